This is an optimization exercise on Yosys and OpenROAD, whose aim is a short achievable clock period and few clock cycles, not a production implementation. The RTL was checked by simulation tests, not by an equivalence proof against the original design. Order is by start time. A run may have started before the one above it ended, and the first run may already hold edits. Some runs may be left out. An edit can pass the tests and still lose a function that they never use.

$ cat run.sh
#!/bin/bash
# synth_recipe.tcl (not shown) runs the flow's synth.tcl, then flattens the netlist and writes it again
# the make line also repeats each setting of config.mk as NAME=value (left out here)
make -C /OpenROAD-flow-scripts/flow DESIGN_CONFIG=/design/flow/config.mk WORK_HOME=/design/flow/orfs CLKGATE_MAP_FILE= SYNTH_SCRIPT=/design/flow/synth_recipe.tcl finish
$ cat config.mk
export PLATFORM = sky130hd
export DESIGN_NAME = processor_verilog
export DESIGN_NICKNAME = processor_verilog
export VERILOG_FILES = /design/flow/design.v
export SDC_FILE = /design/flow/constraint.sdc
export NUM_CORES = 4
export LEC_CHECK = 0
export CAP_MARGIN = 20
export CORE_MARGIN = 2
export CORE_UTILIZATION = 35
export PLACE_DENSITY = 0.55
export SLEW_MARGIN = 20
$ cat constraint.sdc
create_clock -name core_clock -period 12.0 [get_ports {clk}]
set_input_delay 2.4000 -clock core_clock [delete_from_list [all_inputs] [get_ports {clk}]]
set_output_delay 2.4000 -clock core_clock [all_outputs]
set_load 0.01 [all_outputs]
$ cat design.v
module  alu_verilog (
    input wire [(16 - 1):0] opcode,    
    input wire [(16 - 1):0] a,  
    input wire [(16 - 1):0] b,  
    output wire [(16 - 1):0] c,  
    output wire [3:0] flags  
);
    reg [16:0] operation_result;  
    wire [3:0] alu_op_operation;
    assign alu_op_operation = opcode[11:8];
    always @(*) begin
        case(alu_op_operation)
            4'b0000: operation_result = a + b;   
            4'b0001: operation_result = a - b;   
            4'b0010: operation_result = a & b;   
            4'b0011: operation_result = a | b;   
            4'b0100: operation_result = a ^ b;   
            4'b0101: operation_result = ~a;      
            4'b0110: operation_result = a << 1;  
            4'b0111: operation_result = a >> 1;  
            4'b1000: operation_result = a * b;   
            default: operation_result = {(16+1){1'b0}};
        endcase
    end
    assign c = operation_result[(16 - 1):0];
    assign flags[0] = (operation_result[(16 - 1):0] == {16{1'b0}});  
    assign flags[1] = operation_result[16];  
    assign flags[2] = operation_result[(16 - 1)];  
    assign flags[3] = (a[(16 - 1)] == b[(16 - 1)]) && (operation_result[(16 - 1)] != a[(16 - 1)]);  
endmodule
module dual_read_register_verilog (
    input wire clk,
    input wire reset,
    input wire [3:0] addr_1, addr_2, addr_3,
    input wire [(16 - 1):0] write_data,
    input wire write_enable,
    output wire [(16 - 1):0] read_data_1, read_data_2, read_data_reg
);
    reg [(16 - 1):0] registers[0:(16 - 1)] ;  
    integer i;  
    always @(posedge clk) begin
        if (reset) begin
            for (i = 0; i < 16; i = i + 1) registers[i] <= {16{1'b0}};
        end else if (write_enable) begin
            registers[addr_3] <= write_data;
        end
    end
    assign read_data_1 = registers[addr_1];
    assign read_data_2 = registers[addr_2];
    assign read_data_reg = registers[addr_3];
endmodule
module  ram_verilog (
    input wire clk,
    input wire [7:0] write_addr,
    input wire [(16 - 1):0] write_data,
    input wire write_enable,
    input wire [7:0] read_addr,
    output wire [(16 - 1):0] read_data
);
    reg [(16 - 1):0] ram_array [0:255];
    always @(posedge clk) begin
        if (write_enable) begin
            ram_array[write_addr] <= write_data;
        end
    end
    assign read_data = ram_array[read_addr];
endmodule
module  pc_verilog (
    input wire clk,
    input wire reset,
    input wire pc_enable,
    input wire [(16 - 1):0] opcode,
    input wire [(16 - 1):0] operand,
    input wire [(16 - 1):0] data,   
    input wire [3:0] flags,  
    output wire [(16 - 1):0] pc  
);
    localparam PC_JMP = 4'h0;
    localparam PC_JMPZ = 4'h1;
    localparam PC_JMPC = 4'h2;
    localparam PC_JMPN = 4'h3;
    localparam PC_JMPO = 4'h4;
    localparam PC_JMP_REL = 4'h5;
    localparam PC_JMPZ_REL = 4'h6;
    localparam PC_JMPC_REL = 4'h7;
    localparam PC_JMPN_REL = 4'h8;
    localparam PC_JMPO_REL = 4'h9;
    wire [3:0] pc_op_select;
    wire [3:0] pc_op_operation;
    assign pc_op_select = opcode[15:12];
    assign pc_op_operation = opcode[11:8];
    reg [(16 - 1):0] pc_register;
    assign pc = pc_register;
    reg [(16 - 1):0] jump_val;
    always @(*) begin
        if (pc_op_select == 4'b0111) begin
            jump_val = data;
        end else begin
            jump_val = operand;
        end
    end
    always @(posedge clk) begin
        if (reset) begin
            pc_register <= {16{1'b0}};
        end else if (pc_enable) begin
            if ((pc_op_select == 4'b0111) || (pc_op_select == 4'b1111)) begin
                case(pc_op_operation)
                    PC_JMP: pc_register <= jump_val;
                    PC_JMPZ: pc_register <= (flags[0] == 1'b1) ? jump_val : pc_register + 1'b1;
                    PC_JMPC: pc_register <= (flags[1] == 1'b1) ? jump_val : pc_register + 1'b1;
                    PC_JMPN: pc_register <= (flags[2] == 1'b1) ? jump_val : pc_register + 1'b1;
                    PC_JMPO: pc_register <= (flags[3] == 1'b1) ? jump_val : pc_register + 1'b1;
                    PC_JMP_REL: pc_register <= pc_register + jump_val;
                    PC_JMPZ_REL: pc_register <= (flags[0] == 1'b1) ? pc_register + jump_val : pc_register + 1'b1;
                    PC_JMPC_REL: pc_register <= (flags[1] == 1'b1) ? pc_register + jump_val : pc_register + 1'b1;
                    PC_JMPN_REL: pc_register <= (flags[2] == 1'b1) ? pc_register + jump_val : pc_register + 1'b1;
                    PC_JMPO_REL: pc_register <= (flags[3] == 1'b1) ? pc_register + jump_val : pc_register + 1'b1;
                    default: pc_register <= pc_register + 1'b1;
                endcase
            end else begin
                pc_register <= pc_register + 1'b1;
            end
        end
    end
endmodule
module alu_register_verilog (
    input wire clk,
    input wire reset,
    input wire [(16 - 1):0] opcode,
    input wire [(16 - 1):0] operand,
    input wire [(16 - 1):0] reg_write_data,  
    output wire [(16 - 1):0] reg_read_data,  
    input wire write_enable,
    output reg [3:0] alu_flags
);
    wire [(16 - 1):0] reg_a_data;
    wire [(16 - 1):0] reg_b_data;
    wire [(16 - 1):0] alu_result;
    wire [3:0] alu_flags_next;
    wire [3:0] alu_addr_1, alu_addr_2, alu_addr_3;  
    assign alu_addr_1 = operand[3:0];
    assign alu_addr_2 = operand[11:8];
    assign alu_addr_3 = opcode[3:0];
    wire is_alu_op;
    assign is_alu_op = (opcode[15:12] == 4'b0001);
    wire [(16 - 1):0] final_write_data;
    assign final_write_data = is_alu_op ? alu_result : reg_write_data;
    dual_read_register_verilog register(
        .clk(clk),
        .reset(reset),
        .addr_1(alu_addr_1),
        .addr_2(alu_addr_2),
        .addr_3(alu_addr_3),
        .write_data(final_write_data),
        .write_enable(write_enable),
        .read_data_1(reg_a_data),
        .read_data_2(reg_b_data),
        .read_data_reg(reg_read_data)
    );
    alu_verilog alu(
        .opcode(opcode),
        .a(reg_a_data),
        .b(reg_b_data),
        .c(alu_result),
        .flags(alu_flags_next)
    );
    always @(posedge clk) begin
        if (reset) begin
            alu_flags <= 4'b0001;  
        end else if (write_enable && is_alu_op) begin
            alu_flags <= alu_flags_next;
        end
    end
endmodule
module processor_verilog (
    input wire clk,
    input wire reset,
    output wire [(16 - 1):0] rom_addr,
    input wire [31:0] rom_data,
    output wire out_valid,
    output wire [(16 - 1):0] out_data,
    output wire halted
);
    localparam FETCH  = 3'd0;
    localparam DECODE = 3'd1;
    localparam EXEC   = 3'd2;
    localparam WB     = 3'd3;
    localparam HALT   = 3'd4;
    reg [2:0] current_state;
    reg [31:0] ir;  
    wire [(16 - 1):0] opcode_bus;
    wire [(16 - 1):0] operand_bus;
    assign opcode_bus = ir[31:16];
    assign operand_bus = ir[15:0];
    wire [7:0] op_hi;
    assign op_hi = opcode_bus[15:8];
    wire in_exec, in_wb;
    assign in_exec = (current_state == EXEC);
    assign in_wb = (current_state == WB);
    wire [(16 - 1):0] pc;
    wire [(16 - 1):0] reg_read_data;
    wire [(16 - 1):0] ram_read_data;
    wire [3:0] flags_bus;
    reg [7:0] ram_write_addr;
    reg [(16 - 1):0] ram_write_data;
    reg ram_write_enable;
    wire [7:0] ram_read_addr;
    assign ram_read_addr = (op_hi == 8'h32) ? opcode_bus[7:0] : operand_bus[7:0];
    always @* begin
        ram_write_enable = 1'b0;
        ram_write_addr = operand_bus[7:0];
        ram_write_data = operand_bus;
        if (in_exec) begin
            if (op_hi == 8'h41) begin  
                ram_write_enable = 1'b1;
                ram_write_data = operand_bus;
            end else if (op_hi == 8'h91) begin  
                ram_write_enable = 1'b1;
                ram_write_data = reg_read_data;
            end
        end else if (in_wb) begin
            if (op_hi == 8'h31) begin  
                ram_write_enable = 1'b1;
                ram_write_addr = opcode_bus[7:0];
                ram_write_data = rom_data[15:0];
            end else if (op_hi == 8'h32) begin  
                ram_write_enable = 1'b1;
                ram_write_data = rom_data[15:0];
            end
        end
    end
    wire reg_write_enable;
    assign reg_write_enable = in_exec && ((opcode_bus[15:12] == 4'h1) || (op_hi == 8'h92));
    alu_register_verilog alu(
        .clk(clk),
        .reset(reset),
        .opcode(opcode_bus),
        .operand(operand_bus),
        .reg_write_data(ram_read_data),
        .reg_read_data(reg_read_data),
        .write_enable(reg_write_enable),
        .alu_flags(flags_bus)
    );
    pc_verilog pc_unit(
        .clk(clk),
        .reset(reset),
        .pc_enable(in_wb),
        .opcode(opcode_bus),
        .operand(operand_bus),
        .data(ram_read_data),
        .flags(flags_bus),
        .pc(pc)
    );
    ram_verilog ram(
        .clk(clk),
        .write_addr(ram_write_addr),
        .write_data(ram_write_data),
        .write_enable(ram_write_enable),
        .read_addr(ram_read_addr),
        .read_data(ram_read_data)
    );
    assign rom_addr = (in_exec && (op_hi == 8'h31)) ? operand_bus :
                      (in_exec && (op_hi == 8'h32)) ? ram_read_data : pc;
    assign out_valid = in_exec && ((op_hi == 8'h22) || (op_hi == 8'h42));
    assign out_data = (op_hi == 8'h22) ? reg_read_data : ram_read_data;
    assign halted = (current_state == HALT);
    always @(posedge clk) begin
        if (current_state == DECODE) begin
            ir <= rom_data;
        end
    end
    always @(posedge clk) begin
        if (reset) begin
            current_state <= FETCH;
        end else begin
            case (current_state)
                FETCH:  current_state <= DECODE;
                DECODE: current_state <= EXEC;
                EXEC:   current_state <= (opcode_bus == 16'b0) ? HALT : WB;
                WB:     current_state <= FETCH;
                HALT:   current_state <= HALT;
                default: current_state <= FETCH;
            endcase
        end
    end
endmodule
==> flow_summary.json, run 1 <==
{
  "status": "timing/DRC/antenna clean",
  "grt_pass1_vias": 109635,
  "largest_register_ffs": 4096,
  "dieArea_um2": 543000,
  "yosysSeqAreaShare": 0.703,
  "yosysMostFrequentCell": "edfxtp_1",
  "setup_tns_ns": 0,
  "end_kind": "output pin",
  "drt_wl_total_um": 652000,
  "gp_congestion": 0.945,
  "tightest_slew_ns": 1.35,
  "num_vias": 116303,
  "rsz0062_at_grt": "false",
  "arrival_ns": 9.38,
  "start_util": 0.351,
  "drt-initial-drc-count": 17724,
  "dieHeight_um": 737,
  "htree_levels": 5,
  "post_drt_wl_per_cell_um": 33.3,
  "grt_overflow": 0,
  "syn_area_um2": 188000,
  "postSynthAreaPerCell_um2": 16.2,
  "finalCritPeriodShare": 0.981,
  "clockBufferDepth": 4,
  "die_x_um": 737,
  "nets": 12204,
  "finClkSkew_ns": 0.0977,
  "top_register": "ram.ram_array",
  "yosys-top-cells-count": "edfxtp_1 (4384), nand2_1 (1564), mux4_2 (838)",
  "io_buffers": 67,
  "viasPerCell": 5.94,
  "drive_above_1_share": 0.195,
  "syn_nets": 11883,
  "clkSlewWorstSetupHoldPaths_ns": 0.07,
  "fmax_mhz": 84.9,
  "synthArstFlopShare": 0,
  "final_max_slew_viol_count": 0,
  "period_needed_ns": 11.78,
  "cap_viol_max_count": 0,
  "rows": 269,
  "grt_start_max_net_pins": 197,
  "n_fill_cell": 48560,
  "hold_viol": 0,
  "start_kind": "flop",
  "synthDistinctLibCells": 95,
  "drc_errors": 0,
  "synthTopCellsByArea": "edfxtp_1 (70%), mux4_2 (10%), nand2_1 (3.1%)",
  "dpl.hpwl_um": 394000,
  "path_max_fanout": 64,
  "required_ns": 9.60,
  "cts_made_buffers": 458,
  "cts_hold_buf": 0,
  "ys_warn_count": 6,
  "finalSetupViolCount": 0,
  "cts_tree": "done",
  "area_growth_pct": 14.5,
  "ys_ff_latch": 4419,
  "antenna_found_initial": 45,
  "yosys.area.top_type": "edfxtp_1",
  "yosys.area.top_type_share": 0.700,
  "ant_nets": 0,
  "synthCells": 11638,
  "root_buffer": "clkbuf_16",
  "grt_usage": 0.233,
  "synth_ff_type": "edfxtp_1",
  "path_class": "flop to output pin",
  "cts_num_sinks": 4419,
  "clock_latency_ns": 1.06,
  "core-area_um2": 536000,
  "hold_path.class": "flop to flop",
  "synth_edf_count": 4384,
  "slew_headroom": 0.0999,
  "grt_pass1_wl_um": 897000,
  "top_regs": "ram.ram_array (4096), alu.register.registers (256), ir (32)",
  "drt_pass1_iterations": 25,
  "num_io_pins": 68
}
[worst max-delay path, stage by stage, from the launching register on]
cell,delay (ns)
edfxtp_1,0.55
and4bb_2,0.71
a21oi_2,0.12
buf_4,0.26
nor2_4,0.73
buf_4,0.56
buf_4,0.60
buf_12,0.48
mux4_2,0.32
nand2_1,0.05
and3_1,0.21
a31oi_1,0.55
a221oi_1,0.25
o22ai_1,0.89
a221o_1,0.94
nand2_1,0.10
a21oi_1,0.23
clkdlybuf4s50_1,0.58
[what timing repair did]
item | 4_1_cts | 5_1_grt
resized for setup | 0 | 1
buffers inserted | 0 | 4
endpoints found under the setup margin | 0 | 4
[placed cells by master, fill, tap and decap left out, types with 36 or more instances in the layout]
cell type	count
inv_1	185
clkdlybuf4s50_1	67
a211oi_1	205
a31oi_1	173
clkbuf_16	467
nand4_1	55
bufinv_16	43
o21ai_0	199
nor2_4	39
a22oi_1	39
nand2_1	1533
buf_12	43
buf_4	530
nand3_1	493
nor2b_1	165
xnor2_1	60
nor3_1	56
edfxtp_1	4384
a21oi_1	149
nor2_1	512
mux4_2	838
and3_1	191
o211ai_1	47
clkbuf_1	97
o22ai_1	36
mux2_2	60
mux2i_1	339
clkinv_1	115
ha_1	115
nand2b_1	36
diode_2	37
nor2_2	117
a32oi_1	139
a311oi_1	47
clkinv_2	97
fa_1	96
[metrics by stage]
stage	area, um2	std cells	util	hold slack [ns]	setup slack, ns
floorplan	188000	11638	-	0.447	4.09
global placement	200000	18669	0.373	0.491	1.06
detailed placement	200000	18675	0.374	0.504	1.34
CTS	215000	19531	0.401	0.521	0.276
global route	215000	19543	0.402	0.551	0.453
finish	215000	19573	0.402	0.534	0.223
[routing by layer]
metal | global-route usage | wire (um) | vias to the layer above
met3 | 0.0598 | 75400 | 1345
met4 | 0.0884 | 28200 | 22
met1 | 0.327 | 261000 | 61166
met5 | 0 | 166 | -
li1 | - | - | 46497
met2 | 0.350 | 288000 | 7273
[worst paths after layout]
path,startpoint,endpoint,slack [ns],cells past startpoint
max reg2reg,ir[30],pc_unit.pc_register[15],1.34,27
min,current_state[2],current_state[0],0.53,1
max,ir[30],rom_addr[4],0.22,17
min reg2reg,current_state[2],current_state[0],0.53,1
[layout make-up]
cell class | instances | area, um2 | area share
well taps | 7181 | 8980 | 0.0417
diodes | 37 | 92.6 | 0.000430
multi-input cells | 6246 | 52900 | 0.245
inverters | 188 | 706 | 0.00328
flip-flops and latches | 4419 | 132000 | 0.614
clock buffers | 564 | 12100 | 0.0559
repair buffers | 646 | 5600 | 0.0260
clock inverters | 292 | 2750 | 0.0128
[kinds of logic after synthesis]
family                     after synthesis  synth area share
DFF                                   4419             0.703
and+or+nand+nor                       3351            0.0787
AOI/OAI and AO/OA                     1348            0.0507
muxes                                 1249             0.123
buffers and inverters                  973            0.0225
adders and majority gates              211            0.0179
xor gates and xnor gates                87           0.00420
Testbench counts, summed over its fixed seeds: cycles 408,760.
Power of run 1 is not shown: the default activity estimate is doubtful for this run.
==> run 2: changes to the inputs <==
==> design.v (replaced) <==
module processor_verilog (
    input  wire        clk,
    input  wire        reset,
    output wire [15:0] rom_addr,
    input  wire [31:0] rom_data,
    output wire        out_valid,
    output wire [15:0] out_data,
    output wire        halted
);
    reg [15:0] regs [0:15];
    reg [15:0] ram  [0:255];
    reg  [3:0] flags;             
    reg        halted_r;
    reg        out_valid_r;
    reg [15:0] out_data_r;
    reg [15:0] fa;                
    reg        rflag;             
    reg [15:0] res;
    reg        arr_i;             
    reg [15:0] arr_pc;
    reg [15:0] arr_pn;            
    reg [15:0] arr_po;            
    reg        arr_pt;            
    reg        arr_d;             
    reg  [1:0] qc;
    reg [31:0] q0_ir, q1_ir;
    reg [15:0] q0_pc, q1_pc, q0_pn, q1_pn, q0_po, q1_po;
    reg        q0_pt, q1_pt;
    reg        ev;
    reg [31:0] ir;
    reg [15:0] pce, pne, poe;
    reg        pte;
    reg        pend;
    reg        wpend;
    reg  [7:0] rdst;
    reg [15:0] rdr;
    reg  [1:0] mst;
    reg [15:0] ma, mb;
    reg [16:0] ms, mc;
    reg        vst;
    reg [15:0] vreg;
    localparam NB = 4;
    reg [15:0] bt_tag [0:NB-1];
    reg [15:0] bt_tgt [0:NB-1];
    reg [15:0] bt_off [0:NB-1];
    reg        bt_v   [0:NB-1];
    reg  [1:0] bt_ptr;
    wire [7:0]  h     = ir[31:24];
    wire [3:0]  k     = ir[27:24];
    wire [3:0]  rd    = ir[19:16];
    wire [15:0] opnd  = ir[15:0];
    wire [7:0]  ra    = ir[7:0];
    wire is_halt = (ir[31:16] == 16'h0000);
    wire is_alu  = (h[7:4] == 4'h1);
    wire is_mul  = is_alu && (k == 4'h8);
    wire is_out_r  = (h == 8'h22);
    wire is_out_m  = (h == 8'h42);
    wire is_st_imm = (h == 8'h41);
    wire is_ld_rom = (h == 8'h31);
    wire is_ld_ind = (h == 8'h32);
    wire is_ld_reg = (h == 8'h92);
    wire is_st_reg = (h == 8'h91);
    wire is_jf   = (h[7:4] == 4'hF);
    wire is_j7   = (h[7:4] == 4'h7);
    wire is_jmp  = is_jf || is_j7;
    wire is_rom  = is_ld_rom || is_ld_ind;
    wire uses_ra = is_out_m || is_st_imm || is_st_reg || is_ld_reg || is_j7;
    wire [15:0] a  = regs[ir[3:0]];
    wire [15:0] b  = regs[ir[11:8]];
    wire [15:0] dv = regs[rd];
    wire [15:0] ram_a = ram[ra];
    wire [15:0] ram_b = ram[ir[23:16]];
    reg cond;
    always @* begin
        case (k)
            4'd0, 4'd5: cond = 1'b1;
            4'd1, 4'd6: cond = flags[0];
            4'd2, 4'd7: cond = flags[1];
            4'd3, 4'd8: cond = flags[2];
            4'd4, 4'd9: cond = flags[3];
            default:    cond = 1'b0;
        endcase
    end
    wire taken = is_jmp && cond;
    wire rel   = (k >= 4'd5);
    wire [15:0] jv = is_j7 ? vreg : opnd;
    wire [15:0] pc1 = pce + 16'd1;
    wire [15:0] tgt_rel = pce + jv;
    wire [15:0] target = taken ? (rel ? tgt_rel : jv) : pc1;
    wire pred_ok = taken ? (pte ? (rel ? (poe == jv) : (pne == jv))
                                : (rel ? (jv == 16'd1) : (jv == pc1)))
                         : !pte;
    wire haz     = pend && (is_rom || (uses_ra && (ra == rdst)));
    wire mulwait = is_mul && (mst != 2'd2);
    wire v7wait  = is_j7 && cond && !vst;
    wire stall   = haz || mulwait || v7wait;
    wire fire    = ev && !stall && !halted_r;
    wire redirect = fire && !pred_ok;
    wire halting  = fire && is_halt;
    wire dreq     = fire && is_rom;
    wire [16:0] mres = ms + mc;
    reg  [16:0] r;
    always @* begin
        case (k)
            4'd0: r = {1'b0, a} + {1'b0, b};
            4'd1: r = {1'b0, a} - {1'b0, b};
            4'd2: r = {1'b0, a & b};
            4'd3: r = {1'b0, a | b};
            4'd4: r = {1'b0, a ^ b};
            4'd5: r = {1'b1, ~a};
            4'd6: r = {a, 1'b0};
            4'd7: r = {2'b00, a[15:1]};
            4'd8: r = mres;
            default: r = 17'd0;
        endcase
    end
    wire [3:0] alu_flags;
    assign alu_flags[0] = (r[15:0] == 16'd0);
    assign alu_flags[1] = r[16];
    assign alu_flags[2] = r[15];
    assign alu_flags[3] = (a[15] == b[15]) && (r[15] != a[15]);
    function [33:0] csa;   
        input [16:0] x, y, z;
        csa = {((x & y) | (x & z) | (y & z)) << 1, x ^ y ^ z};
    endfunction
    reg [16:0] l0 [0:15];
    reg [16:0] l1 [0:10];
    reg [16:0] l2 [0:7];
    reg [16:0] l3 [0:5];
    reg [16:0] l4 [0:3];
    reg [16:0] l5 [0:2];
    reg [16:0] l6 [0:1];
    integer j;
    always @* begin
        for (j = 0; j < 16; j = j + 1) l0[j] = mb[j] ? ({1'b0, ma} << j) : 17'd0;
        for (j = 0; j < 5; j = j + 1) {l1[2*j+1], l1[2*j]} = csa(l0[3*j], l0[3*j+1], l0[3*j+2]);
        l1[10] = l0[15];
        for (j = 0; j < 3; j = j + 1) {l2[2*j+1], l2[2*j]} = csa(l1[3*j], l1[3*j+1], l1[3*j+2]);
        l2[6] = l1[9];
        l2[7] = l1[10];
        for (j = 0; j < 2; j = j + 1) {l3[2*j+1], l3[2*j]} = csa(l2[3*j], l2[3*j+1], l2[3*j+2]);
        l3[4] = l2[6];
        l3[5] = l2[7];
        for (j = 0; j < 2; j = j + 1) {l4[2*j+1], l4[2*j]} = csa(l3[3*j], l3[3*j+1], l3[3*j+2]);
        {l5[1], l5[0]} = csa(l4[0], l4[1], l4[2]);
        l5[2] = l4[3];
        {l6[1], l6[0]} = csa(l5[0], l5[1], l5[2]);
    end
    reg        bhit;
    reg [15:0] btgt, boff;
    integer bi;
    always @* begin
        bhit = 1'b0;
        btgt = 16'd0;
        boff = 16'd0;
        for (bi = 0; bi < NB; bi = bi + 1) begin
            if (bt_v[bi] && bt_tag[bi] == fa) begin
                bhit = 1'b1;
                btgt = bt_tgt[bi];
                boff = bt_off[bi];
            end
        end
    end
    wire [15:0] pred = bhit ? btgt : fa + 16'd1;
    wire can_issue = !rflag && !halted_r && !halting && !redirect &&
                     (qc == 2'd0 || (qc == 2'd1 && !arr_i));
    always @(posedge clk) begin
        if (reset) begin
            fa     <= {15'd0, fa == 16'd0};
            arr_i  <= (fa == 16'd0);
            arr_pc <= 16'd0;
            arr_pn <= 16'd1;
            arr_po <= 16'd1;
            arr_pt <= 1'b0;
            arr_d  <= 1'b0;
            rflag  <= 1'b0;
        end else begin
            arr_i  <= can_issue;
            arr_pc <= fa;
            arr_pn <= pred;
            arr_po <= boff;
            arr_pt <= bhit;
            arr_d  <= rflag;
            if (halting || halted_r) begin
                fa    <= 16'd0;
                rflag <= 1'b0;
            end else if (redirect) begin
                fa    <= target;
                rflag <= 1'b0;
            end else if (dreq) begin
                fa    <= is_ld_rom ? opnd : ram_b;
                res   <= can_issue ? pred : fa;
                rflag <= 1'b1;
            end else if (rflag) begin
                fa    <= res;
                rflag <= 1'b0;
            end else if (can_issue) begin
                fa    <= pred;
            end
        end
    end
    reg        bmatch;
    reg  [1:0] bmi;
    always @* begin
        bmatch = 1'b0;
        bmi = bt_ptr;
        for (bi = 0; bi < NB; bi = bi + 1) begin
            if (bt_v[bi] && bt_tag[bi] == pce) begin
                bmatch = 1'b1;
                bmi = bi[1:0];
            end
        end
    end
    always @(posedge clk) begin
        if (reset) begin
            for (bi = 0; bi < NB; bi = bi + 1) bt_v[bi] <= 1'b0;
            bt_ptr <= 2'd0;
        end else if (redirect) begin
            if (taken) begin
                bt_v[bmi]   <= 1'b1;
                bt_tag[bmi] <= pce;
                bt_tgt[bmi] <= target;
                bt_off[bmi] <= target - pce;
                if (!bmatch) bt_ptr <= bt_ptr + 2'd1;
            end else if (bmatch) begin
                bt_v[bmi] <= 1'b0;
            end
        end
    end
    wire take = !ev || fire;
    always @(posedge clk) begin
        if (reset || redirect || halting || halted_r) begin
            ev <= 1'b0;
            qc <= 2'd0;
        end else if (take) begin
            if (qc == 2'd0) begin
                ev  <= arr_i;
                ir  <= rom_data;
                pce <= arr_pc; pne <= arr_pn; poe <= arr_po; pte <= arr_pt;
            end else begin
                ev  <= 1'b1;
                ir  <= q0_ir;
                pce <= q0_pc; pne <= q0_pn; poe <= q0_po; pte <= q0_pt;
                if (qc == 2'd1) begin
                    q0_ir <= rom_data;
                    q0_pc <= arr_pc; q0_pn <= arr_pn; q0_po <= arr_po; q0_pt <= arr_pt;
                    qc <= arr_i ? 2'd1 : 2'd0;
                end else begin
                    q0_ir <= q1_ir;
                    q0_pc <= q1_pc; q0_pn <= q1_pn; q0_po <= q1_po; q0_pt <= q1_pt;
                    q1_ir <= rom_data;
                    q1_pc <= arr_pc; q1_pn <= arr_pn; q1_po <= arr_po; q1_pt <= arr_pt;
                    qc <= arr_i ? 2'd2 : 2'd1;
                end
            end
        end else if (arr_i) begin
            if (qc == 2'd0) begin
                q0_ir <= rom_data;
                q0_pc <= arr_pc; q0_pn <= arr_pn; q0_po <= arr_po; q0_pt <= arr_pt;
            end else begin
                q1_ir <= rom_data;
                q1_pc <= arr_pc; q1_pn <= arr_pn; q1_po <= arr_po; q1_pt <= arr_pt;
            end
            qc <= qc + 2'd1;
        end
    end
    wire reg_we = fire && (is_alu || is_ld_reg);
    wire [15:0] reg_wd = is_alu ? r[15:0] : ram_a;
    integer ri;
    always @(posedge clk) begin
        if (reset) begin
            for (ri = 0; ri < 16; ri = ri + 1) regs[ri] <= 16'd0;
            flags <= 4'b0001;
        end else begin
            if (reg_we) regs[rd] <= reg_wd;
            if (fire && is_alu) flags <= alu_flags;
        end
    end
    wire        ram_we = fire && (is_st_imm || is_st_reg);
    wire [15:0] ram_wd = is_st_imm ? opnd : dv;
    integer wi;
    always @(posedge clk) begin
        for (wi = 0; wi < 256; wi = wi + 1) begin
            if (ram_we && ra == wi[7:0]) ram[wi] <= ram_wd;
            else if (wpend && rdst == wi[7:0]) ram[wi] <= rdr;
        end
    end
    always @(posedge clk) begin
        if (reset) begin
            pend  <= 1'b0;
            wpend <= 1'b0;
        end else begin
            if (dreq) begin
                pend <= 1'b1;
                rdst <= is_ld_rom ? ir[23:16] : ra;
            end
            if (arr_d) begin
                rdr   <= rom_data[15:0];
                wpend <= 1'b1;
            end
            if (wpend) begin
                wpend <= 1'b0;
                pend  <= 1'b0;
            end
        end
    end
    always @(posedge clk) begin
        if (reset) begin
            mst <= 2'd0;
            vst <= 1'b0;
        end else begin
            if (ev && is_mul && !halted_r) begin
                case (mst)
                    2'd0: begin ma <= a; mb <= b; mst <= 2'd1; end
                    2'd1: begin ms <= l6[0]; mc <= l6[1]; mst <= 2'd2; end
                    default: mst <= 2'd0;
                endcase
            end
            if (ev && v7wait && !haz && !halted_r) begin
                vreg <= ram_a;
                vst  <= 1'b1;
            end else if (fire) begin
                vst <= 1'b0;
            end
        end
    end
    always @(posedge clk) begin
        if (reset) begin
            out_valid_r <= 1'b0;
            halted_r    <= 1'b0;
        end else begin
            out_valid_r <= fire && (is_out_r || is_out_m);
            if (fire) out_data_r <= is_out_r ? dv : ram_a;
            if (halting) halted_r <= 1'b1;
        end
    end
    assign rom_addr  = fa;
    assign out_valid = out_valid_r;
    assign out_data  = out_data_r;
    assign halted    = halted_r;
endmodule
--- a/config.mk
+++ b/config.mk
@@ -5,8 +5,9 @@
 export SDC_FILE = /design/flow/constraint.sdc
 export NUM_CORES = 4
 export LEC_CHECK = 0
+export ABC_CLOCK_PERIOD_IN_PS = 3000
 export CAP_MARGIN = 20
 export CORE_MARGIN = 2
-export CORE_UTILIZATION = 35
-export PLACE_DENSITY = 0.55
+export CORE_UTILIZATION = 40
+export PLACE_DENSITY = 0.6
 export SLEW_MARGIN = 20
==> flow_summary.json, run 2 <==
{
  "postSynthAreaPerCell_um2": 10.1,
  "synthArstFlopShare": 0,
  "stop_error": "[ERROR GRT-0116] Global routing finished with congestion. Check the congestion regions in the DRC Viewer.",
  "synth-simple-area-share": 0.126,
  "start_util": 0.401,
  "yosys.area_share.xor_xnor": 0.00831,
  "ys_warn_count": 9,
  "grt_usage": 1.23,
  "cts_made_buffers": 577,
  "synthDistinctLibCells": 108,
  "synth_top_family_by_area": "compound AO/OA/AOI/OAI gates",
  "grt_pass1_vias": 358534,
  "cts_num_sinks": 5018,
  "io_buffers": 67,
  "synth_mux_area_frac": 0.0387,
  "yosysMostFrequentCell": "edfxtp_1",
  "synth_edf_count": 4922,
  "yosys.area.top_type": "edfxtp_1",
  "synth_ff_type": "edfxtp_1",
  "synth_compound_area_frac": 0.226,
  "root_buffer": "clkbuf_16",
  "die_x_um": 835,
  "grt_start_max_net_pins": 105,
  "post_cts_buffers": 0,
  "synthCells": 27292,
  "grt_pass1_wl_um": 5390000,
  "yosys.area.top_type_share": 0.535,
  "grt_overflow": 142977,
  "yosys-top-cells-count": "edfxtp_1 (4922), nand2_1 (4450), o21ai_0 (3865)",
  "synthTopCellsByArea": "edfxtp_1 (54%), a22oi_1 (7.2%), o21ai_0 (7.0%)",
  "synth_fa_ha_area_frac": 0.0131,
  "cts_hold_buf": 0,
  "status": "did not finish",
  "ys_ff_latch": 5018,
  "gp_congestion": 2.24,
  "syn_nets": 27555,
  "yosysSeqAreaShare": 0.542,
  "rows": 305,
  "htree_levels": 6,
  "pre_cts_ws_ns": 3.89,
  "clockBufferDepth": 4,
  "dpl.hpwl_um": 3130000,
  "flow.stopped_at": "global routing (5_1_grt)",
  "num_io_pins": 68,
  "syn_area_um2": 276000,
  "post_cts_resized": 0,
  "dieHeight_um": 835
}
## run 2: cell count changes after synthesis, sizes merged, moves of 361 or more
cell / before / now
a22oi: 41 / 2643
clkbuf: 409 / 2139
nor2: 668 / 1909
a22o: 9 / 370
a21oi: 155 / 1238
o21ai: 218 / 3876
buf: 376 / 859
nand2: 1566 / 4451
edfxtp: 4384 / 4922
mux4: 838 / 237
## run 2: worst max-delay path by stage
stage | to | slack (ns) | cells past startpoint
floorplan | q1_ir[0] | 2.29 | 6
global placement | regs[0][9] | 0.18 | 15
detailed placement | regs[8][9] | 3.89 | 14
CTS | regs[2][2] | 3.89 | 16
## run 2: through the flow
step,cells,utilization,area [um2]
floorplan,27292,-,276000
global placement,35976,0.438,302000
detailed placement,36150,0.442,305000
CTS,37189,0.469,323000
## run 2: cell families after synthesis
logic type / count (synthesis)
DFF: 5018
AOI/OAI and AO/OA: 9799
and+or+nand+nor: 8066
buffers and inverters: 3184
adders and majority gates: 229
xor gates and xnor gates: 262
muxes: 734
## run 2: routing by layer
layer,GRT overflow,global-route usage
met1,33345,1.16
met2,78436,1.52
met5,1792,0.947
met3,16831,1.06
met4,12573,1.10
Testbench counts for the RTL of run 2, summed over its fixed seeds: cycles 123,096.
==> run 3: changes to the inputs <==
--- a/design.v
+++ b/design.v
@@ -26,17 +26,18 @@
     reg [31:0] q0_ir, q1_ir;
     reg [15:0] q0_pc, q1_pc, q0_pn, q1_pn, q0_po, q1_po;
     reg        q0_pt, q1_pt;
+    reg        q0_bi, q1_bi;
     reg        ev;
     reg [31:0] ir;
+    reg  [7:0] raddr;             
     reg [15:0] pce, pne, poe;
     reg        pte;
-    reg        pend;
-    reg        wpend;
-    reg  [7:0] rdst;
-    reg [15:0] rdr;
-    reg  [1:0] mst;
-    reg [15:0] ma, mb;
-    reg [16:0] ms, mc;
+    reg        bie;               
+    reg  [7:0] rq_dst, ar_dst;
+    reg        mwb;               
+    reg [16:0] m8 [0:7];          
+    reg  [3:0] md;                
+    reg        ma15, mb15;
     reg        vst;
     reg [15:0] vreg;
     localparam NB = 4;
@@ -68,8 +69,7 @@
     wire [15:0] a  = regs[ir[3:0]];
     wire [15:0] b  = regs[ir[11:8]];
     wire [15:0] dv = regs[rd];
-    wire [15:0] ram_a = ram[ra];
-    wire [15:0] ram_b = ram[ir[23:16]];
+    wire [15:0] ram_a = ram[raddr];    
     reg cond;
     always @* begin
         case (k)
@@ -87,18 +87,21 @@
     wire [15:0] pc1 = pce + 16'd1;
     wire [15:0] tgt_rel = pce + jv;
     wire [15:0] target = taken ? (rel ? tgt_rel : jv) : pc1;
-    wire pred_ok = taken ? (pte ? (rel ? (poe == jv) : (pne == jv))
+    wire pred_ok = bie ? 1'b1 : taken ? (pte ? (rel ? (poe == jv) : (pne == jv))
                                 : (rel ? (jv == 16'd1) : (jv == pc1)))
                          : !pte;
-    wire haz     = pend && (is_rom || (uses_ra && (ra == rdst)));
-    wire mulwait = is_mul && (mst != 2'd2);
+    wire haz     = (rflag && ((uses_ra && ra == rq_dst) || (is_ld_ind && raddr == rq_dst))) ||
+                   (arr_d && ((uses_ra && ra == ar_dst) || (is_ld_ind && raddr == ar_dst)));
+    wire needs_flags = is_jmp && (k != 4'd0) && (k != 4'd5) && (k <= 4'd9);
+    wire mulwait = mwb && ((is_alu && (ir[3:0] == md || ir[11:8] == md)) ||
+                           ((is_out_r || is_st_reg) && rd == md) || needs_flags);
     wire v7wait  = is_j7 && cond && !vst;
     wire stall   = haz || mulwait || v7wait;
     wire fire    = ev && !stall && !halted_r;
     wire redirect = fire && !pred_ok;
     wire halting  = fire && is_halt;
     wire dreq     = fire && is_rom;
-    wire [16:0] mres = ms + mc;
+    wire [16:0] mres = l6[0] + l6[1];
     reg  [16:0] r;
     always @* begin
         case (k)
@@ -110,10 +113,14 @@
             4'd5: r = {1'b1, ~a};
             4'd6: r = {a, 1'b0};
             4'd7: r = {2'b00, a[15:1]};
-            4'd8: r = mres;
             default: r = 17'd0;
         endcase
     end
+    wire [3:0] mflags;
+    assign mflags[0] = (mres[15:0] == 16'd0);
+    assign mflags[1] = mres[16];
+    assign mflags[2] = mres[15];
+    assign mflags[3] = (ma15 == mb15) && (mres[15] != ma15);
     wire [3:0] alu_flags;
     assign alu_flags[0] = (r[15:0] == 16'd0);
     assign alu_flags[1] = r[16];
@@ -126,26 +133,55 @@
     reg [16:0] l0 [0:15];
     reg [16:0] l1 [0:10];
     reg [16:0] l2 [0:7];
+    reg [16:0] l2r [0:7];
     reg [16:0] l3 [0:5];
     reg [16:0] l4 [0:3];
     reg [16:0] l5 [0:2];
     reg [16:0] l6 [0:1];
     integer j;
     always @* begin
-        for (j = 0; j < 16; j = j + 1) l0[j] = mb[j] ? ({1'b0, ma} << j) : 17'd0;
+        for (j = 0; j < 16; j = j + 1) l0[j] = b[j] ? ({1'b0, a} << j) : 17'd0;
         for (j = 0; j < 5; j = j + 1) {l1[2*j+1], l1[2*j]} = csa(l0[3*j], l0[3*j+1], l0[3*j+2]);
         l1[10] = l0[15];
         for (j = 0; j < 3; j = j + 1) {l2[2*j+1], l2[2*j]} = csa(l1[3*j], l1[3*j+1], l1[3*j+2]);
         l2[6] = l1[9];
         l2[7] = l1[10];
-        for (j = 0; j < 2; j = j + 1) {l3[2*j+1], l3[2*j]} = csa(l2[3*j], l2[3*j+1], l2[3*j+2]);
-        l3[4] = l2[6];
-        l3[5] = l2[7];
+    end
+    always @* begin
+        for (j = 0; j < 8; j = j + 1) l2r[j] = m8[j];
+        for (j = 0; j < 2; j = j + 1) {l3[2*j+1], l3[2*j]} = csa(l2r[3*j], l2r[3*j+1], l2r[3*j+2]);
+        l3[4] = l2r[6];
+        l3[5] = l2r[7];
         for (j = 0; j < 2; j = j + 1) {l4[2*j+1], l4[2*j]} = csa(l3[3*j], l3[3*j+1], l3[3*j+2]);
         {l5[1], l5[0]} = csa(l4[0], l4[1], l4[2]);
         l5[2] = l4[3];
         {l6[1], l6[0]} = csa(l5[0], l5[1], l5[2]);
     end
+    wire [31:0] w     = rom_data;
+    wire [3:0]  wk    = w[27:24];
+    wire        w_jf  = (w[31:28] == 4'hF) && (wk <= 4'd9);
+    reg         wcond;
+    always @* begin
+        case (wk)
+            4'd0, 4'd5: wcond = 1'b1;
+            4'd1, 4'd6: wcond = flags[0];
+            4'd2, 4'd7: wcond = flags[1];
+            4'd3, 4'd8: wcond = flags[2];
+            4'd4, 4'd9: wcond = flags[3];
+            default:    wcond = 1'b0;
+        endcase
+    end
+    wire        wrel   = (wk >= 4'd5);
+    wire [15:0] wpc1   = arr_pc + 16'd1;
+    wire [15:0] wnext  = wcond ? (wrel ? arr_pc + w[15:0] : w[15:0]) : wpc1;
+    wire        wself  = wrel ? (w[15:0] == 16'd1) : (w[15:0] == wpc1);
+    wire        flags_final = (qc == 2'd0) && (!ev || !is_alu) && !mwb;
+    wire        early  = arr_i && w_jf && (flags_final || wk == 4'd0 || wk == 4'd5) &&
+                         (arr_pt ? !wcond : (wcond && !wself));
+    wire [15:0] in_pn  = arr_pn;
+    wire [15:0] in_po  = arr_po;
+    wire        in_pt  = arr_pt;
+    wire        in_bi  = early;    
     reg        bhit;
     reg [15:0] btgt, boff;
     integer bi;
@@ -162,7 +198,7 @@
         end
     end
     wire [15:0] pred = bhit ? btgt : fa + 16'd1;
-    wire can_issue = !rflag && !halted_r && !halting && !redirect &&
+    wire can_issue = !rflag && !halted_r && !halting && !redirect && !early &&
                      (qc == 2'd0 || (qc == 2'd1 && !arr_i));
     always @(posedge clk) begin
         if (reset) begin
@@ -188,9 +224,12 @@
                 fa    <= target;
                 rflag <= 1'b0;
             end else if (dreq) begin
-                fa    <= is_ld_rom ? opnd : ram_b;
-                res   <= can_issue ? pred : fa;
+                fa    <= is_ld_rom ? opnd : ram_a;
+                res   <= early ? wnext : rflag ? res : can_issue ? pred : fa;
                 rflag <= 1'b1;
+            end else if (early) begin
+                fa    <= wnext;
+                rflag <= 1'b0;
             end else if (rflag) begin
                 fa    <= res;
                 rflag <= 1'b0;
@@ -215,7 +254,7 @@
         if (reset) begin
             for (bi = 0; bi < NB; bi = bi + 1) bt_v[bi] <= 1'b0;
             bt_ptr <= 2'd0;
-        end else if (redirect) begin
+        end else if (redirect || (fire && bie)) begin
             if (taken) begin
                 bt_v[bmi]   <= 1'b1;
                 bt_tag[bmi] <= pce;
@@ -228,6 +267,10 @@
         end
     end
     wire take = !ev || fire;
+    wire [31:0] ir_in = (qc == 2'd0) ? rom_data : q0_ir;
+    always @(posedge clk) begin
+        if (take) raddr <= (ir_in[31:24] == 8'h32) ? ir_in[23:16] : ir_in[7:0];
+    end
     always @(posedge clk) begin
         if (reset || redirect || halting || halted_r) begin
             ev <= 1'b0;
@@ -236,35 +279,35 @@
             if (qc == 2'd0) begin
                 ev  <= arr_i;
                 ir  <= rom_data;
-                pce <= arr_pc; pne <= arr_pn; poe <= arr_po; pte <= arr_pt;
+                pce <= arr_pc; pne <= in_pn; poe <= in_po; pte <= in_pt; bie <= in_bi;
             end else begin
                 ev  <= 1'b1;
                 ir  <= q0_ir;
-                pce <= q0_pc; pne <= q0_pn; poe <= q0_po; pte <= q0_pt;
+                pce <= q0_pc; pne <= q0_pn; poe <= q0_po; pte <= q0_pt; bie <= q0_bi;
                 if (qc == 2'd1) begin
                     q0_ir <= rom_data;
-                    q0_pc <= arr_pc; q0_pn <= arr_pn; q0_po <= arr_po; q0_pt <= arr_pt;
+                    q0_pc <= arr_pc; q0_pn <= in_pn; q0_po <= in_po; q0_pt <= in_pt; q0_bi <= in_bi;
                     qc <= arr_i ? 2'd1 : 2'd0;
                 end else begin
                     q0_ir <= q1_ir;
-                    q0_pc <= q1_pc; q0_pn <= q1_pn; q0_po <= q1_po; q0_pt <= q1_pt;
+                    q0_pc <= q1_pc; q0_pn <= q1_pn; q0_po <= q1_po; q0_pt <= q1_pt; q0_bi <= q1_bi;
                     q1_ir <= rom_data;
-                    q1_pc <= arr_pc; q1_pn <= arr_pn; q1_po <= arr_po; q1_pt <= arr_pt;
+                    q1_pc <= arr_pc; q1_pn <= in_pn; q1_po <= in_po; q1_pt <= in_pt; q1_bi <= in_bi;
                     qc <= arr_i ? 2'd2 : 2'd1;
                 end
             end
         end else if (arr_i) begin
             if (qc == 2'd0) begin
                 q0_ir <= rom_data;
-                q0_pc <= arr_pc; q0_pn <= arr_pn; q0_po <= arr_po; q0_pt <= arr_pt;
+                q0_pc <= arr_pc; q0_pn <= in_pn; q0_po <= in_po; q0_pt <= in_pt; q0_bi <= in_bi;
             end else begin
                 q1_ir <= rom_data;
-                q1_pc <= arr_pc; q1_pn <= arr_pn; q1_po <= arr_po; q1_pt <= arr_pt;
+                q1_pc <= arr_pc; q1_pn <= in_pn; q1_po <= in_po; q1_pt <= in_pt; q1_bi <= in_bi;
             end
             qc <= qc + 2'd1;
         end
     end
-    wire reg_we = fire && (is_alu || is_ld_reg);
+    wire reg_we = fire && ((is_alu && !is_mul) || is_ld_reg);
     wire [15:0] reg_wd = is_alu ? r[15:0] : ram_a;
     integer ri;
     always @(posedge clk) begin
@@ -272,8 +315,12 @@
             for (ri = 0; ri < 16; ri = ri + 1) regs[ri] <= 16'd0;
             flags <= 4'b0001;
         end else begin
-            if (reg_we) regs[rd] <= reg_wd;
-            if (fire && is_alu) flags <= alu_flags;
+            for (ri = 0; ri < 16; ri = ri + 1) begin
+                if (reg_we && rd == ri[3:0]) regs[ri] <= reg_wd;
+                else if (mwb && md == ri[3:0]) regs[ri] <= mres[15:0];
+            end
+            if (fire && is_alu && !is_mul) flags <= alu_flags;
+            else if (mwb) flags <= mflags;
         end
     end
     wire        ram_we = fire && (is_st_imm || is_st_reg);
@@ -282,39 +329,24 @@
     always @(posedge clk) begin
         for (wi = 0; wi < 256; wi = wi + 1) begin
             if (ram_we && ra == wi[7:0]) ram[wi] <= ram_wd;
-            else if (wpend && rdst == wi[7:0]) ram[wi] <= rdr;
+            else if (arr_d && ar_dst == wi[7:0]) ram[wi] <= rom_data[15:0];
         end
     end
     always @(posedge clk) begin
-        if (reset) begin
-            pend  <= 1'b0;
-            wpend <= 1'b0;
-        end else begin
-            if (dreq) begin
-                pend <= 1'b1;
-                rdst <= is_ld_rom ? ir[23:16] : ra;
-            end
-            if (arr_d) begin
-                rdr   <= rom_data[15:0];
-                wpend <= 1'b1;
-            end
-            if (wpend) begin
-                wpend <= 1'b0;
-                pend  <= 1'b0;
-            end
-        end
+        if (dreq) rq_dst <= is_ld_rom ? ir[23:16] : ra;
+        ar_dst <= rq_dst;
     end
     always @(posedge clk) begin
         if (reset) begin
-            mst <= 2'd0;
+            mwb <= 1'b0;
             vst <= 1'b0;
         end else begin
-            if (ev && is_mul && !halted_r) begin
-                case (mst)
-                    2'd0: begin ma <= a; mb <= b; mst <= 2'd1; end
-                    2'd1: begin ms <= l6[0]; mc <= l6[1]; mst <= 2'd2; end
-                    default: mst <= 2'd0;
-                endcase
+            mwb <= fire && is_mul;
+            if (fire && is_mul) begin
+                for (j = 0; j < 8; j = j + 1) m8[j] <= l2[j];
+                md   <= rd;
+                ma15 <= a[15];
+                mb15 <= b[15];
             end
             if (ev && v7wait && !haz && !halted_r) begin
                 vreg <= ram_a;
==> flow/run.sh (new file) <==
#!/bin/bash
# Standard ORFS layout (standard.sh, standard synthesis), with the setup repair
# steps aiming for a larger slack than the 12 ns clock needs, so that the layout is
# optimised for a short period. The SDC is the standard flow's, unchanged.
set -eo pipefail
export SETUP_SLACK_MARGIN=7.5
export SKIP_LAST_GASP=1
bash standard.sh > make_standard.log 2>&1
==> standard.sh (new file) <==
#!/bin/bash
# synth_recipe.tcl (not shown) runs the flow's synth.tcl, then flattens the netlist and writes it again
# the make line also repeats each setting of config.mk as NAME=value (left out here)
make -C /OpenROAD-flow-scripts/flow DESIGN_CONFIG=/design/flow/config.mk WORK_HOME=/design/flow/orfs CLKGATE_MAP_FILE= SYNTH_SCRIPT=/design/flow/synth_recipe.tcl "${@:-finish}"
--- a/config.mk
+++ b/config.mk
@@ -5,9 +5,9 @@
 export SDC_FILE = /design/flow/constraint.sdc
 export NUM_CORES = 4
 export LEC_CHECK = 0
-export ABC_CLOCK_PERIOD_IN_PS = 3000
 export CAP_MARGIN = 20
 export CORE_MARGIN = 2
-export CORE_UTILIZATION = 40
-export PLACE_DENSITY = 0.6
+export CORE_UTILIZATION = 35
+export PLACE_DENSITY = 0.55
 export SLEW_MARGIN = 20
+export TNS_END_PERCENT = 5
removed: run.sh
==> flow_summary.json, run 3 <==
{
  "stop_error": "[ERROR GRT-0116] Global routing finished with congestion. Check the congestion regions in the DRC Viewer.",
  "grt_pass1_vias": 355280,
  "synth_ff_type": "edfxtp_1",
  "grt_start_max_net_pins": 103,
  "htree_levels": 6,
  "cts_hold_buf": 0,
  "ys_ff_latch": 5024,
  "syn_nets": 25251,
  "yosys.area.top_type": "edfxtp_1",
  "cts_made_buffers": 600,
  "flow.stopped_at": "global routing (5_1_grt)",
  "dieHeight_um": 859,
  "grt_overflow": 28462,
  "yosysMostFrequentCell": "nand2_1",
  "io_buffers": 67,
  "synthArstFlopShare": 0,
  "yosys.area.top_type_share": 0.549,
  "status": "did not finish",
  "grt_pass1_wl_um": 4530000,
  "synth_edf_count": 4679,
  "dpl.hpwl_um": 1750000,
  "synthTopCellsByArea": "edfxtp_1 (55%), o21ai_0 (8.6%), nand2_1 (6.9%)",
  "ys_warn_count": 12,
  "start_util": 0.352,
  "cts_num_sinks": 5024,
  "die_x_um": 859,
  "yosys-top-cells-count": "nand2_1 (4732), edfxtp_1 (4679), o21ai_0 (4411)",
  "num_io_pins": 68,
  "root_buffer": "clkbuf_16",
  "clockBufferDepth": 4,
  "synthDistinctLibCells": 119,
  "postSynthAreaPerCell_um2": 10.2,
  "syn_area_um2": 256000,
  "gp_congestion": 1.70,
  "yosysSeqAreaShare": 0.576,
  "synthCells": 24974,
  "rows": 313,
  "grt_usage": 0.918
}
[run 3: cell count changes after synthesis, sizes merged, moves of 155 or more]
cell / delta
a22oi: -1488
nor2: -792
a21oi: -631
o21ai: +554
a211oi: +375
nand2: +282
dfxtp: +249
edfxtp: -243
mux4: -224
o22ai: -200
nand3: +157
a221oi: -155
[run 3: worst min path at each step]
stage,depth (start not counted),from,endpoint,slack [ns]
after global placement,0,arr_po[6],q1_po[6],0.44
after detailed placement,0,arr_po[6],q1_po[6],0.44
after CTS,0,arr_po[6],q1_po[6],0.45
after floorplan,0,arr_pc[15],q1_pc[15],0.41
[run 3: per-stage QoR]
| stage | std cells | hold WS [ns] | cell area, um2 | utilization | setup WS [ns] |
|---|---|---|---|---|---|
| after CTS | 35799 | 0.453 | 320000 | 0.439 | 5.83 |
| after detailed placement | 33749 | 0.438 | 280000 | 0.385 | 2.35 |
| after global placement | 33532 | 0.442 | 276000 | 0.379 | 1.61 |
| after floorplan | 24974 | 0.406 | 256000 | - | 6.29 |
[run 3: per-layer routing]
layer,GRT usage,overflow
met1,0.919,6155
met2,0.988,12027
met3,0.872,4636
met5,0.783,575
met4,0.869,5069
[run 3: timing repair]
action                                  4_1_cts
cloned                                       96
endpoints found under the setup margin     9364
gates resized for setup                    1913
pin swaps                                   295
setup buffers                               865
[run 3: cell families after synthesis]
logic type	Yosys count	share of synthesized area
AOI/OAI and AO/OA	8228	0.199
xor gates and xnor gates	322	0.0112
adders and majority gates	243	0.0149
buffers and inverters	3051	0.0472
DFF	5024	0.576
muxes	539	0.0230
and+or+nand+nor	7567	0.128
Testbench counts for the RTL of run 3, summed over its fixed seeds: cycles 115,775.
==> run 4: changes to the inputs <==
==> design.v (replaced) <==
module processor_verilog (
    input  wire        clk,
    input  wire        reset,
    output wire [15:0] rom_addr,
    input  wire [31:0] rom_data,
    output wire        out_valid,
    output wire [15:0] out_data,
    output wire        halted
);
    reg [15:0] regs [0:15];
    reg [15:0] ram  [0:255];
    reg        fo, fn, fc;        
    reg [15:0] zr;                
    wire       fz = (zr == 16'd0);
    reg        halted_r;
    reg        out_valid_r;
    reg [15:0] out_data_r;
    reg [15:0] fa;                
    reg        rflag;             
    reg [15:0] res;
    reg        arr_i;             
    reg [15:0] arr_pc;
    reg [15:0] arr_pc1;           
    reg [15:0] arr_pn;            
    reg [15:0] arr_po;            
    reg        arr_pt;            
    reg        arr_d;             
    reg  [1:0] qc;
    reg [31:0] q0_ir, q1_ir;
    reg [15:0] q0_pc, q1_pc, q0_pn, q1_pn, q0_po, q1_po;
    reg        q0_pt, q1_pt, q0_bi, q1_bi;
    reg        ev;
    reg [31:0] ir;
    reg [15:0] pce, pc1e, pne, poe;
    reg        pte;
    reg        bie;               
    reg  [7:0] rq_dst, ar_dst;
    reg        mwb;               
    reg [16:0] m8 [0:7];          
    reg [15:0] md_oh;             
    reg        ma15, mb15;
    reg        w_v;
    reg [15:0] w_data;
    reg [15:0] w_lo, w_hi;        
    reg        fwd;               
    localparam NB = 4;
    reg [15:0] bt_tag [0:NB-1];
    reg [15:0] bt_tgt [0:NB-1];
    reg [15:0] bt_off [0:NB-1];
    reg        bt_v   [0:NB-1];
    reg  [1:0] bt_ptr;
    reg        bu_v, bu_taken;
    reg [15:0] bu_pc, bu_tgt, bu_off;
    reg  [7:0] raddr;             
    reg        d_alu, d_mul, d_regwe, d_out_r, d_out_m, d_st_imm, d_store, d_ld_reg;
    reg        d_ld_rom, d_rom, d_jmp, d_j7, d_rel, d_halt, d_self;
    reg  [8:0] d_op;              
    reg  [4:0] d_cs;              
    reg [15:0] d_rd_oh;           
    reg [15:0] d_rlo, d_rhi;      
    reg        hz_rq, hz_ar;      
    reg        mdep;              
    wire [3:0]  rd    = ir[19:16];
    wire [15:0] opnd  = ir[15:0];
    wire [15:0] a  = regs[ir[3:0]];
    wire [15:0] b  = regs[ir[11:8]];
    wire [15:0] dv = regs[rd];
    wire [15:0] ram_a = fwd ? w_data : ram[raddr];    
    wire cond  = (d_cs[0]) | (d_cs[1] & fz) | (d_cs[2] & fc) | (d_cs[3] & fn) | (d_cs[4] & fo);
    wire taken = d_jmp && cond;
    wire [15:0] jv = d_j7 ? ram_a : opnd;
    wire [15:0] target = taken ? (d_rel ? pce + jv : jv) : pc1e;
    wire pred_ok = bie | (d_j7 ? (!taken && !pte) :
                          taken ? (pte ? (d_rel ? (poe == opnd) : (pne == opnd)) : d_self) : !pte);
    wire haz      = hz_rq || hz_ar;
    wire stall    = haz || mdep || (d_store && rflag);
    wire fire     = ev && !stall && !halted_r;
    wire redirect = fire && !pred_ok;
    wire halting  = fire && d_halt;
    wire dreq     = fire && d_rom;
    wire [16:0] sum  = {1'b0, a} + {1'b0, b};
    wire [16:0] diff = {1'b0, a} - {1'b0, b};
    wire [16:0] r = ({17{d_op[0]}} & sum) |
                    ({17{d_op[1]}} & diff) |
                    ({17{d_op[2]}} & {1'b0, a & b}) |
                    ({17{d_op[3]}} & {1'b0, a | b}) |
                    ({17{d_op[4]}} & {1'b0, a ^ b}) |
                    ({17{d_op[5]}} & {1'b1, ~a}) |
                    ({17{d_op[6]}} & {a, 1'b0}) |
                    ({17{d_op[7]}} & {2'b00, a[15:1]});
    wire alu_o = (a[15] == b[15]) && (r[15] != a[15]);
    function [33:0] csa;   
        input [16:0] x, y, z;
        csa = {((x & y) | (x & z) | (y & z)) << 1, x ^ y ^ z};
    endfunction
    reg [16:0] l0 [0:15];
    reg [16:0] l1 [0:10];
    reg [16:0] l2 [0:7];
    reg [16:0] l3 [0:5];
    reg [16:0] l4 [0:3];
    reg [16:0] l5 [0:2];
    reg [16:0] l6 [0:1];
    integer j;
    always @* begin
        for (j = 0; j < 16; j = j + 1) l0[j] = b[j] ? ({1'b0, a} << j) : 17'd0;
        for (j = 0; j < 5; j = j + 1) {l1[2*j+1], l1[2*j]} = csa(l0[3*j], l0[3*j+1], l0[3*j+2]);
        l1[10] = l0[15];
        for (j = 0; j < 3; j = j + 1) {l2[2*j+1], l2[2*j]} = csa(l1[3*j], l1[3*j+1], l1[3*j+2]);
        l2[6] = l1[9];
        l2[7] = l1[10];
    end
    always @* begin
        for (j = 0; j < 2; j = j + 1) {l3[2*j+1], l3[2*j]} = csa(m8[3*j], m8[3*j+1], m8[3*j+2]);
        l3[4] = m8[6];
        l3[5] = m8[7];
        for (j = 0; j < 2; j = j + 1) {l4[2*j+1], l4[2*j]} = csa(l3[3*j], l3[3*j+1], l3[3*j+2]);
        {l5[1], l5[0]} = csa(l4[0], l4[1], l4[2]);
        l5[2] = l4[3];
        {l6[1], l6[0]} = csa(l5[0], l5[1], l5[2]);
    end
    wire [16:0] mres = l6[0] + l6[1];
    wire mul_o = (ma15 == mb15) && (mres[15] != ma15);
    wire [31:0] w     = rom_data;
    wire [3:0]  wk    = w[27:24];
    wire        w_jf  = (w[31:28] == 4'hF) && (wk <= 4'd9);
    reg         wcond;
    always @* begin
        case (wk)
            4'd0, 4'd5: wcond = 1'b1;
            4'd1, 4'd6: wcond = fz;
            4'd2, 4'd7: wcond = fc;
            4'd3, 4'd8: wcond = fn;
            4'd4, 4'd9: wcond = fo;
            default:    wcond = 1'b0;
        endcase
    end
    wire        wrel   = (wk >= 4'd5);
    wire [15:0] wnext  = wcond ? (wrel ? arr_pc + w[15:0] : w[15:0]) : arr_pc1;
    wire        wself  = wrel ? (w[15:0] == 16'd1) : (w[15:0] == arr_pc1);
    wire        flags_final = (qc == 2'd0) && (!ev || !d_alu) && !mwb;
    wire        early  = arr_i && w_jf && (flags_final || wk == 4'd0 || wk == 4'd5) &&
                         (arr_pt ? !wcond : (wcond && !wself));
    reg        bhit;
    reg [15:0] btgt, boff;
    integer bi;
    always @* begin
        bhit = 1'b0;
        btgt = 16'd0;
        boff = 16'd0;
        for (bi = 0; bi < NB; bi = bi + 1) begin
            if (bt_v[bi] && bt_tag[bi] == fa) begin
                bhit = 1'b1;
                btgt = bt_tgt[bi];
                boff = bt_off[bi];
            end
        end
    end
    wire [15:0] fa1  = fa + 16'd1;
    wire [15:0] pred = bhit ? btgt : fa1;
    wire can_issue = !rflag && !halted_r && !halting && !redirect && !early &&
                     (qc == 2'd0 || (qc == 2'd1 && !arr_i));
    always @(posedge clk) begin
        if (reset) begin
            fa      <= {15'd0, fa == 16'd0};
            arr_i   <= (fa == 16'd0);
            arr_pc  <= 16'd0;
            arr_pc1 <= 16'd1;
            arr_pn  <= 16'd1;
            arr_po  <= 16'd1;
            arr_pt  <= 1'b0;
            arr_d   <= 1'b0;
            rflag   <= 1'b0;
        end else begin
            arr_i   <= can_issue;
            arr_pc  <= fa;
            arr_pc1 <= fa1;
            arr_pn  <= pred;
            arr_po  <= boff;
            arr_pt  <= bhit;
            arr_d   <= rflag;
            if (halting || halted_r) begin
                fa    <= 16'd0;
                rflag <= 1'b0;
            end else if (redirect) begin
                fa    <= target;
                rflag <= 1'b0;
            end else if (dreq) begin
                fa    <= d_ld_rom ? opnd : ram_a;
                res   <= early ? wnext : rflag ? res : can_issue ? pred : fa;
                rflag <= 1'b1;
            end else if (early) begin
                fa    <= wnext;
                rflag <= 1'b0;
            end else if (rflag) begin
                fa    <= res;
                rflag <= 1'b0;
            end else if (can_issue) begin
                fa    <= pred;
            end
        end
    end
    always @(posedge clk) begin
        if (reset) begin
            bu_v <= 1'b0;
        end else begin
            bu_v     <= (redirect || (fire && bie)) && d_jmp && !d_j7;
            bu_taken <= taken;
            bu_pc    <= pce;
            bu_tgt   <= target;
            bu_off   <= d_rel ? jv : jv - pce;
        end
    end
    reg        bmatch;
    reg  [1:0] bmi;
    always @* begin
        bmatch = 1'b0;
        bmi = bt_ptr;
        for (bi = 0; bi < NB; bi = bi + 1) begin
            if (bt_v[bi] && bt_tag[bi] == bu_pc) begin
                bmatch = 1'b1;
                bmi = bi[1:0];
            end
        end
    end
    always @(posedge clk) begin
        if (reset) begin
            for (bi = 0; bi < NB; bi = bi + 1) bt_v[bi] <= 1'b0;
            bt_ptr <= 2'd0;
        end else if (bu_v) begin
            if (bu_taken) begin
                bt_v[bmi]   <= 1'b1;
                bt_tag[bmi] <= bu_pc;
                bt_tgt[bmi] <= bu_tgt;
                bt_off[bmi] <= bu_off;
                if (!bmatch) bt_ptr <= bt_ptr + 2'd1;
            end else if (bmatch) begin
                bt_v[bmi] <= 1'b0;
            end
        end
    end
    wire take = !ev || fire;
    always @(posedge clk) begin
        if (reset || redirect || halting || halted_r) begin
            ev <= 1'b0;
            qc <= 2'd0;
        end else if (take) begin
            if (qc == 2'd0) begin
                ev  <= arr_i;
                ir  <= rom_data;
                pce <= arr_pc; pc1e <= arr_pc1; pne <= arr_pn; poe <= arr_po; pte <= arr_pt; bie <= early;
            end else begin
                ev  <= 1'b1;
                ir  <= q0_ir;
                pce <= q0_pc; pc1e <= q0_pc + 16'd1; pne <= q0_pn; poe <= q0_po; pte <= q0_pt; bie <= q0_bi;
                if (qc == 2'd1) begin
                    q0_ir <= rom_data;
                    q0_pc <= arr_pc; q0_pn <= arr_pn; q0_po <= arr_po; q0_pt <= arr_pt; q0_bi <= early;
                    qc <= arr_i ? 2'd1 : 2'd0;
                end else begin
                    q0_ir <= q1_ir;
                    q0_pc <= q1_pc; q0_pn <= q1_pn; q0_po <= q1_po; q0_pt <= q1_pt; q0_bi <= q1_bi;
                    q1_ir <= rom_data;
                    q1_pc <= arr_pc; q1_pn <= arr_pn; q1_po <= arr_po; q1_pt <= arr_pt; q1_bi <= early;
                    qc <= arr_i ? 2'd2 : 2'd1;
                end
            end
        end else if (arr_i) begin
            if (qc == 2'd0) begin
                q0_ir <= rom_data;
                q0_pc <= arr_pc; q0_pn <= arr_pn; q0_po <= arr_po; q0_pt <= arr_pt; q0_bi <= early;
            end else begin
                q1_ir <= rom_data;
                q1_pc <= arr_pc; q1_pn <= arr_pn; q1_po <= arr_po; q1_pt <= arr_pt; q1_bi <= early;
            end
            qc <= qc + 2'd1;
        end
    end
    wire [31:0] x    = (qc == 2'd0) ? rom_data : q0_ir;
    wire [15:0] xpc1 = (qc == 2'd0) ? arr_pc1 : q0_pc + 16'd1;
    wire [7:0]  xh   = x[31:24];
    wire [3:0]  xk   = x[27:24];
    wire x_alu    = (xh[7:4] == 4'h1);
    wire x_mul    = x_alu && (xk == 4'h8);
    wire x_out_r  = (xh == 8'h22);
    wire x_out_m  = (xh == 8'h42);
    wire x_st_imm = (xh == 8'h41);
    wire x_st_reg = (xh == 8'h91);
    wire x_ld_reg = (xh == 8'h92);
    wire x_ld_rom = (xh == 8'h31);
    wire x_ld_ind = (xh == 8'h32);
    wire x_jmp    = (xh[7:4] == 4'hF) || (xh[7:4] == 4'h7);
    wire x_rel    = (xk >= 4'd5);
    wire x_uses_ra = x_out_m || x_st_imm || x_st_reg || x_ld_reg || (xh[7:4] == 4'h7);
    wire x_flags  = x_jmp && (xk != 4'd0) && (xk != 4'd5) && (xk <= 4'd9);
    wire [7:0] x_raddr = x_ld_ind ? x[23:16] : x[7:0];
    wire [7:0] e_dst = d_ld_rom ? ir[23:16] : ir[7:0];
    wire x_hz_rq = dreq && ((x_uses_ra && x[7:0] == e_dst) || (x_ld_ind && x[23:16] == e_dst));
    wire x_hz_ar = rflag && ((x_uses_ra && x[7:0] == rq_dst) || (x_ld_ind && x[23:16] == rq_dst));
    wire x_mdep  = fire && d_mul && ((x_alu && (x[3:0] == rd || x[11:8] == rd)) ||
                                     ((x_out_r || x_st_reg) && x[19:16] == rd) || x_flags);
    wire x_fwd   = fire && d_store && (x_raddr == ir[7:0]);
    integer di;
    always @(posedge clk) begin
        if (reset) begin
            hz_rq <= 1'b0;
            hz_ar <= 1'b0;
            mdep  <= 1'b0;
            fwd   <= 1'b0;
        end else if (take) begin
            hz_rq <= x_hz_rq;
            hz_ar <= x_hz_ar;
            mdep  <= x_mdep;
            fwd   <= x_fwd;
        end else begin
            hz_rq <= 1'b0;
            hz_ar <= hz_rq;
            mdep  <= 1'b0;
            fwd   <= 1'b0;
        end
        if (take) begin
            raddr    <= x_raddr;
            d_alu    <= x_alu;
            d_mul    <= x_mul;
            d_regwe  <= (x_alu && !x_mul) || x_ld_reg;
            d_out_r  <= x_out_r;
            d_out_m  <= x_out_m;
            d_st_imm <= x_st_imm;
            d_store  <= x_st_imm || x_st_reg;
            d_ld_reg <= x_ld_reg;
            d_ld_rom <= x_ld_rom;
            d_rom    <= x_ld_rom || x_ld_ind;
            d_jmp    <= x_jmp;
            d_j7     <= (xh[7:4] == 4'h7);
            d_rel    <= x_rel;
            d_halt   <= (x[31:16] == 16'h0000);
            d_self   <= x_rel ? (x[15:0] == 16'd1) : (x[15:0] == xpc1);
            for (di = 0; di < 9; di = di + 1) d_op[di] <= x_alu && (xk == di[3:0]);
            d_cs[0]  <= x_jmp && (xk == 4'd0 || xk == 4'd5);
            d_cs[1]  <= x_jmp && (xk == 4'd1 || xk == 4'd6);
            d_cs[2]  <= x_jmp && (xk == 4'd2 || xk == 4'd7);
            d_cs[3]  <= x_jmp && (xk == 4'd3 || xk == 4'd8);
            d_cs[4]  <= x_jmp && (xk == 4'd4 || xk == 4'd9);
            for (di = 0; di < 16; di = di + 1) begin
                d_rd_oh[di] <= (x[19:16] == di[3:0]);
                d_rlo[di]   <= (x[3:0] == di[3:0]);
                d_rhi[di]   <= (x[7:4] == di[3:0]);
            end
        end
    end
    wire reg_we = ev && d_regwe && !mdep;
    wire [15:0] reg_wd = d_ld_reg ? ram_a : r[15:0];
    integer ri;
    always @(posedge clk) begin
        if (reset) begin
            for (ri = 0; ri < 16; ri = ri + 1) regs[ri] <= 16'd0;
            fo <= 1'b0;
            fn <= 1'b0;
            fc <= 1'b0;
            zr <= 16'd0;
        end else begin
            for (ri = 0; ri < 16; ri = ri + 1) begin
                if (reg_we && d_rd_oh[ri]) regs[ri] <= reg_wd;
                else if (mwb && md_oh[ri]) regs[ri] <= mres[15:0];
            end
            if (ev && d_alu && !d_mul) begin
                fo <= alu_o;
                fn <= r[15];
                fc <= r[16];
                zr <= r[15:0];
            end else if (mwb) begin
                fo <= mul_o;
                fn <= mres[15];
                fc <= mres[16];
                zr <= mres[15:0];
            end
        end
    end
    wire [15:0] ram_wd = d_st_imm ? opnd : dv;
    always @(posedge clk) begin
        if (reset) begin
            w_v <= 1'b0;
        end else begin
            w_v <= fire && d_store;
        end
        if (fire && d_store) begin
            w_data <= ram_wd;
            w_lo   <= d_rlo;
            w_hi   <= d_rhi;
        end
    end
    wire [15:0] ram_wbus = arr_d ? rom_data[15:0] : w_data;
    wire [15:0] ar_lo, ar_hi;
    genvar gi;
    generate
        for (gi = 0; gi < 16; gi = gi + 1) begin : g_dec
            assign ar_lo[gi] = (ar_dst[3:0] == gi);
            assign ar_hi[gi] = (ar_dst[7:4] == gi);
        end
    endgenerate
    wire [15:0] wen_lo = arr_d ? ar_lo : (w_v ? w_lo : 16'd0);
    wire [15:0] wen_hi = arr_d ? ar_hi : w_hi;
    integer wi;
    always @(posedge clk) begin
        for (wi = 0; wi < 256; wi = wi + 1) begin
            if (wen_hi[wi / 16] && wen_lo[wi % 16]) ram[wi] <= ram_wbus;
        end
    end
    always @(posedge clk) begin
        if (dreq) rq_dst <= e_dst;
        ar_dst <= rq_dst;
    end
    always @(posedge clk) begin
        if (reset) begin
            mwb <= 1'b0;
        end else begin
            mwb <= fire && d_mul;
            if (ev && d_mul) begin
                for (j = 0; j < 8; j = j + 1) m8[j] <= l2[j];
                md_oh <= d_rd_oh;
                ma15  <= a[15];
                mb15  <= b[15];
            end
        end
    end
    always @(posedge clk) begin
        if (reset) begin
            out_valid_r <= 1'b0;
            halted_r    <= 1'b0;
        end else begin
            out_valid_r <= fire && (d_out_r || d_out_m);
            out_data_r  <= d_out_r ? dv : ram_a;
            if (halting) halted_r <= 1'b1;
        end
    end
    assign rom_addr  = fa;
    assign out_valid = out_valid_r;
    assign out_data  = out_data_r;
    assign halted    = halted_r;
endmodule
--- a/config.mk
+++ b/config.mk
@@ -5,9 +5,10 @@
 export SDC_FILE = /design/flow/constraint.sdc
 export NUM_CORES = 4
 export LEC_CHECK = 0
+export ABC_CLOCK_PERIOD_IN_PS = 4000
 export CAP_MARGIN = 20
 export CORE_MARGIN = 2
-export CORE_UTILIZATION = 35
-export PLACE_DENSITY = 0.55
+export CORE_UTILIZATION = 38
+export PLACE_DENSITY = 0.6
 export SLEW_MARGIN = 20
 export TNS_END_PERCENT = 5
==> flow_summary.json, run 4 <==
{
  "root_buffer": "clkbuf_16",
  "cts_num_sinks": 5236,
  "rows": 279,
  "synth_compound_area_frac": 0.134,
  "grt_overflow": 2,
  "dieHeight_um": 766,
  "gp_congestion": 1.24,
  "yosysSeqAreaShare": 0.695,
  "yosys.area.top_type_share": 0.661,
  "synth_edf_count": 4856,
  "grt_usage": 0.688,
  "num_io_pins": 68,
  "synth_mux_area_frac": 0.0275,
  "synth_fa_ha_area_frac": 0.0176,
  "stop_error": "[ERROR GRT-0232] Routing congestion too high. Check the congestion heatmap in the GUI.",
  "synth_ff_type": "edfxtp_1",
  "synthTopCellsByArea": "edfxtp_1 (66%), a22oi_1 (4.2%), dfxtp_1 (3.4%)",
  "yosys-top-cells-count": "edfxtp_1 (4856), nor2_1 (1245), a22oi_1 (1244)",
  "synth_top_family_by_area": "compound AO/OA/AOI/OAI gates",
  "yosys.area_share.xor_xnor": 0.0132,
  "ys_ff_latch": 5236,
  "syn_nets": 15956,
  "htree_levels": 6,
  "status": "did not finish",
  "syn_area_um2": 221000,
  "dpl.hpwl_um": 1360000,
  "start_util": 0.382,
  "flow.stopped_at": "global routing (5_1_grt)",
  "synthArstFlopShare": 0,
  "yosysMostFrequentCell": "edfxtp_1",
  "yosys.area.top_type": "edfxtp_1",
  "synthDistinctLibCells": 114,
  "synthCells": 15673,
  "grt_start_max_net_pins": 210,
  "postSynthAreaPerCell_um2": 14.1,
  "ys_warn_count": 11,
  "cts_made_buffers": 595,
  "io_buffers": 67,
  "synth-simple-area-share": 0.0846,
  "cts_hold_buf": 0,
  "die_x_um": 766,
  "clockBufferDepth": 4
}
-- run 4: cell count changes after synthesis, moves of 62 or more --
cell	change
nand3_1	+75
and3_1	-83
o22ai_1	+71
buf_2	-62
a22oi_1	+89
o21ai_0	-4007
a211oi_1	-248
clkbuf_1	-1370
buf_1	-290
a311oi_1	+92
nand2_1	-3887
edfxtp_1	+177
a21oi_1	-109
nor2_1	+133
-- run 4: worst min-delay path by stage --
stage	startpoint	end	cells after the start
4_1_cts	d_rhi[11]	w_hi[11]	0
2_1_floorplan	d_rhi[0]	w_hi[0]	0
3_3_place_gp	d_rlo[4]	w_lo[4]	0
3_5_place_dp	d_rhi[2]	w_hi[2]	0
-- run 4: routing by layer --
| layer | GRT usage | GRT overflow |
|---|---|---|
| met4 | 0.590 | 2 |
| met2 | 0.773 | 0 |
| met5 | 0.445 | 0 |
| met1 | 0.727 | 0 |
| met3 | 0.610 | 0 |
-- run 4: cell families after synthesis --
| logic type | after synthesis |
|---|---|
| flops | 5236 |
| compound gates | 4046 |
| simple gates | 3856 |
| buf+inv | 1389 |
| mux | 564 |
| xor+xnor | 333 |
| fa+ha+maj | 249 |
-- run 4: repair_timing --
action,CTS
endpoints found under the hold margin,0
setup buffers,349
endpoints found under the setup margin,1781
gates cloned,54
pin swaps,189
resized for setup,880
-- run 4: per-stage QoR --
stage           util  worst slack, ns  instances  instance area (um2)  hold WS [ns]
3_3_place_gp   0.418             1.42      23741               242000         0.402
4_1_cts        0.468             4.61      25262               271000         0.417
2_1_floorplan      -             5.82      15673               221000         0.400
3_5_place_dp   0.420             1.86      23784               243000         0.405
Testbench counts for the RTL of run 4, summed over its fixed seeds: cycles 116,226.
==> run 5: changes to the inputs <==
--- a/design.v
+++ b/design.v
@@ -51,7 +51,8 @@
     reg  [1:0] bt_ptr;
     reg        bu_v, bu_taken;
     reg [15:0] bu_pc, bu_tgt, bu_off;
-    reg  [7:0] raddr;             
+    reg [15:0] ra_lo, ra_hi;      
+    reg [15:0] d_a_oh, d_b_oh;    
     reg        d_alu, d_mul, d_regwe, d_out_r, d_out_m, d_st_imm, d_store, d_ld_reg;
     reg        d_ld_rom, d_rom, d_jmp, d_j7, d_rel, d_halt, d_self;
     reg  [8:0] d_op;              
@@ -62,14 +63,55 @@
     reg        mdep;              
     wire [3:0]  rd    = ir[19:16];
     wire [15:0] opnd  = ir[15:0];
-    wire [15:0] a  = regs[ir[3:0]];
-    wire [15:0] b  = regs[ir[11:8]];
-    wire [15:0] dv = regs[rd];
-    wire [15:0] ram_a = fwd ? w_data : ram[raddr];    
+    reg  [15:0] a, b, dv, ram_rd;
+    reg  [15:0] ram_grp [0:15];
+    integer si, sj;
+    always @* begin
+        a  = 16'd0;
+        b  = 16'd0;
+        dv = 16'd0;
+        for (si = 0; si < 16; si = si + 1) begin
+            a  = a  | ({16{d_a_oh[si]}}  & regs[si]);
+            b  = b  | ({16{d_b_oh[si]}}  & regs[si]);
+            dv = dv | ({16{d_rd_oh[si]}} & regs[si]);
+        end
+        ram_rd = 16'd0;
+        for (si = 0; si < 16; si = si + 1) begin
+            ram_grp[si] = 16'd0;
+            for (sj = 0; sj < 16; sj = sj + 1)
+                ram_grp[si] = ram_grp[si] | ({16{ra_lo[sj]}} & ram[16 * si + sj]);
+            ram_rd = ram_rd | ({16{ra_hi[si]}} & ram_grp[si]);
+        end
+    end
+    wire [15:0] ram_a = fwd ? w_data : ram_rd;    
+    function [16:0] ks17;
+        input [16:0] x, y;
+        input        cin;
+        reg   [16:0] g, p, gg, pp;
+        integer i;
+        begin
+            g = x & y;
+            p = x ^ y;
+            gg = g;
+            pp = p;
+            gg[0] = g[0] | (p[0] & cin);
+            for (i = 16; i >= 1; i = i - 1) begin gg[i] = gg[i] | (pp[i] & gg[i-1]); pp[i] = pp[i] & pp[i-1]; end
+            for (i = 16; i >= 2; i = i - 1) begin gg[i] = gg[i] | (pp[i] & gg[i-2]); pp[i] = pp[i] & pp[i-2]; end
+            for (i = 16; i >= 4; i = i - 1) begin gg[i] = gg[i] | (pp[i] & gg[i-4]); pp[i] = pp[i] & pp[i-4]; end
+            for (i = 16; i >= 8; i = i - 1) begin gg[i] = gg[i] | (pp[i] & gg[i-8]); pp[i] = pp[i] & pp[i-8]; end
+            for (i = 16; i >= 16; i = i - 1) begin gg[i] = gg[i] | (pp[i] & gg[i-16]); pp[i] = pp[i] & pp[i-16]; end
+            ks17 = p ^ {gg[15:0], cin};
+        end
+    endfunction
     wire cond  = (d_cs[0]) | (d_cs[1] & fz) | (d_cs[2] & fc) | (d_cs[3] & fn) | (d_cs[4] & fo);
     wire taken = d_jmp && cond;
-    wire [15:0] jv = d_j7 ? ram_a : opnd;
-    wire [15:0] target = taken ? (d_rel ? pce + jv : jv) : pc1e;
+    wire [15:0] jv = opnd;
+    wire [16:0] pce_jv = ks17({1'b0, pce}, {1'b0, jv}, 1'b0);
+    wire [15:0] target = taken ? (d_rel ? pce_jv[15:0] : jv) : pc1e;
+    reg         j7p, j7rel;
+    reg  [15:0] j7pc, vreg;
+    wire [16:0] j7sum = ks17({1'b0, j7pc}, {1'b0, vreg}, 1'b0);
+    wire [15:0] j7tgt = j7rel ? j7sum[15:0] : vreg;
     wire pred_ok = bie | (d_j7 ? (!taken && !pte) :
                           taken ? (pte ? (d_rel ? (poe == opnd) : (pne == opnd)) : d_self) : !pte);
     wire haz      = hz_rq || hz_ar;
@@ -78,8 +120,9 @@
     wire redirect = fire && !pred_ok;
     wire halting  = fire && d_halt;
     wire dreq     = fire && d_rom;
-    wire [16:0] sum  = {1'b0, a} + {1'b0, b};
-    wire [16:0] diff = {1'b0, a} - {1'b0, b};
+    wire [16:0] sum  = ks17({1'b0, a}, {1'b0, b}, 1'b0);
+    wire [16:0] dsum = ks17({1'b0, a}, {1'b0, ~b}, 1'b1);
+    wire [16:0] diff = {~dsum[16], dsum[15:0]};
     wire [16:0] r = ({17{d_op[0]}} & sum) |
                     ({17{d_op[1]}} & diff) |
                     ({17{d_op[2]}} & {1'b0, a & b}) |
@@ -118,7 +161,7 @@
         l5[2] = l4[3];
         {l6[1], l6[0]} = csa(l5[0], l5[1], l5[2]);
     end
-    wire [16:0] mres = l6[0] + l6[1];
+    wire [16:0] mres = ks17(l6[0], l6[1], 1'b0);
     wire mul_o = (ma15 == mb15) && (mres[15] != ma15);
     wire [31:0] w     = rom_data;
     wire [3:0]  wk    = w[27:24];
@@ -157,7 +200,7 @@
     end
     wire [15:0] fa1  = fa + 16'd1;
     wire [15:0] pred = bhit ? btgt : fa1;
-    wire can_issue = !rflag && !halted_r && !halting && !redirect && !early &&
+    wire can_issue = !rflag && !halted_r && !halting && !redirect && !early && !j7p &&
                      (qc == 2'd0 || (qc == 2'd1 && !arr_i));
     always @(posedge clk) begin
         if (reset) begin
@@ -184,6 +227,9 @@
             end else if (redirect) begin
                 fa    <= target;
                 rflag <= 1'b0;
+            end else if (j7p) begin
+                fa    <= j7tgt;
+                rflag <= 1'b0;
             end else if (dreq) begin
                 fa    <= d_ld_rom ? opnd : ram_a;
                 res   <= early ? wnext : rflag ? res : can_issue ? pred : fa;
@@ -245,34 +291,35 @@
             qc <= 2'd0;
         end else if (take) begin
             if (qc == 2'd0) begin
-                ev  <= arr_i;
-                ir  <= rom_data;
-                pce <= arr_pc; pc1e <= arr_pc1; pne <= arr_pn; poe <= arr_po; pte <= arr_pt; bie <= early;
+                ev <= arr_i;
             end else begin
-                ev  <= 1'b1;
-                ir  <= q0_ir;
-                pce <= q0_pc; pc1e <= q0_pc + 16'd1; pne <= q0_pn; poe <= q0_po; pte <= q0_pt; bie <= q0_bi;
-                if (qc == 2'd1) begin
-                    q0_ir <= rom_data;
-                    q0_pc <= arr_pc; q0_pn <= arr_pn; q0_po <= arr_po; q0_pt <= arr_pt; q0_bi <= early;
-                    qc <= arr_i ? 2'd1 : 2'd0;
-                end else begin
-                    q0_ir <= q1_ir;
-                    q0_pc <= q1_pc; q0_pn <= q1_pn; q0_po <= q1_po; q0_pt <= q1_pt; q0_bi <= q1_bi;
-                    q1_ir <= rom_data;
-                    q1_pc <= arr_pc; q1_pn <= arr_pn; q1_po <= arr_po; q1_pt <= arr_pt; q1_bi <= early;
-                    qc <= arr_i ? 2'd2 : 2'd1;
-                end
+                ev <= 1'b1;
+                qc <= (qc == 2'd1) ? {1'b0, arr_i} : (arr_i ? 2'd2 : 2'd1);
             end
         end else if (arr_i) begin
+            qc <= qc + 2'd1;
+        end
+    end
+    always @(posedge clk) begin
+        if (take) begin
             if (qc == 2'd0) begin
-                q0_ir <= rom_data;
-                q0_pc <= arr_pc; q0_pn <= arr_pn; q0_po <= arr_po; q0_pt <= arr_pt; q0_bi <= early;
+                ir  <= rom_data;
+                pce <= arr_pc; pc1e <= arr_pc1; pne <= arr_pn; poe <= arr_po; pte <= arr_pt; bie <= early;
             end else begin
-                q1_ir <= rom_data;
-                q1_pc <= arr_pc; q1_pn <= arr_pn; q1_po <= arr_po; q1_pt <= arr_pt; q1_bi <= early;
+                ir  <= q0_ir;
+                pce <= q0_pc; pc1e <= q0_pc + 16'd1; pne <= q0_pn; poe <= q0_po; pte <= q0_pt; bie <= q0_bi;
             end
-            qc <= qc + 2'd1;
+        end
+        if (take ? (qc == 2'd2) : 1'b0) begin
+            q0_ir <= q1_ir;
+            q0_pc <= q1_pc; q0_pn <= q1_pn; q0_po <= q1_po; q0_pt <= q1_pt; q0_bi <= q1_bi;
+        end else if (take ? (qc == 2'd1) : (qc == 2'd0)) begin
+            q0_ir <= rom_data;
+            q0_pc <= arr_pc; q0_pn <= arr_pn; q0_po <= arr_po; q0_pt <= arr_pt; q0_bi <= early;
+        end
+        if (take ? (qc == 2'd2) : (qc == 2'd1)) begin
+            q1_ir <= rom_data;
+            q1_pc <= arr_pc; q1_pn <= arr_pn; q1_po <= arr_po; q1_pt <= arr_pt; q1_bi <= early;
         end
     end
     wire [31:0] x    = (qc == 2'd0) ? rom_data : q0_ir;
@@ -318,7 +365,12 @@
             fwd   <= 1'b0;
         end
         if (take) begin
-            raddr    <= x_raddr;
+            for (di = 0; di < 16; di = di + 1) begin
+                ra_lo[di]  <= (x_raddr[3:0] == di[3:0]);
+                ra_hi[di]  <= (x_raddr[7:4] == di[3:0]);
+                d_a_oh[di] <= (x[3:0] == di[3:0]);
+                d_b_oh[di] <= (x[11:8] == di[3:0]);
+            end
             d_alu    <= x_alu;
             d_mul    <= x_mul;
             d_regwe  <= (x_alu && !x_mul) || x_ld_reg;
@@ -406,6 +458,15 @@
         end
     end
     always @(posedge clk) begin
+        if (reset) j7p <= 1'b0;
+        else       j7p <= fire && d_j7 && taken;
+        if (ev && d_j7) begin
+            vreg  <= ram_a;
+            j7rel <= d_rel;
+            j7pc  <= pce;
+        end
+    end
+    always @(posedge clk) begin
         if (dreq) rq_dst <= e_dst;
         ar_dst <= rq_dst;
     end
--- a/config.mk
+++ b/config.mk
@@ -8,7 +8,7 @@
 export ABC_CLOCK_PERIOD_IN_PS = 4000
 export CAP_MARGIN = 20
 export CORE_MARGIN = 2
-export CORE_UTILIZATION = 38
-export PLACE_DENSITY = 0.6
+export CORE_UTILIZATION = 30
+export PLACE_DENSITY = 0.5
 export SLEW_MARGIN = 20
 export TNS_END_PERCENT = 5
==> flow_summary.json, run 5 <==
{
  "start_kind": "flop",
  "ys_ff_latch": 5310,
  "grt_pass1_wl_um": 1170000,
  "dieHeight_um": 847,
  "post_drt_wl_per_cell_um": 35.8,
  "hold_viol": 0,
  "reg2reg_from": "ra_lo[1]",
  "top_register": "ram",
  "yosys.area_share.xor_xnor": 0.0135,
  "drt_pass1_iterations": 12,
  "die_x_um": 847,
  "num_vias": 143517,
  "drive_above_1_share": 0.174,
  "ys_warn_count": 12,
  "clock_latency_ns": 1.15,
  "seqCellArea_um2": 156000,
  "synthDistinctLibCells": 100,
  "viasPerCell": 5.86,
  "layout.cells.non_filler": 24511,
  "cts_hold_buf": 0,
  "clockBufferDepth": 4,
  "status": "timing/DRC/antenna clean",
  "cts_tree": "done",
  "crit_start": "ra_lo[1]",
  "yosys.area.top_type_share": 0.694,
  "reg2reg_to": "regs[15][15]",
  "fmax_mhz": 204,
  "end_kind": "flop",
  "setup_tns_ns": 0,
  "dieArea_um2": 718000,
  "largest_register_ffs": 4096,
  "htree_levels": 6,
  "layout_common_cells": "edfxtp_1 (4929), a22oi_1 (1198), nor2_1 (736), buf_4 (724), a22o_1 (652)",
  "cap_viol_max_count": 0,
  "start_util": 0.301,
  "synth_mux_area_frac": 0.0170,
  "layout_commonest_cell": "edfxtp_1",
  "multi_input_area_um2": 54900,
  "grt_pass1_vias": 134036,
  "drc_errors": 0,
  "ff2ff_setup_slack_ns": 7.10,
  "syn_nets": 14191,
  "reg2regPathDepth": 13,
  "cpMaxStageDelayCell": "nand4_1",
  "top_regs": "ram (4096), regs (256), m8 (71)",
  "synth_fa_ha_area_frac": 0.0190,
  "finClkSkew_ns": 0.128,
  "ant_nets": 0,
  "period_needed_ns": 4.90,
  "synth_ff_type": "edfxtp_1",
  "n_fill_cell": 67114,
  "io_buffers": 67,
  "yosysSeqAreaShare": 0.730,
  "path_max_fanout": 44,
  "core-area_um2": 708000,
  "synth_edf_count": 4929,
  "nets": 14846,
  "grt_overflow": 0,
  "placed_cells": 23171,
  "cts_num_sinks": 5310,
  "arrival_ns": 5.82,
  "finalCritPeriodShare": 0.408,
  "drt-initial-drc-count": 22723,
  "area_growth_pct": 18.7,
  "synth_top_family_by_area": "compound AO/OA/AOI/OAI gates",
  "clkSlewWorstSetupHoldPaths_ns": 0.06,
  "required_ns": 12.92,
  "postSynthAreaPerCell_um2": 15.4,
  "path_class": "flop to flop",
  "synth_compound_area_frac": 0.136,
  "slew_headroom": 0.154,
  "yosys.area.top_type": "edfxtp_1",
  "synthCells": 13896,
  "tightest_slew_ns": 1.27,
  "synthArstFlopShare": 0,
  "worst_hold_path.num_cells": 0,
  "path_cells": "buf_4, buf_12, buf_4, a221oi_1, nand3_1, o21ai_4, nand4_1, o41a_1, buf_12, nor2_2, a41o_2, mux2_2, nor2_1",
  "slowest_delay_ns": 0.81,
  "synth-simple-area-share": 0.0576,
  "syn_area_um2": 213000,
  "cts_made_buffers": 573,
  "synthTopCellsByArea": "edfxtp_1 (69%), a22oi_1 (4.3%), dfxtp_1 (3.6%)",
  "hold_path.class": "flop to flop",
  "fin_util": 0.358,
  "root_buffer": "clkbuf_16",
  "rows": 309,
  "yosysMostFrequentCell": "edfxtp_1",
  "num_io_pins": 68,
  "holdPathEnd": "w_hi[5]",
  "grt_start_max_net_pins": 179,
  "drt_wl_total_um": 877000,
  "dpl.hpwl_um": 495000,
  "finalSetupViolCount": 0,
  "whs_ns": 0.414,
  "yosys-top-cells-count": "edfxtp_1 (4929), a22oi_1 (1235), nor2_1 (1012)",
  "min_from": "d_rhi[5]",
  "rsz0062_at_grt": "true",
  "antenna_found_initial": 51,
  "final_max_slew_viol_count": 0,
  "grt_usage": 0.233,
  "gp_congestion": 0.956
}
-- run 5: cell types whose count changed after synthesis, moves of 73 or more --
cell | before | now
nor2_1 | 1245 | 1012
nor4_1 | 147 | 51
a21oi_1 | 491 | 201
a22o_1 | 252 | 653
edfxtp_1 | 4856 | 4929
buf_2 | 253 | 356
a221oi_1 | 120 | 616
o21ai_0 | 404 | 301
nand2_1 | 845 | 510
a32oi_1 | 274 | 8
nor3_1 | 213 | 54
mux2i_1 | 321 | 116
clkbuf_1 | 650 | 465
o22ai_1 | 230 | 59
-- run 5: cells by family after synthesis --
logic type               count (synthesis)
XOR/XNOR                               330
AND/OR/NAND/NOR                       2658
flip-flops                            5310
buffers and inverters                 1268
adder cells (fa/ha/maj)                262
AO/OA/AOI/OAI                         3739
multiplexers                           329
-- run 5: worst max-delay path by stage --
stage	cells past startpoint	slack (ns)	endpoint
2_1_floorplan	6	6.11	q0_bi
3_3_place_gp	11	5.09	regs[6][2]
3_5_place_dp	12	5.43	fa[14]
4_1_cts	1	7.25	out_data[11]
5_1_grt	20	7.18	regs[2][14]
6_report	13	7.10	regs[15][15]
-- run 5: layout make-up --
cell class	instances	area share
Clock inverter	299	0.0102
Sequential cell	5310	0.615
Clock buffer	735	0.0607
Tap cell	9485	0.0469
Antenna cell	16	0.000158
Multi-Input combinational cell	7325	0.217
Inverter	284	0.00436
Timing Repair Buffer	1057	0.0466
-- run 5: what timing repair did --
item,4_1_cts,5_1_grt
setup endpoints to repair,1134,977
buffers inserted,186,27
pin swaps,98,77
cloned,71,6
resized for setup,495,171
-- run 5: per-layer routing --
metal | share of wire | routed length (um) | vias to the layer above | track usage
met5 | 0.00030 | 263 | - | 0
met4 | 0.059 | 51800 | 16 | 0.110
li1 | - | - | 57370 | -
met3 | 0.10 | 87900 | 1921 | 0.0479
met1 | 0.39 | 345000 | 75171 | 0.312
met2 | 0.45 | 393000 | 9039 | 0.364
-- run 5: critical path: cells and delay by family, from the launching register on --
family	cells	cell delay, ns
multiplexers	1	0.19
AO/OA/AOI/OAI	4	1.74
flip-flops	1	0.42
buffers and inverters	4	0.93
AND/OR/NAND/NOR	4	1.21
-- run 5: through the flow --
| stage | setup WS [ns] | instance area (um2) |
|---|---|---|
| 6_report | 7.10 | 253000 |
| 5_1_grt | 7.18 | 253000 |
| 3_3_place_gp | 5.09 | 228000 |
| 2_1_floorplan | 6.11 | 213000 |
| 4_1_cts | 7.25 | 252000 |
| 3_5_place_dp | 5.43 | 228000 |
Testbench counts for the RTL of run 5, summed over its fixed seeds: cycles 117,221.
Power of run 5 is not shown: the default activity estimate is doubtful for this run.
==> run 6: changes to the inputs <==
--- a/design.v
+++ b/design.v
@@ -109,15 +109,16 @@
     wire [16:0] pce_jv = ks17({1'b0, pce}, {1'b0, jv}, 1'b0);
     wire [15:0] target = taken ? (d_rel ? pce_jv[15:0] : jv) : pc1e;
     reg         j7p, j7rel;
-    reg  [15:0] j7pc, vreg;
+    reg  [15:0] j7pc, j7pn, vreg;
     wire [16:0] j7sum = ks17({1'b0, j7pc}, {1'b0, vreg}, 1'b0);
     wire [15:0] j7tgt = j7rel ? j7sum[15:0] : vreg;
-    wire pred_ok = bie | (d_j7 ? (!taken && !pte) :
+    wire pred_ok = bie | (d_j7 ? (taken || !pte) :
                           taken ? (pte ? (d_rel ? (poe == opnd) : (pne == opnd)) : d_self) : !pte);
     wire haz      = hz_rq || hz_ar;
-    wire stall    = haz || mdep || (d_store && rflag);
+    wire stall    = haz || mdep || (d_store && rflag) || j7p;
     wire fire     = ev && !stall && !halted_r;
     wire redirect = fire && !pred_ok;
+    wire j7redir  = j7p && (j7tgt != j7pn);
     wire halting  = fire && d_halt;
     wire dreq     = fire && d_rom;
     wire [16:0] sum  = ks17({1'b0, a}, {1'b0, b}, 1'b0);
@@ -200,7 +201,7 @@
     end
     wire [15:0] fa1  = fa + 16'd1;
     wire [15:0] pred = bhit ? btgt : fa1;
-    wire can_issue = !rflag && !halted_r && !halting && !redirect && !early && !j7p &&
+    wire can_issue = !rflag && !halted_r && !halting && !redirect && !early && !j7redir &&
                      (qc == 2'd0 || (qc == 2'd1 && !arr_i));
     always @(posedge clk) begin
         if (reset) begin
@@ -227,7 +228,7 @@
             end else if (redirect) begin
                 fa    <= target;
                 rflag <= 1'b0;
-            end else if (j7p) begin
+            end else if (j7redir) begin
                 fa    <= j7tgt;
                 rflag <= 1'b0;
             end else if (dreq) begin
@@ -286,7 +287,7 @@
     end
     wire take = !ev || fire;
     always @(posedge clk) begin
-        if (reset || redirect || halting || halted_r) begin
+        if (reset || redirect || j7redir || halting || halted_r) begin
             ev <= 1'b0;
             qc <= 2'd0;
         end else if (take) begin
@@ -399,8 +400,8 @@
             end
         end
     end
-    wire reg_we = ev && d_regwe && !mdep;
-    wire [15:0] reg_wd = d_ld_reg ? ram_a : r[15:0];
+    wire reg_we = ev && d_regwe && !mdep && !j7p;    
+    wire [15:0] reg_wd = ({16{d_ld_reg}} & ram_a) | r[15:0];    
     integer ri;
     always @(posedge clk) begin
         if (reset) begin
@@ -414,7 +415,7 @@
                 if (reg_we && d_rd_oh[ri]) regs[ri] <= reg_wd;
                 else if (mwb && md_oh[ri]) regs[ri] <= mres[15:0];
             end
-            if (ev && d_alu && !d_mul) begin
+            if (ev && d_alu && !d_mul && !j7p) begin
                 fo <= alu_o;
                 fn <= r[15];
                 fc <= r[16];
@@ -464,6 +465,7 @@
             vreg  <= ram_a;
             j7rel <= d_rel;
             j7pc  <= pce;
+            j7pn  <= pne;
         end
     end
     always @(posedge clk) begin
==> flow/run.sh (replaced) <==
#!/bin/bash
# Standard ORFS layout (standard.sh, standard synthesis), with the setup repair
# steps aiming for a larger slack than the 12 ns clock needs, so that the layout is
# optimised for a short period, and with plain buffers on the ports. The SDC is
# the standard flow's, unchanged.
set -eo pipefail
export SETUP_SLACK_MARGIN=8.0
export SKIP_LAST_GASP=1
export BUFFER_PORTS_ARGS="-buffer_cell sky130_fd_sc_hd__buf_4"
bash standard.sh > make_standard.log 2>&1
--- a/config.mk
+++ b/config.mk
@@ -5,7 +5,7 @@
 export SDC_FILE = /design/flow/constraint.sdc
 export NUM_CORES = 4
 export LEC_CHECK = 0
-export ABC_CLOCK_PERIOD_IN_PS = 4000
+export ABC_CLOCK_PERIOD_IN_PS = 2500
 export CAP_MARGIN = 20
 export CORE_MARGIN = 2
 export CORE_UTILIZATION = 30
==> flow_summary.json, run 6 <==
{
  "reg2reg_to": "regs[9][12]",
  "clockBufferDepth": 4,
  "grt_usage": 0.233,
  "yosys-top-cells-count": "edfxtp_1 (4945), a22oi_1 (929), nor2_1 (898)",
  "status": "timing/DRC/antenna clean",
  "synthCells": 13726,
  "period_needed_ns": 4.99,
  "yosysSeqAreaShare": 0.734,
  "syn_area_um2": 213000,
  "tightest_slew_ns": 1.30,
  "top_register": "ram",
  "layout_common_cells": "edfxtp_1 (4945), a22oi_1 (890), a22o_1 (812), a221oi_1 (788), buf_4 (772)",
  "synthTopCellsByArea": "edfxtp_1 (70%), dfxtp_1 (3.6%), a221oi_1 (3.4%)",
  "cpLargestDelayFamily": "compound AO/OA/AOI/OAI gates",
  "ys_warn_count": 12,
  "ant_nets": 0,
  "arrival_ns": 5.88,
  "finalInstanceArea_um2": 253000,
  "nets": 14628,
  "synth_edf_count": 4945,
  "finClkSkew_ns": 0.113,
  "post_drt_wl_per_cell_um": 36.5,
  "synth_compound_area_frac": 0.143,
  "required_ns": 12.89,
  "yosys.area_share.xor_xnor": 0.0148,
  "cap_viol_max_count": 0,
  "grt_start_max_net_pins": 201,
  "dpl-instance-area_um2": 228000,
  "grt_pass1_wl_um": 1170000,
  "dieHeight_um": 846,
  "top_regs": "ram (4096), regs (256), m8 (71)",
  "finalCritPeriodShare": 0.415,
  "holdPathEnd": "w_hi[2]",
  "ys_ff_latch": 5326,
  "root_buffer": "clkbuf_16",
  "num_vias": 143659,
  "synth_ff_type": "edfxtp_1",
  "cts_made_buffers": 554,
  "final_max_slew_viol_count": 0,
  "core-area_um2": 707000,
  "cts_hold_buf": 0,
  "end_kind": "flop",
  "start_kind": "flop",
  "dpl.hpwl_um": 489000,
  "crit_buf_inv": 5,
  "path_cells": "buf_4, buf_12, buf_16, a22o_1, a221oi_2, nand4_1, a221oi_2, buf_4, nand4_1, o31a_4, a21oi_4, buf_6, a211oi_1",
  "clkSlewWorstSetupHoldPaths_ns": 0.06,
  "fmax_mhz": 201,
  "drive_above_1_share": 0.175,
  "reg2reg_from": "ra_lo[0]",
  "drt-initial-drc-count": 24001,
  "cts_num_sinks": 5326,
  "synth_fa_ha_area_frac": 0.0190,
  "layout.cells.non_filler": 24122,
  "die_x_um": 846,
  "grtUsageMet3": 0.0623,
  "path_class": "flop to flop",
  "synth_mux_area_frac": 0.0137,
  "start_util": 0.301,
  "drt_pass1_iterations": 14,
  "grt_busiest_layer": "met2",
  "num_io_pins": 68,
  "ff2ff_setup_slack_ns": 7.01,
  "synth-simple-area-share": 0.0529,
  "dieArea_um2": 716000,
  "area_growth_pct": 18.9,
  "grt_pass1_vias": 133654,
  "hold_viol": 0,
  "yosysMostFrequentCell": "edfxtp_1",
  "viasPerCell": 5.96,
  "synth_top_family_by_area": "compound AO/OA/AOI/OAI gates",
  "worst_hold_path.num_cells": 0,
  "postSynthAreaPerCell_um2": 15.5,
  "pre_cts_ws_ns": 5.68,
  "grt_overflow": 0,
  "synthArstFlopShare": 0,
  "hold_path.class": "flop to flop",
  "setup_tns_ns": 0,
  "cpMaxStageDelayCell": "nand4_1",
  "finalSetupViolCount": 0,
  "antenna_found_initial": 66,
  "slew_headroom": 0.132,
  "grt_util_met1": 0.325,
  "gp_congestion": 0.917,
  "cts_tree": "done",
  "htree_levels": 6,
  "path_max_fanout": 35,
  "rows": 309,
  "io_buffers": 67,
  "gr-usage-met2": 0.349,
  "yosys.area.top_type_share": 0.698,
  "worst_slack_ns": 7.01,
  "placed_cells": 22807,
  "reg2regPathDepth": 13,
  "synthDistinctLibCells": 93,
  "rsz0062_at_grt": "true",
  "syn_nets": 14021,
  "min_from": "d_rhi[2]",
  "drt_wl_total_um": 881000,
  "largest_register_ffs": 4096,
  "drc_errors": 0,
  "clock_latency_ns": 1.14,
  "layout_commonest_cell": "edfxtp_1",
  "slowest_delay_ns": 1.00,
  "yosys.area.top_type": "edfxtp_1"
}
-- run 6: cell count changes after synthesis, sizes merged, moves of 46 or more --
cell    before  now
o21ai      316  270
a22o       653  813
a211oi     208  522
clkbuf     465  782
buf        519  205
a22oi     1235  929
and3        61  183
nand3      461  244
a311oi     134    8
nand2      510  342
a221oi     663  830
nor2      1012  899
-- run 6: cells by family after synthesis --
family,Yosys count
AO/OA/AOI/OAI,3916
XOR/XNOR,357
adder cells (fa/ha/maj),261
buffers and inverters,1260
flip-flops,5326
multiplexers,270
AND/OR/NAND/NOR,2336
-- run 6: per-stage QoR --
| stage | util | hold slack [ns] |
|---|---|---|
| after floorplan | - | 0.400 |
| after global placement | 0.323 | 0.404 |
| after detailed placement | 0.323 | 0.405 |
| after CTS | 0.355 | 0.412 |
| after global routing | 0.357 | 0.417 |
| final | 0.357 | 0.414 |
-- run 6: metal layers --
layer | wire length, um | share of wire
met5 | 99 | 0.00011
met4 | 39900 | 0.045
met1 | 354000 | 0.40
met3 | 106000 | 0.12
met2 | 381000 | 0.43
-- run 6: worst max-delay path by stage --
stage	endpoint	start	slack, ns	cells after the start
after global routing	regs[15][14]	d_b_oh[9]	7.06	21
final	regs[9][12]	ra_lo[0]	7.01	13
after CTS	fa[10]	ra_lo[10]	7.45	13
after global placement	regs[0][5]	ra_lo[1]	5.03	14
after floorplan	q0_bi	ev	6.68	7
after detailed placement	res[6]	rom_data[13]	5.68	14
-- run 6: timing repair --
item | 4_1_cts | 5_1_grt
pin swaps | 141 | 33
cloned | 70 | 16
resized for setup | 537 | 95
endpoints found under the hold margin | 0 | 0
endpoints found under the setup margin | 827 | 996
buffers inserted | 152 | 56
-- run 6: worst reg2reg max path, cell delays in order, from the launching register on --
cell	delay [ns]
edfxtp_1	0.49
buf_4	0.20
buf_12	0.19
buf_16	0.25
a22o_1	0.34
a221oi_2	0.30
nand4_1	1.00
a221oi_2	0.63
buf_4	0.18
nand4_1	0.12
o31a_4	0.49
a21oi_4	0.34
buf_6	0.22
a211oi_1	0.10
-- run 6: layout make-up --
type / count / area [um2]
clock buffers: 716 / 14900
well taps: 9330 / 11700
inverters: 273 / 1040
diodes: 27 / 67.6
multi-input cells: 7141 / 55100
flip-flops and latches: 5326 / 156000
repair buffers: 1037 / 11500
fillers: 66832 / 454000
clock inverters: 272 / 2370
Testbench counts for the RTL of run 6, summed over its fixed seeds: cycles 116,218.
Power of run 6 is not shown: the default activity estimate is doubtful for this run.
==> run 7: changes to the inputs <==
--- a/design.v
+++ b/design.v
@@ -115,7 +115,7 @@
     wire pred_ok = bie | (d_j7 ? (taken || !pte) :
                           taken ? (pte ? (d_rel ? (poe == opnd) : (pne == opnd)) : d_self) : !pte);
     wire haz      = hz_rq || hz_ar;
-    wire stall    = haz || mdep || (d_store && rflag) || j7p;
+    wire stall    = haz || mdep || (d_store && rflag) || j7p || (mwb && d_regwe);
     wire fire     = ev && !stall && !halted_r;
     wire redirect = fire && !pred_ok;
     wire j7redir  = j7p && (j7tgt != j7pn);
@@ -124,14 +124,15 @@
     wire [16:0] sum  = ks17({1'b0, a}, {1'b0, b}, 1'b0);
     wire [16:0] dsum = ks17({1'b0, a}, {1'b0, ~b}, 1'b1);
     wire [16:0] diff = {~dsum[16], dsum[15:0]};
-    wire [16:0] r = ({17{d_op[0]}} & sum) |
-                    ({17{d_op[1]}} & diff) |
-                    ({17{d_op[2]}} & {1'b0, a & b}) |
-                    ({17{d_op[3]}} & {1'b0, a | b}) |
-                    ({17{d_op[4]}} & {1'b0, a ^ b}) |
-                    ({17{d_op[5]}} & {1'b1, ~a}) |
-                    ({17{d_op[6]}} & {a, 1'b0}) |
-                    ({17{d_op[7]}} & {2'b00, a[15:1]});
+    wire [7:0]  opg = d_op[7:0] & {8{!mwb}};
+    wire [16:0] r = ({17{opg[0]}} & sum) |
+                    ({17{opg[1]}} & diff) |
+                    ({17{opg[2]}} & {1'b0, a & b}) |
+                    ({17{opg[3]}} & {1'b0, a | b}) |
+                    ({17{opg[4]}} & {1'b0, a ^ b}) |
+                    ({17{opg[5]}} & {1'b1, ~a}) |
+                    ({17{opg[6]}} & {a, 1'b0}) |
+                    ({17{opg[7]}} & {2'b00, a[15:1]});
     wire alu_o = (a[15] == b[15]) && (r[15] != a[15]);
     function [33:0] csa;   
         input [16:0] x, y, z;
@@ -400,8 +401,9 @@
             end
         end
     end
-    wire reg_we = ev && d_regwe && !mdep && !j7p;    
-    wire [15:0] reg_wd = ({16{d_ld_reg}} & ram_a) | r[15:0];    
+    wire reg_we = ev && d_regwe && !mdep && !j7p && !mwb;    
+    wire [16:0] rall   = r | ({17{mwb}} & mres);
+    wire [15:0] reg_wd = ({16{d_ld_reg && !mwb}} & ram_a) | rall[15:0];
     integer ri;
     always @(posedge clk) begin
         if (reset) begin
@@ -412,19 +414,13 @@
             zr <= 16'd0;
         end else begin
             for (ri = 0; ri < 16; ri = ri + 1) begin
-                if (reg_we && d_rd_oh[ri]) regs[ri] <= reg_wd;
-                else if (mwb && md_oh[ri]) regs[ri] <= mres[15:0];
+                if ((reg_we && d_rd_oh[ri]) || (mwb && md_oh[ri])) regs[ri] <= reg_wd;
             end
-            if (ev && d_alu && !d_mul && !j7p) begin
-                fo <= alu_o;
-                fn <= r[15];
-                fc <= r[16];
-                zr <= r[15:0];
-            end else if (mwb) begin
-                fo <= mul_o;
-                fn <= mres[15];
-                fc <= mres[16];
-                zr <= mres[15:0];
+            if (mwb || (ev && d_alu && !d_mul && !j7p)) begin
+                fo <= mwb ? mul_o : alu_o;
+                fn <= rall[15];
+                fc <= rall[16];
+                zr <= rall[15:0];
             end
         end
     end
--- a/config.mk
+++ b/config.mk
@@ -5,7 +5,7 @@
 export SDC_FILE = /design/flow/constraint.sdc
 export NUM_CORES = 4
 export LEC_CHECK = 0
-export ABC_CLOCK_PERIOD_IN_PS = 2500
+export ABC_CLOCK_PERIOD_IN_PS = 4000
 export CAP_MARGIN = 20
 export CORE_MARGIN = 2
 export CORE_UTILIZATION = 30
==> flow_summary.json, run 7 <==
{
  "gp_congestion": 0.945,
  "worst_slack_ns": 6.96,
  "grt_overflow": 0,
  "finalSetupViolCount": 0,
  "drt-initial-drc-count": 21796,
  "period_needed_ns": 5.04,
  "finalCritPeriodShare": 0.420,
  "num_io_pins": 68,
  "arrival_ns": 5.99,
  "syn_area_um2": 210000,
  "io_buffers": 67,
  "final_max_slew_viol_count": 0,
  "dpl.hpwl_um": 481000,
  "synth_ff_type": "edfxtp_1",
  "hold_path.class": "flop to flop",
  "grt_pass1_wl_um": 1150000,
  "hold_viol": 0,
  "clkSlewWorstSetupHoldPaths_ns": 0.06,
  "clock_latency_ns": 1.14,
  "fmax_mhz": 199,
  "top_register": "ram",
  "tightest_slew_ns": 1.31,
  "synthCells": 13454,
  "yosys-top-cells-count": "edfxtp_1 (4945), nor2_1 (1047), a22oi_1 (879)",
  "synthTopCellsByArea": "edfxtp_1 (71%), dfxtp_1 (3.6%), a221oi_1 (3.6%)",
  "yosys.area.top_type": "edfxtp_1",
  "viasPerCell": 5.86,
  "yosys.area.top_type_share": 0.705,
  "crit_start": "ra_lo[9]",
  "post_drt_wl_per_cell_um": 36.2,
  "path_max_fanout": 12,
  "drive_above_1_share": 0.187,
  "largest_register_ffs": 4096,
  "setup_tns_ns": 0,
  "layout_common_cells": "edfxtp_1 (4945), a22o_1 (862), a22oi_1 (832), buf_4 (830), a221oi_1 (811)",
  "antenna_found_initial": 58,
  "ant_nets": 0,
  "postSynthAreaPerCell_um2": 15.6,
  "cts_made_buffers": 577,
  "top_regs": "ram (4096), regs (256), m8 (71)",
  "ys_warn_count": 12,
  "finClkSkew_ns": 0.116,
  "cap_viol_max_count": 0,
  "num_vias": 140768,
  "drt_pass1_iterations": 10,
  "start_kind": "flop",
  "drt_wl_total_um": 868000,
  "start_util": 0.301,
  "required_ns": 12.95,
  "slew_headroom": 0.118,
  "pre_cts_ws_ns": 5.35,
  "cts_num_sinks": 5326,
  "end_kind": "flop",
  "cts_hold_buf": 0,
  "dieHeight_um": 842,
  "rows": 307,
  "synthDistinctLibCells": 87,
  "layout_commonest_cell": "edfxtp_1",
  "cts_tree": "done",
  "grt_start_max_net_pins": 193,
  "synth_edf_count": 4945,
  "drc_errors": 0,
  "die_x_um": 842,
  "core-area_um2": 699000,
  "syn_nets": 13749,
  "grt_usage": 0.232,
  "yosysMostFrequentCell": "edfxtp_1",
  "synthArstFlopShare": 0,
  "cpLargestDelayFamily": "simple AND/OR/NAND/NOR gates",
  "min_from": "d_rhi[11]",
  "clockBufferDepth": 4,
  "grt_pass1_vias": 131586,
  "cpMaxStageDelayCell": "nor4_4",
  "dieArea_um2": 708000,
  "nets": 14559,
  "path_class": "flop to flop",
  "area_growth_pct": 20.4,
  "reg2reg_from": "ra_lo[9]",
  "crit_buf_inv": 6,
  "root_buffer": "clkbuf_16",
  "ys_ff_latch": 5326,
  "slowest_delay_ns": 0.68,
  "status": "timing/DRC/antenna clean",
  "yosysSeqAreaShare": 0.742,
  "htree_levels": 6,
  "path_cells": "buf_12, buf_8, buf_16, a221oi_2, nand4_1, a22oi_1, nand4_1, nor4_4, buf_4, a21oi_4, buf_12, a221oi_4, buf_6, a211oi_1",
  "rsz0062_at_grt": "true"
}
run 7: final cells by class:
cell class	instances	area, um2
clock buffer	725	15300
sequential	5326	156000
clock inverter	311	3000
timing repair inverter	1	5.00
inverter	285	1100
fill	66017	446000
timing repair buffer	1130	12800
antenna	31	77.6
multi-input combinational	6943	53400
tap	9270	11600
run 7: cell families after synthesis:
kind of cell               after synthesis  synth area share
adders and majority gates              261            0.0192
xor gates and xnor gates               327            0.0136
muxes                                  278            0.0142
DFF                                   5326             0.742
buffers and inverters                 1186            0.0213
AOI/OAI and AO/OA                     3725             0.138
and+or+nand+nor                       2351            0.0519
run 7: worst paths after layout:
kind | slack (ns) | depth (start not counted) | to
min reg2reg | 0.42 | 0 | w_hi[11]
max | 6.96 | 14 | regs[8][11]
max reg2reg | 6.96 | 14 | regs[8][11]
min | 0.42 | 0 | w_hi[11]
run 7: worst reg2reg max path, cell delays in order (launching register included):
cell	delay [ns]
edfxtp_1	0.52
buf_12	0.21
buf_8	0.17
buf_16	0.19
a221oi_2	0.34
nand4_1	0.61
a22oi_1	0.38
nand4_1	0.64
nor4_4	0.68
buf_4	0.22
a21oi_4	0.04
buf_12	0.19
a221oi_4	0.39
buf_6	0.21
a211oi_1	0.08
run 7: routing by layer:
layer | global-route usage | wire length [um] | vias up
met5 | 0.000610 | 176 | -
met4 | 0.104 | 46600 | 19
met3 | 0.0505 | 89900 | 1715
met2 | 0.353 | 383000 | 8898
met1 | 0.318 | 349000 | 73940
li1 | - | - | 56196
run 7: through the flow:
step | cells | hold slack, ns | cell area (um2) | util
2_1_floorplan | 13454 | 0.400 | 211000 | -
3_3_place_gp | 22583 | 0.404 | 226000 | 0.324
3_5_place_dp | 22588 | 0.405 | 227000 | 0.324
4_1_cts | 23871 | 0.418 | 251000 | 0.359
5_1_grt | 23999 | 0.424 | 253000 | 0.362
6_report | 24022 | 0.418 | 253000 | 0.362
run 7: repair_timing:
action,4_1_cts,5_1_grt
resized for setup,477,266
endpoints found under the setup margin,2113,2522
buffers inserted,177,94
pin swaps,111,108
gates cloned,70,25
hold endpoints to repair,0,0
Testbench counts for the RTL of run 7, summed over its fixed seeds: cycles 116,821.
Power of run 7 is not shown: the default activity estimate is doubtful for this run.
==> run 8: changes to the inputs <==
--- a/design.v
+++ b/design.v
@@ -63,16 +63,13 @@
     reg        mdep;              
     wire [3:0]  rd    = ir[19:16];
     wire [15:0] opnd  = ir[15:0];
-    reg  [15:0] a, b, dv, ram_rd;
+    reg  [15:0] a, b;             
+    reg  [15:0] dv, ram_rd;
     reg  [15:0] ram_grp [0:15];
     integer si, sj;
     always @* begin
-        a  = 16'd0;
-        b  = 16'd0;
         dv = 16'd0;
         for (si = 0; si < 16; si = si + 1) begin
-            a  = a  | ({16{d_a_oh[si]}}  & regs[si]);
-            b  = b  | ({16{d_b_oh[si]}}  & regs[si]);
             dv = dv | ({16{d_rd_oh[si]}} & regs[si]);
         end
         ram_rd = 16'd0;
@@ -404,6 +401,32 @@
     wire reg_we = ev && d_regwe && !mdep && !j7p && !mwb;    
     wire [16:0] rall   = r | ({17{mwb}} & mres);
     wire [15:0] reg_wd = ({16{d_ld_reg && !mwb}} & ram_a) | rall[15:0];
+    wire [15:0] we_vec = ({16{reg_we}} & d_rd_oh) | ({16{mwb}} & md_oh);
+    reg  [15:0] xa_oh, xb_oh, xa_val, xb_val;
+    integer oi;
+    always @* begin
+        xa_val = 16'd0;
+        xb_val = 16'd0;
+        for (oi = 0; oi < 16; oi = oi + 1) begin
+            xa_oh[oi] = (x[3:0] == oi[3:0]);
+            xb_oh[oi] = (x[11:8] == oi[3:0]);
+            xa_val = xa_val | ({16{xa_oh[oi]}} & regs[oi]);
+            xb_val = xb_val | ({16{xb_oh[oi]}} & regs[oi]);
+        end
+    end
+    wire xa_w  = |(xa_oh & we_vec);
+    wire xb_w  = |(xb_oh & we_vec);
+    wire cur_a_w = |(d_a_oh & we_vec);
+    wire cur_b_w = |(d_b_oh & we_vec);
+    always @(posedge clk) begin
+        if (take) begin
+            a <= xa_w ? reg_wd : xa_val;
+            b <= xb_w ? reg_wd : xb_val;
+        end else begin
+            if (cur_a_w) a <= reg_wd;
+            if (cur_b_w) b <= reg_wd;
+        end
+    end
     integer ri;
     always @(posedge clk) begin
         if (reset) begin
@@ -414,7 +437,7 @@
             zr <= 16'd0;
         end else begin
             for (ri = 0; ri < 16; ri = ri + 1) begin
-                if ((reg_we && d_rd_oh[ri]) || (mwb && md_oh[ri])) regs[ri] <= reg_wd;
+                if (we_vec[ri]) regs[ri] <= reg_wd;
             end
             if (mwb || (ev && d_alu && !d_mul && !j7p)) begin
                 fo <= mwb ? mul_o : alu_o;
==> flow_summary.json, run 8 <==
{
  "dieArea_um2": 710000,
  "num_vias": 141248,
  "ff2ff_setup_slack_ns": 7.00,
  "tightest_slew_ns": 1.28,
  "start_util": 0.301,
  "reg2reg_to": "regs[12][10]",
  "finalSetupViolCount": 0,
  "viasPerCell": 5.87,
  "root_buffer": "clkbuf_16",
  "synthCells": 13477,
  "core-area_um2": 702000,
  "syn_nets": 13772,
  "reg2regPathDepth": 17,
  "required_ns": 12.90,
  "die_x_um": 843,
  "worst_hold_path.num_cells": 0,
  "clockBufferDepth": 4,
  "drt_wl_total_um": 863000,
  "cts_hold_buf": 0,
  "yosys.area.top_type_share": 0.708,
  "nets": 14562,
  "end_kind": "flop",
  "start_kind": "flop",
  "synthTopCellsByArea": "edfxtp_1 (71%), a22oi_1 (3.6%), dfxtp_1 (3.6%)",
  "setup_tns_ns": 0,
  "synthArstFlopShare": 0,
  "path_class": "flop to flop",
  "ys_ff_latch": 5358,
  "grt_usage": 0.230,
  "holdPathEnd": "w_hi[13]",
  "rsz0062_at_grt": "true",
  "drive_above_1_share": 0.182,
  "yosysSeqAreaShare": 0.744,
  "largest_register_ffs": 4096,
  "grt_pass1_vias": 131562,
  "yosysMostFrequentCell": "edfxtp_1",
  "seqCellArea_um2": 157000,
  "drt_pass1_iterations": 8,
  "arrival_ns": 5.90,
  "top_regs": "ram (4096), regs (256), m8 (71)",
  "top_register": "ram",
  "fmax_mhz": 200,
  "num_io_pins": 68,
  "n_fill_cell": 66194,
  "yosys.area.top_type": "edfxtp_1",
  "clkSlewWorstSetupHoldPaths_ns": 0.06,
  "dpl-instance-area_um2": 227000,
  "grt_overflow": 0,
  "drt-initial-drc-count": 23718,
  "syn_area_um2": 211000,
  "multi_input_area_um2": 53000,
  "clock_latency_ns": 1.15,
  "dieHeight_um": 843,
  "status": "timing/DRC/antenna clean",
  "grt_pass1_wl_um": 1150000,
  "ys_warn_count": 12,
  "htree_levels": 6,
  "yosys-top-cells-count": "edfxtp_1 (4977), a22oi_1 (1020), nor2_1 (984)",
  "grt_start_max_net_pins": 176,
  "rows": 308,
  "cap_viol_max_count": 0,
  "synth_ff_type": "edfxtp_1",
  "finalInstanceArea_um2": 254000,
  "final_max_slew_viol_count": 0,
  "min_from": "d_rhi[13]",
  "hold_path.class": "flop to flop",
  "cts_made_buffers": 577,
  "layout_common_cells": "edfxtp_1 (4977), a22oi_1 (966), buf_4 (801), a22o_1 (790), a221oi_1 (749)",
  "post_drt_wl_per_cell_um": 35.9,
  "reg2reg_from": "ra_lo[8]",
  "cts_num_sinks": 5358,
  "antenna_found_initial": 61,
  "synthDistinctLibCells": 89,
  "synth_edf_count": 4977,
  "drc_errors": 0,
  "period_needed_ns": 5.00,
  "finalCritPeriodShare": 0.416,
  "dpl.hpwl_um": 474000,
  "path_max_fanout": 14,
  "cts_tree": "done",
  "area_growth_pct": 20.1,
  "slew_headroom": 0.145,
  "finClkSkew_ns": 0.143,
  "layout_commonest_cell": "edfxtp_1",
  "gp_congestion": 0.902,
  "io_buffers": 67,
  "ant_nets": 0,
  "postSynthAreaPerCell_um2": 15.7,
  "hold_viol": 0
}
## run 8: cell count changes after synthesis, sizes merged, moves of 27 or more
cell	delta
a211oi	-78
a21oi	+102
a221oi	-59
a22o	-72
a22oi	+141
clkbuf	-31
edfxtp	+32
mux2i	+27
nand2	-73
nand3	+54
nor2	-63
o21ai	+114
## run 8: through the flow
| step | hold slack, ns | instances | worst slack (ns) | utilization |
|---|---|---|---|---|
| finish | 0.414 | 24043 | 7.00 | 0.361 |
| global route | 0.422 | 24022 | 7.05 | 0.361 |
| CTS | 0.418 | 23918 | 7.27 | 0.358 |
| detailed placement | 0.405 | 22641 | 5.22 | 0.324 |
| global placement | 0.402 | 22631 | 4.88 | 0.323 |
| floorplan | 0.400 | 13477 | 6.58 | - |
## run 8: how the worst max path moves through the flow
stage	depth (start not counted)	endpoint	start
finish	17	regs[12][10]	ra_lo[8]
global route	15	fa[4]	ra_lo[9]
CTS	15	fa[15]	vreg[0]
detailed placement	11	a[4]	ra_lo[5]
global placement	11	b[4]	ra_lo[5]
floorplan	8	q0_bi	mwb
## run 8: logic make-up after synthesis
group,Yosys count,share of synthesized area
compound gates,3795,0.137
xor+xnor,337,0.0141
fa+ha+maj,261,0.0192
buf+inv,1172,0.0210
flops,5358,0.744
mux,292,0.0147
simple gates,2262,0.0500
## run 8: metal layers
layer,vias up,GRT usage,part of all wire
met5,-,0.000666,0.00016
met4,14,0.0789,0.041
met3,1564,0.0554,0.12
met2,9422,0.344,0.43
met1,74009,0.327,0.41
li1,56239,-,-
## run 8: area by class of cell
class | count | share of cell area
Sequential cell | 5358 | 0.620
Multi-Input combinational cell | 6948 | 0.209
Clock buffer | 769 | 0.0624
Timing Repair Buffer | 1099 | 0.0502
Tap cell | 9300 | 0.0459
Clock inverter | 262 | 0.00849
Inverter | 282 | 0.00430
Antenna cell | 24 | 0.000237
Timing Repair inverter | 1 | 0.0000197
## run 8: repair_timing
| item | 4_1_cts | 5_1_grt |
|---|---|---|
| setup endpoints to repair | 2135 | 2231 |
| gates cloned | 81 | 19 |
| pin swaps | 124 | 114 |
| buffers inserted | 165 | 80 |
| gates resized for setup | 463 | 180 |
## run 8: critical path, stage by stage, from the launching register on
cell and delay [ns]:
edfxtp_1 0.45, buf_12 0.18, buf_16 0.15, buf_16 0.15, buf_12 0.14, bufbuf_16 0.31, a22o_1 0.22, a221oi_1 0.39
nand4_1 0.55, a22oi_1 0.39, nand4_1 0.47, nor3_2 0.37, buf_6 0.20, a21oi_2 0.11, a21oi_2 0.22, buf_6 0.17
buf_12 0.14, a21oi_1 0.08
Testbench counts for the RTL of run 8, summed over its fixed seeds: cycles 116,821.
Power of run 8 is not shown: the default activity estimate is doubtful for this run.
==> run 9: changes to the inputs <==
--- a/design.v
+++ b/design.v
@@ -36,6 +36,9 @@
     reg        bie;               
     reg  [7:0] rq_dst, ar_dst;
     reg        mwb;               
+    reg        lwb;               
+    reg [15:0] lq;                
+    reg [15:0] ld_oh;             
     reg [16:0] m8 [0:7];          
     reg [15:0] md_oh;             
     reg        ma15, mb15;
@@ -61,6 +64,7 @@
     reg [15:0] d_rlo, d_rhi;      
     reg        hz_rq, hz_ar;      
     reg        mdep;              
+    reg        ldep;              
     wire [3:0]  rd    = ir[19:16];
     wire [15:0] opnd  = ir[15:0];
     reg  [15:0] a, b;             
@@ -112,7 +116,7 @@
     wire pred_ok = bie | (d_j7 ? (taken || !pte) :
                           taken ? (pte ? (d_rel ? (poe == opnd) : (pne == opnd)) : d_self) : !pte);
     wire haz      = hz_rq || hz_ar;
-    wire stall    = haz || mdep || (d_store && rflag) || j7p || (mwb && d_regwe);
+    wire stall    = haz || mdep || ldep || (d_store && rflag) || j7p || ((mwb || lwb) && d_regwe);
     wire fire     = ev && !stall && !halted_r;
     wire redirect = fire && !pred_ok;
     wire j7redir  = j7p && (j7tgt != j7pn);
@@ -121,7 +125,7 @@
     wire [16:0] sum  = ks17({1'b0, a}, {1'b0, b}, 1'b0);
     wire [16:0] dsum = ks17({1'b0, a}, {1'b0, ~b}, 1'b1);
     wire [16:0] diff = {~dsum[16], dsum[15:0]};
-    wire [7:0]  opg = d_op[7:0] & {8{!mwb}};
+    wire [7:0]  opg = d_op[7:0] & {8{!mwb && !lwb}};
     wire [16:0] r = ({17{opg[0]}} & sum) |
                     ({17{opg[1]}} & diff) |
                     ({17{opg[2]}} & {1'b0, a & b}) |
@@ -342,6 +346,8 @@
     wire [7:0] e_dst = d_ld_rom ? ir[23:16] : ir[7:0];
     wire x_hz_rq = dreq && ((x_uses_ra && x[7:0] == e_dst) || (x_ld_ind && x[23:16] == e_dst));
     wire x_hz_ar = rflag && ((x_uses_ra && x[7:0] == rq_dst) || (x_ld_ind && x[23:16] == rq_dst));
+    wire x_ldep  = fire && d_ld_reg && ((x_alu && (x[3:0] == rd || x[11:8] == rd)) ||
+                                        ((x_out_r || x_st_reg) && x[19:16] == rd));
     wire x_mdep  = fire && d_mul && ((x_alu && (x[3:0] == rd || x[11:8] == rd)) ||
                                      ((x_out_r || x_st_reg) && x[19:16] == rd) || x_flags);
     wire x_fwd   = fire && d_store && (x_raddr == ir[7:0]);
@@ -351,16 +357,19 @@
             hz_rq <= 1'b0;
             hz_ar <= 1'b0;
             mdep  <= 1'b0;
+            ldep  <= 1'b0;
             fwd   <= 1'b0;
         end else if (take) begin
             hz_rq <= x_hz_rq;
             hz_ar <= x_hz_ar;
             mdep  <= x_mdep;
+            ldep  <= x_ldep;
             fwd   <= x_fwd;
         end else begin
             hz_rq <= 1'b0;
             hz_ar <= hz_rq;
             mdep  <= 1'b0;
+            ldep  <= 1'b0;
             fwd   <= 1'b0;
         end
         if (take) begin
@@ -398,10 +407,10 @@
             end
         end
     end
-    wire reg_we = ev && d_regwe && !mdep && !j7p && !mwb;    
+    wire reg_we = ev && d_regwe && !d_ld_reg && !mdep && !ldep && !j7p && !mwb && !lwb;    
     wire [16:0] rall   = r | ({17{mwb}} & mres);
-    wire [15:0] reg_wd = ({16{d_ld_reg && !mwb}} & ram_a) | rall[15:0];
-    wire [15:0] we_vec = ({16{reg_we}} & d_rd_oh) | ({16{mwb}} & md_oh);
+    wire [15:0] reg_wd = ({16{lwb}} & lq) | rall[15:0];
+    wire [15:0] we_vec = ({16{reg_we}} & d_rd_oh) | ({16{mwb}} & md_oh) | ({16{lwb}} & ld_oh);
     reg  [15:0] xa_oh, xb_oh, xa_val, xb_val;
     integer oi;
     always @* begin
@@ -439,7 +448,7 @@
             for (ri = 0; ri < 16; ri = ri + 1) begin
                 if (we_vec[ri]) regs[ri] <= reg_wd;
             end
-            if (mwb || (ev && d_alu && !d_mul && !j7p)) begin
+            if (mwb || (ev && d_alu && !d_mul && !j7p && !lwb)) begin
                 fo <= mwb ? mul_o : alu_o;
                 fn <= rall[15];
                 fc <= rall[16];
@@ -494,8 +503,14 @@
     always @(posedge clk) begin
         if (reset) begin
             mwb <= 1'b0;
+            lwb <= 1'b0;
         end else begin
             mwb <= fire && d_mul;
+            lwb <= fire && d_ld_reg;
+            if (ev && d_ld_reg) begin
+                lq    <= ram_a;
+                ld_oh <= d_rd_oh;
+            end
             if (ev && d_mul) begin
                 for (j = 0; j < 8; j = j + 1) m8[j] <= l2[j];
                 md_oh <= d_rd_oh;
==> flow_summary.json, run 9 <==
{
  "status": "timing/DRC/antenna clean",
  "synth_edf_count": 5009,
  "grt_usage": 0.233,
  "clock_latency_ns": 1.17,
  "syn_area_um2": 213000,
  "synthTopCellsByArea": "edfxtp_1 (71%), a22oi_1 (4.2%), dfxtp_1 (3.6%)",
  "yosysSeqAreaShare": 0.743,
  "largest_register_ffs": 4096,
  "num_vias": 142442,
  "gp_congestion": 0.915,
  "end_kind": "flop",
  "drive_above_1_share": 0.183,
  "final_max_slew_viol_count": 0,
  "nets": 14755,
  "rsz0062_at_grt": "true",
  "tightest_slew_ns": 1.28,
  "num_io_pins": 68,
  "dieHeight_um": 846,
  "slew_headroom": 0.147,
  "setup_tns_ns": 0,
  "syn_nets": 13927,
  "required_ns": 12.84,
  "fmax_mhz": 205,
  "path_class": "flop to flop",
  "postSynthAreaPerCell_um2": 15.6,
  "synth_ff_type": "edfxtp_1",
  "area_growth_pct": 20.0,
  "grt_overflow": 0,
  "ant_nets": 0,
  "synthCells": 13632,
  "viasPerCell": 5.87,
  "die_x_um": 846,
  "layout_commonest_cell": "edfxtp_1",
  "layout_common_cells": "edfxtp_1 (5009), a22oi_1 (1176), buf_4 (830), nor2_1 (737), a22o_1 (672)",
  "ff2ff_setup_slack_ns": 7.12,
  "htree_levels": 6,
  "top_regs": "ram (4096), regs (256), m8 (71)",
  "ys_warn_count": 12,
  "hold_viol": 0,
  "finClkSkew_ns": 0.119,
  "reg2regPathDepth": 13,
  "top_register": "ram",
  "seqCellArea_um2": 158000,
  "post_drt_wl_per_cell_um": 35.9,
  "yosys.area.top_type_share": 0.707,
  "grt_start_max_net_pins": 162,
  "io_buffers": 67,
  "start_kind": "flop",
  "cts_made_buffers": 580,
  "dieArea_um2": 716000,
  "cts_tree": "done",
  "worst_hold_path.num_cells": 0,
  "yosysMostFrequentCell": "edfxtp_1",
  "yosys.area.top_type": "edfxtp_1",
  "synthArstFlopShare": 0,
  "drt-initial-drc-count": 22187,
  "start_util": 0.301,
  "drc_errors": 0,
  "cts_hold_buf": 0,
  "hold_path.class": "flop to flop",
  "antenna_found_initial": 75,
  "ys_ff_latch": 5392,
  "drt_wl_total_um": 871000,
  "path_max_fanout": 7,
  "clkSlewWorstSetupHoldPaths_ns": 0.06,
  "core-area_um2": 708000,
  "grt_pass1_wl_um": 1170000,
  "cap_viol_max_count": 0,
  "multi_input_area_um2": 53800,
  "arrival_ns": 5.72,
  "synthDistinctLibCells": 101,
  "finalCritPeriodShare": 0.407,
  "drt_pass1_iterations": 8,
  "rows": 309,
  "n_fill_cell": 66768,
  "dpl.hpwl_um": 480000,
  "root_buffer": "clkbuf_16",
  "yosys-top-cells-count": "edfxtp_1 (5009), a22oi_1 (1203), nor2_1 (1032)",
  "period_needed_ns": 4.88,
  "cts_num_sinks": 5392,
  "grt_pass1_vias": 133372,
  "clockBufferDepth": 4,
  "finalSetupViolCount": 0
}
-- run 9: changes by cell type after synthesis, moves of 26 or more --
| cell | delta |
|---|---|
| clkbuf_1 | -56 |
| xor2_1 | +26 |
| o21ai_0 | -84 |
| mux2i_1 | -47 |
| a221oi_1 | -112 |
| a21oi_1 | -68 |
| a22oi_1 | +183 |
| nand3_1 | +50 |
| a211oi_1 | +85 |
| nor2_1 | +48 |
| xnor2_1 | -30 |
| a22o_1 | -121 |
| edfxtp_1 | +32 |
| nand2_1 | +51 |
-- run 9: timing repair --
action                                  in CTS  in global routing
pin swaps                                  129                 29
endpoints found under the setup margin    1217               1218
gates cloned                                91                  7
resized for setup                          544                143
setup buffers                              227                 48
-- run 9: critical path, stage by stage (launching register included) --
cell      delay (ns)
edfxtp_1        0.52
buf_6           0.19
buf_8           0.12
buf_16          0.16
buf_16          0.19
a22o_1          0.23
a221oi_2        0.20
nand4_1         0.41
a221oi_2        0.52
nand4_1         0.82
nor4_4          0.78
a21oi_4         0.16
nor2_1          0.17
a21oi_1         0.06
-- run 9: metrics by stage --
stage	hold slack [ns]	util	setup WS [ns]	instance area, um2	instances
6_report	0.395	0.361	7.12	255000	24264
5_1_grt	0.405	0.361	7.16	255000	24245
4_1_cts	0.392	0.359	7.26	254000	24182
3_5_place_dp	0.406	0.324	5.34	229000	22831
3_3_place_gp	0.409	0.323	5.39	229000	22823
2_1_floorplan	0.400	-	6.93	213000	13632
-- run 9: final timing paths --
check	start	to
hold / removal	d_rhi[6]	w_hi[6]
hold reg to reg	d_rhi[6]	w_hi[6]
setup / recovery	ra_lo[8]	out_data_r[10]
setup reg to reg	ra_lo[8]	out_data_r[10]
-- run 9: layout make-up --
type | count | area share
timing repair inverter | 1 | 0.0000637
timing repair buffer | 1124 | 0.0501
clock buffer | 756 | 0.0611
inverter | 260 | 0.00408
clock inverter | 277 | 0.00935
sequential | 5392 | 0.619
multi-input combinational | 7101 | 0.210
tap | 9330 | 0.0457
antenna | 23 | 0.000225
-- run 9: cells by family (layout without fill, tap and decap cells) --
logic type                 count (synthesis)  in the layout  share of synthesized area
AOI/OAI and AO/OA                       3766           3767                      0.135
DFF                                     5392           5392                      0.743
buffers and inverters                   1143           2418                     0.0205
other                                      0             23                          0
adders and majority gates                261            261                     0.0190
and+or+nand+nor                         2469           2472                     0.0547
muxes                                    268            268                     0.0136
xor gates and xnor gates                 333            333                     0.0138
-- run 9: layer usage --
metal	vias to the layer above	global-route usage	wire (um)
li1	56987	-	-
met1	74918	0.327	355000
met2	8834	0.353	382000
met3	1669	0.0496	91600
met4	34	0.0937	41800
met5	-	0	210
Testbench counts for the RTL of run 9, summed over its fixed seeds: cycles 119,272.
Power of run 9 is not shown: the default activity estimate is doubtful for this run.
==> run 10: changes to the inputs <==
==> design.v: back to that of run 6 <==
==> config.mk (replaced) <==
export PLATFORM = sky130hd
export DESIGN_NAME = processor_verilog
export DESIGN_NICKNAME = processor_verilog
export VERILOG_FILES = /design/flow/design.v
export SDC_FILE = /design/flow/constraint.sdc
export NUM_CORES = 4
export LEC_CHECK = 0
export ABC_CLOCK_PERIOD_IN_PS = 2500
export CAP_MARGIN = 20
export CORE_MARGIN = 2
export CORE_UTILIZATION = 36
export PLACE_DENSITY = 0.7
export SLEW_MARGIN = 20
export TNS_END_PERCENT = 5
==> flow_summary.json, run 10 <==
{
  "status": "timing/DRC/antenna clean",
  "yosys.area.top_type_share": 0.698,
  "reg2reg_to": "fa[13]",
  "worst_hold_path.num_cells": 0,
  "critical_path_depth": 13,
  "root_buffer": "clkbuf_16",
  "tightest_slew_ns": 1.28,
  "clockBufferDepth": 4,
  "finalCritPeriodShare": 0.401,
  "grt_pass1_wl_um": 1040000,
  "grt_start_max_net_pins": 178,
  "top_register": "ram",
  "end_kind": "flop",
  "period_needed_ns": 4.82,
  "grt_overflow": 0,
  "num_vias": 145443,
  "path_max_fanout": 18,
  "slowest_delay_ns": 0.74,
  "drt_pass1_iterations": 10,
  "postSynthAreaPerCell_um2": 15.5,
  "rows": 282,
  "cpLargestDelayFamily": "compound AO/OA/AOI/OAI gates",
  "cts_tree": "done",
  "final_max_slew_viol_count": 0,
  "dpl.hpwl_um": 437000,
  "yosys.area.top_type": "edfxtp_1",
  "core-area_um2": 589000,
  "area_growth_pct": 16.8,
  "slew_headroom": 0.148,
  "clkSlewWorstSetupHoldPaths_ns": 0.06,
  "syn_area_um2": 213000,
  "rsz0062_at_grt": "true",
  "dieArea_um2": 597000,
  "io_buffers": 67,
  "synth_ff_type": "edfxtp_1",
  "layout_common_cells": "edfxtp_1 (4945), a22oi_1 (890), a22o_1 (813), a221oi_1 (792), buf_4 (712)",
  "cp-endpoint": "fa[13]",
  "crit_buf_inv": 2,
  "top_regs": "ram (4096), regs (256), m8 (71)",
  "worst_slack_ns": 7.18,
  "min_from": "d_rhi[7]",
  "layout_commonest_cell": "edfxtp_1",
  "setup_tns_ns": 0,
  "synthCells": 13726,
  "path_cells": "clkbuf_16, buf_4, a22o_1, a221oi_1, nand4_1, a22oi_2, nand4_1, nor3_4, a21oi_4, mux2i_2, a221oi_1, o21ai_0, a31oi_1",
  "cts_num_sinks": 5326,
  "start_util": 0.361,
  "yosys-top-cells-count": "edfxtp_1 (4945), a22oi_1 (929), nor2_1 (898)",
  "dieHeight_um": 773,
  "viasPerCell": 6.47,
  "num_io_pins": 68,
  "synthArstFlopShare": 0,
  "drt_wl_total_um": 788000,
  "gp_congestion": 0.979,
  "post_drt_wl_per_cell_um": 35.1,
  "required_ns": 12.89,
  "yosysSeqAreaShare": 0.734,
  "n_fill_cell": 51303,
  "yosysMostFrequentCell": "edfxtp_1",
  "ys_warn_count": 12,
  "path_class": "flop to flop",
  "reg2reg_from": "ra_lo[9]",
  "finalSetupViolCount": 0,
  "ys_ff_latch": 5326,
  "fin_util": 0.422,
  "drc_errors": 0,
  "synthTopCellsByArea": "edfxtp_1 (70%), dfxtp_1 (3.6%), a221oi_1 (3.4%)",
  "grt_usage": 0.243,
  "crit_start": "ra_lo[9]",
  "reg2regPathDepth": 13,
  "hold_path.class": "flop to flop",
  "clock_latency_ns": 1.12,
  "cpMaxStageDelayCell": "a22oi_2",
  "synthDistinctLibCells": 93,
  "drive_above_1_share": 0.173,
  "cts_made_buffers": 518,
  "nets": 14522,
  "hold_viol": 0,
  "grt_pass1_vias": 134270,
  "syn_nets": 14021,
  "ant_nets": 0,
  "fmax_mhz": 208,
  "pre_cts_ws_ns": 5.59,
  "ff2ff_setup_slack_ns": 7.18,
  "synth_edf_count": 4945,
  "finClkSkew_ns": 0.108,
  "cap_viol_max_count": 0,
  "largest_register_ffs": 4096,
  "htree_levels": 6,
  "start_kind": "flop",
  "antenna_found_initial": 31,
  "die_x_um": 773,
  "arrival_ns": 5.70,
  "drt-initial-drc-count": 29169
}
==> run 10: cell types whose count changed in the layout (fill, tap and decap cells not counted), moves of 46 or more <==
cell,before,now
nand3_1,322,240
a211oi_1,262,482
nor3_1,92,46
and3_1,30,180
a22oi_1,1176,890
a21oi_1,234,186
a22o_1,672,813
buf_4,830,712
nor2_2,269,221
edfxtp_1,5009,4945
nor2_1,737,620
a221oi_1,649,792
bufbuf_16,78,10
==> run 10: per-layer routing <==
metal / wire, um / global-route usage / share of wire
met1: 272000 / 0.319 / 0.34
met2: 330000 / 0.352 / 0.42
met3: 135000 / 0.0905 / 0.17
met4: 51200 / 0.122 / 0.065
met5: 889 / 0.00201 / 0.0011
==> run 10: area by class of cell <==
| cell class | count | area (um2) | area share |
|---|---|---|---|
| diodes | 31 | 77.6 | 0.000312 |
| clock buffers | 657 | 13800 | 0.0556 |
| clock inverters | 258 | 2230 | 0.00899 |
| inverters | 273 | 1060 | 0.00429 |
| multi-input cells | 7142 | 55500 | 0.223 |
| flip-flops and latches | 5326 | 156000 | 0.628 |
| well taps | 7810 | 9770 | 0.0393 |
| repair buffers | 966 | 9880 | 0.0398 |
==> run 10: worst register-to-register path, delay by kind of cell (launching register included) <==
kind | cells | cell delay [ns]
DFF | 1 | 0.51
AOI/OAI and AO/OA | 7 | 1.70
muxes | 1 | 0.24
and+or+nand+nor | 3 | 1.62
buffers and inverters | 2 | 0.60
==> run 10: worst min path at each step <==
stage / end
4_1_cts: w_hi[7]
5_1_grt: w_hi[7]
6_report: w_hi[7]
2_1_floorplan: w_hi[0]
3_5_place_dp: w_hi[5]
3_3_place_gp: w_hi[2]
==> run 10: timing repair <==
item / CTS / global route
buffers inserted: 78 / 138
pin swaps: 110 / 155
gates cloned: 14 / 53
endpoints found under the setup margin: 1228 / 1266
gates resized for setup: 314 / 398
hold buffers: 0 / 0
==> run 10: kinds of logic after synthesis <==
family | share of synthesized area
buffers and inverters | 0.0224
XOR/XNOR | 0.0148
AND/OR/NAND/NOR | 0.0529
flip-flops | 0.734
AO/OA/AOI/OAI | 0.143
adder cells (fa/ha/maj) | 0.0190
multiplexers | 0.0137
==> run 10: through the flow <==
step	hold WS (ns)	instances	area, um2
final	0.377	22463	248000
after global routing	0.384	22435	248000
after CTS	0.384	22238	244000
after detailed placement	0.405	21231	226000
after global placement	0.405	21220	226000
after floorplan	0.400	13726	213000
Testbench counts for the RTL of run 10, summed over its fixed seeds: cycles 116,218.
Power of run 10 is not shown: the default activity estimate is doubtful for this run.

[static timing again, ports no longer ideal]
How much do the figures lean on ideal ports? The routed layouts below were timed once more, with nothing changed but the port constraints. Step 1: set_driving_cell puts a clkbuf_16 on clk and a buf_2 on each other input, an assumption about the parent block. Step 2 times the ports against the registers' clock, not the clock port: input delays grow and output delays shrink by t, the midpoint of the rising clock arrivals with the driver on. a / b / c = ideal / step 1 / step 2; a / b = the first two.
run	t, ns	slack for setup (ns)	latest minus earliest clock arrival (ns)	worst register clock-pin slew, ns	worst slew at a driven data input, ns
run 1	1.126	0.223 / 0.104 / 1.230	0.103 / 0.102	0.07 / 0.07	0.07
run 5	1.219	7.100 / 7.100 / 6.141	0.144 / 0.144	0.07 / 0.07	0.09
run 6	1.188	7.014 / 7.014 / 6.134	0.125 / 0.124	0.07 / 0.07	0.15
run 7	1.238	6.963 / 6.963 / 6.036	0.125 / 0.125	0.07 / 0.07	0.18
run 8	1.203	7.002 / 7.002 / 6.100	0.150 / 0.150	0.07 / 0.07	0.04
run 9	1.219	7.122 / 7.122 / 6.077	0.133 / 0.134	0.07 / 0.07	0.25
run 10	1.155	7.183 / 7.183 / 6.229	0.113 / 0.113	0.07 / 0.07	0.12
After both steps every run listed still meets setup and hold. For run 9, which loses most, drivers alone change the setup slack by 0.000 ns; drivers and shift together by -1.045 ns.
